Source: an optimization exercise on an open RTL-to-GDS flow (aim: small area and a short achievable clock period). Production flows keep margins and buffers that such runs may drop.
At most, simulation tests tie the RTL to the original design; equivalence was not proved.
Runs are listed by start time; runs that overlapped did not see each other's results, and the first one shown may already differ from the original design.
Some runs may be left out. An edit can pass the tests and still lose a function that they never use.
Function not checked in runs 4, 6 and 7: the RTL went through the layout flow alone.
Power and IR drop assume default switching activity. The clock port is modelled as an ideal driver; clocking choices that lean on that would not hold on a real chip.

$ cat run.sh
#!/bin/bash
# synth_recipe.tcl (not shown) runs the flow's synth.tcl, then flattens the netlist and writes it again
# the make line also repeats each setting of config.mk as NAME=value (left out here)
make -C /OpenROAD-flow-scripts/flow DESIGN_CONFIG=/design/flow/config.mk WORK_HOME=/design/flow/orfs CLKGATE_MAP_FILE= SYNTH_SCRIPT=/design/flow/synth_recipe.tcl finish
$ cat config.mk
export PLATFORM = sky130hd
export DESIGN_NAME = top_5stage
export DESIGN_NICKNAME = top_5stage
export VERILOG_FILES = /design/flow/design.v
export SDC_FILE = /design/flow/constraint.sdc
export NUM_CORES = 4
export LEC_CHECK = 0
export CAP_MARGIN = 20
export CORE_MARGIN = 2
export CORE_UTILIZATION = 40
export SLEW_MARGIN = 20
$ cat constraint.sdc
create_clock -name core_clock -period 9.0 [get_ports {clk}]
set_input_delay 1.8000 -clock core_clock [delete_from_list [all_inputs] [get_ports {clk}]]
set_output_delay 1.8000 -clock core_clock [all_outputs]
set_load 0.01 [all_outputs]
$ cat design.v
module PC( 
          input logic clk,
          input logic reset,
          input logic[15:0] pc_new,
          input logic pc_write_zero,
          output logic[15:0] pc
          );
          always @(posedge clk) begin
                if(reset == 1'b1)
                     pc <= {32{1'b0}};
                else if(pc_write_zero == 1'b1)
                     pc <= pc;
                else
                    pc <= pc_new;      
         end
endmodule        
module pc_adder_1(
                  input logic[15:0] pc,
                  output logic[15:0] pc_plus4
                  );
                  assign pc_plus4 = pc + 16'b0000_0000_0000_0100;
endmodule
module pc_new_mux(
                  input logic[15:0] pc_plus4,
                  input logic[15:0] dest_pc,
                  input logic pc_src,
                  output logic[15:0] pc_new
                  );
                 assign pc_new = (pc_src)?dest_pc : pc_plus4;
endmodule
module instruction_memory(
                          input logic [15:0] pc,
                          input logic clk,
                          input logic[31:0] imem_rdata,
                          output logic[15:0] imem_addr,
                          output logic[31:0] instr
                          );
                          assign imem_addr = {pc[15:2], 2'b00};
                          always @(posedge clk) begin
                                 instr <= imem_rdata;
                          end
endmodule
module IF_top(
              input logic clk,
              input logic reset,
              input logic pc_src,
              input logic pc_write_zero, 
              input logic[15:0] dest_pc,
              output logic[31:0] instr,
              output logic[15:0] pc  ,
              output logic[15:0] pc_plus4,
              output logic[15:0] imem_addr,
              input logic[31:0] imem_rdata
              );
              wire[15:0] pc_new;
              instruction_memory IM(
                                    .clk(clk),
                                    .pc(pc),
                                    .imem_rdata(imem_rdata),
                                    .imem_addr(imem_addr),
                                    .instr(instr)
                                    );
              PC Pc(
                    .clk(clk),
                    .reset(reset),
                    .pc_new(pc_new),
                    .pc_write_zero(pc_write_zero),
                    .pc(pc)
                    );
             pc_adder_1 PC_adder_1(
                                   .pc(pc),
                                   .pc_plus4(pc_plus4)
                                   );
             pc_new_mux PC_new_mux(
                                   .pc_plus4(pc_plus4),
                                   .dest_pc(dest_pc),
                                   .pc_src(pc_src),
                                   .pc_new(pc_new)
                                   );
endmodule          
module instruction_fetch_pipeline(
                                  input logic clk,
                                  input logic reset,
                                  input logic pc_src,
                                  input logic IF_pipeline_write_zero,
                                  input logic pc_write_zero,
                                  input logic[15:0] dest_pc,
                                  output logic[31:0] instr_D,
                                  output logic[15:0] pc_D,
                                  output logic[15:0] pc_plus4D,
                                  output logic[15:0] imem_addr,
                                  input logic[31:0] imem_rdata
                                  );
                                  wire[15:0] pc_IF;
                                  wire[31:0] instr_IF;
                                  wire[15:0] pc_plus4_IF;
                                  logic[15:0] pc_IFp;
                                  logic[31:0] instr_IFp;
                                  logic[15:0] pc_plus4_IFp;
                                  IF_top IF_stage(
                                         .clk(clk),
                                         .reset(reset),
                                         .pc_src(pc_src),
                                         .pc_write_zero(pc_write_zero),
                                         .dest_pc(dest_pc),
                                         .instr(instr_IF),
                                         .pc(pc_IF),
                                         .pc_plus4(pc_plus4_IF),
                                         .imem_addr(imem_addr),
                                         .imem_rdata(imem_rdata)
                                         );
                                always @(posedge clk) begin
                                         if(reset == 1'b1 || IF_pipeline_write_zero == 1'b1) begin
                                                  pc_IFp <= 0;
                                                  instr_IFp <= 0; 
                                                  pc_plus4_IFp <= 0;
                                         end
                                         else begin
                                             pc_IFp <= pc_IF;
                                             instr_IFp <= instr_IF;
                                             pc_plus4_IFp <= pc_plus4_IF;
                                         end
                                 end
                                 assign instr_D =  instr_IFp ;
                                 assign pc_D = pc_IFp;
                                 assign pc_plus4D = pc_plus4_IFp;
endmodule
module instruction_decode(       
								 input logic[31:0] instr,
								 input logic[15:0] pc,
								 output logic[15:0] dest_pc,
								 output logic[4:0] rs1,
								 output logic[4:0] rs2,
								 output logic[4:0] rd,
								 input logic[15:0] jalr_ra,  
								 output logic[31:0] imm32_final,
								 output logic[2:0] funct3,
								 output logic[6:0] funct7,	
								 output logic[6:0] opcode
								 ); 
								 wire r_inst_check, i_inst_check, s_inst_check, b_inst_check, u_inst_check, j_inst_check, i_jalr_check;
								 wire rs1_valid,rs2_valid, imm_valid,funct3_valid,rd_valid,funct7_valid;
								 wire[11:0] i_imm;
								 wire[6:0] s_msb_imm;
								 wire[4:0] s_lsb_imm;
								 wire[19:0] u_imm;
								 wire[4:0]shamt;	
								 wire[12:0] b_imm;
								 wire[20:0] j_imm;
								 wire[31:0] i_imm_32;
								 wire[31:0] u_imm_32;
								 wire[31:0] s_imm_32;
								 wire[31:0] shamt_32;
								 wire[31:0] b_imm_32;
								 wire[31:0] j_imm_32;		
								 assign opcode = instr[6:0];
								 assign r_inst_check = opcode == 7'b0110011;
								 assign i_inst_check = (opcode & 7'b1101111) == 7'b0000011;  
								 assign s_inst_check = opcode == 7'b0100011;
								 assign b_inst_check = opcode == 7'b1100011;
								 assign u_inst_check = (opcode & 7'b1011111) == 7'b0010111;  
								 assign j_inst_check = opcode == 7'b1101111;
								 assign i_jalr_check = opcode ==7'b1100111;			
								 assign rs2_valid = r_inst_check || s_inst_check || b_inst_check;
								 assign imm_valid = ~r_inst_check;
								 assign funct3_valid = r_inst_check || i_inst_check || s_inst_check || b_inst_check;
								 assign rs1_valid =  r_inst_check || i_inst_check || s_inst_check || b_inst_check;
								 assign funct7_valid = r_inst_check;	
								 assign rd_valid = ~(s_inst_check||b_inst_check);
								 assign funct7 = (funct7_valid)?instr[31:25]:7'b0000000;
								 assign funct3 = (funct3_valid)?instr[14:12]:3'b000;							
								 assign rs1 =(rs1_valid)?instr[19:15]:5'b00000;
								 assign rs2 =(rs2_valid)?instr[24:20]:5'b00000;
								 assign rd = (rd_valid)?instr[11:7]:5'b00000;
								 assign i_imm = instr[31:20];
								 assign i_imm_32 = {{20{i_imm[11]}},i_imm};
								 assign shamt = instr[24:20];
								 assign shamt_32 = {{27{1'b0}},shamt};
								 assign s_msb_imm = instr[31:25];
								 assign s_lsb_imm = instr[11:7]; 
								 assign s_imm_32 = {{20{s_msb_imm[6]}},{s_msb_imm,s_lsb_imm}};
								 assign u_imm = instr[31:12];
								 assign u_imm_32 = {u_imm,{12{1'b0}}};
								 assign b_imm = {instr[31],instr[19:12],instr[20],instr[30:21],1'b0};
								 assign b_imm_32 = {{19{b_imm[12]}},b_imm};
								 assign j_imm = {instr[31],instr[19:12],instr[20],instr[30:21],1'b0};
								 assign j_imm_32 = {{11{j_imm[20]}},j_imm};
								 assign imm32_final = (i_inst_check && (funct3 == 3'b001||funct3==3'b101))?shamt_32:
								                             (i_inst_check)?i_imm_32:														 
															 (s_inst_check)?s_imm_32:
															 (u_inst_check)?u_imm_32:
															 (b_inst_check)?b_imm_32:
															 (j_inst_check)?j_imm_32:
															 (i_jalr_check)?i_imm_32:
															 0;
							assign dest_pc = (b_inst_check)?(pc + b_imm_32[15:0]):
							                 (j_inst_check)?(pc+j_imm_32[15:0]):
							                 (i_jalr_check)?jalr_ra:
							                 0;
endmodule
module control_unit(      
                          input logic[6:0] opcode,
						  input logic[6:0] funct7,
						  input logic[2:0] funct3, 
						  input stall,
					   	  output logic reg_we,
						  output logic mem_we,
						  output logic mem_re,
						  output logic branch,
						  output logic mem_to_reg,
						  output logic alu_src,
						  output logic[6:0] ALU_control,
						  output logic[2:0] mem_read_type,
						  output logic[1:0] mem_store_type
						  );
						  always @(*) begin
                              reg_we = 1'b0;
							  mem_we = 1'b0;
							  mem_re = 1'b0;
							  branch = 1'b0;
						      mem_to_reg = 1'b0;
							  alu_src = 1'b0;  
							  mem_read_type = 3'b000;
							  mem_store_type = 2'b00;
							  ALU_control     = 7'b0000000; 
						      if(stall) begin 
						      end
						      else begin
						  		casez(opcode)
								7'b0110011: begin 
					                reg_we = 1;
						 			mem_we = 0;
									mem_re = 0;
									branch = 0;
									mem_to_reg = 0;
									alu_src = 0;
									mem_store_type = 2'b00;
									mem_read_type = 3'b000;
									if(funct3 == 3'b000) begin
										if(funct7 == 7'b0000000) begin
											ALU_control = 7'b0000000;  
											end
										else begin
											ALU_control = 7'b0001000;  
											end
									end
									else if(funct3 == 3'b010) begin
										ALU_control = 7'b0000010;  
									end
									else if(funct3 == 3'b100) begin
										ALU_control = 7'b0000100;  
									end
									else if(funct3 == 3'b111) begin
										ALU_control = 7'b0000111;  
									end
									else if(funct3 == 3'b001) begin
										ALU_control = 7'b0000001; 
									end
									else if(funct3 == 3'b011) begin
										ALU_control = 7'b0000010; 
									end
									else if(funct3 == 3'b110) begin
										ALU_control = 7'b0000110; 
									end
									else if(funct3 == 3'b101) begin
										if(funct7 == 7'b0000000) begin
											ALU_control = 7'b000101;  
										end
										else begin
										ALU_control = 7'b001101; 
										end
									end
								end
								7'b0010011:begin 
									reg_we = 1;
									mem_we = 0;
									mem_re = 0;
									branch = 0;
									mem_to_reg = 0;
									alu_src = 1;
									mem_store_type = 2'b00;
									mem_read_type = 3'b000;
								if(funct3==3'b000) begin
									ALU_control = 7'b0000000; 
								end
								else if(funct3==3'b110) begin
									ALU_control = 7'b0000110; 
								end
								else if (funct3 == 3'b111) begin 
									ALU_control = 7'b0000111;  
								end
								else if (funct3 == 3'b100) begin 
									ALU_control = 7'b0000100;  
								end
								else if (funct3 == 3'b011) begin
									ALU_control = 7'b0000011;  
								end
								 else if (funct3 == 3'b010) begin
									ALU_control = 7'b0000011;  
								end
								else if (funct3 == 3'b001) begin
									ALU_control = 7'b0000001;  
								end
								else if (funct3 == 3'b101) begin 
									if (funct7 == 7'b0000000) begin 
										ALU_control = 7'b0000101;  
									end 
									else begin 
										ALU_control = 7'b0001101;  
									end
								end
								end
								7'b0000011: begin  
									reg_we = 1;
									mem_we = 0;
									mem_re = 1;
									branch = 0;
									mem_to_reg = 1;
									alu_src = 1; 
									ALU_control = 7'b0000000;
									mem_store_type = 2'b00;
									if(funct3 == 3'b000) begin
										mem_read_type = 3'b001; 
									end
									else if(funct3 == 3'b001) begin
										mem_read_type = 3'b010; 
									end
									else if(funct3 == 3'b010) begin
										mem_read_type = 3'b011; 
									end
									else if(funct3 == 3'b100) begin
										mem_read_type = 3'b100;  
									end
									else if(funct3 == 3'b101) begin
										mem_read_type = 3'b101;  
									end
									end
								  7'b0100011: begin  
									reg_we = 0;
									mem_we = 1;
									mem_re = 0;
									branch = 0;
									mem_to_reg = 1'b0;
									alu_src = 1; 
									ALU_control = 7'b0000000;
									mem_read_type = 3'b000;
									if(funct3 == 3'b000) begin
										mem_store_type = 2'b01;  
									end
									if(funct3 == 3'b001) begin
										mem_store_type = 2'b10;  
									end
									if(funct3 == 3'b010) begin
										mem_store_type = 2'b11;  
								   end		 																								
			                      end	
			                      7'b1100011:begin  
			                        reg_we = 0;
									mem_we = 0;
									mem_re = 0;
									branch = 1;
									mem_to_reg = 1'b0;
									alu_src = 1;
									mem_read_type = 3'b000;
									mem_store_type = 2'b00;
									if(funct3 == 3'b000) begin
									   ALU_control = 7'b0010000; 
									end
									else if(funct3 == 3'b001) begin
									   ALU_control = 7'b0010001; 
									end
									else if(funct3 == 3'b100) begin
									   ALU_control = 7'b0000010; 
									end
									else if(funct3 == 3'b101) begin
									   ALU_control = 7'b0010101; 
									end
									else if(funct3 == 3'b110) begin
									   ALU_control = 7'b0010110; 
									end
									else if(funct3 == 3'b111) begin
									   ALU_control = 7'b0010111;  
									end
								end
								7'b1101111: begin  
								    reg_we = 1;
									mem_we = 0;
									mem_re = 0;
									branch = 1;
									mem_to_reg = 0;
									alu_src = 1;   
									mem_read_type = 3'b000;
									mem_store_type = 2'b00;
									ALU_control = 7'b0011111;
								end
								7'b1100111: begin  
								    reg_we = 1;
									mem_we = 0;
									mem_re = 0;
									branch = 1;
									mem_to_reg = 0;
									alu_src = 1;
									mem_read_type = 3'b000;
									mem_store_type = 2'b00;
									 ALU_control = 7'b0111111;
								end
								7'b0?10111 :begin 
								  reg_we = 1;
								  mem_we = 0;
								  mem_re = 0;
								  branch = 0;
								  mem_to_reg = 0;
								  alu_src = 1;  
								  mem_read_type = 3'b000;
								  mem_store_type = 2'b00;
								  ALU_control = 7'b000000;
								end
								default: begin 
								reg_we = 1;
								  mem_we = 0;
								  mem_re = 0;
								  branch = 0;
								  mem_to_reg = 0;
								  alu_src = 1;  
								  mem_read_type = 3'b000;
								  mem_store_type = 2'b00;
								  ALU_control = 7'b000000;
								  end 
						  endcase
						  end
						  end
endmodule
module hazard_detection_unit(
                             input logic reset,
                             input logic mem_re_E,
                             input logic[4:0] rs1_D,
                             input logic[4:0] rs2_D,
                             input logic[4:0] rd_E,
                             output logic IF_pipeline_write_zero,
                             output logic stall ,
                             output logic pc_write_zero
                             );
                             assign stall = (reset == 1'b1)?1'b0:
                                            ((mem_re_E == 1) && ((rs1_D == rd_E) || (rs2_D == rd_E)))?1'b1:
                                            0;
                             assign IF_pipeline_write_zero = (reset == 1'b1)?1'b0:
                                                         ((mem_re_E == 1) && ((rs1_D == rd_E) || (rs2_D == rd_E)))?1'b1:
                                                         0;
                              assign pc_write_zero = (reset == 1'b1)?1'b0:
                                                     ((mem_re_E == 1) && ((rs1_D == rd_E) || (rs2_D == rd_E)))?1'b1:
                                                     0;
 endmodule
module ID_top(
              input logic[31:0] instr,
			  input logic[15:0] pc,
			  input logic[15:0] jalr_ra,
			  input logic reset,
              input logic mem_re_E,
              input logic[4:0] rs1_D,
              input logic[4:0] rs2_D,
              input logic[4:0] rd_E,
			  output logic[15:0] dest_pc,
			  output logic[4:0] rs1,
			  output logic[4:0] rs2,
			  output logic[4:0] rd,
			  output logic[31:0] imm32_final,
			  output logic reg_we,
			  output logic mem_we,
			  output logic mem_re,
			  output logic branch,
			  output logic mem_to_reg,
			  output logic alu_src,
			  output logic[6:0] ALU_control,
			  output logic[2:0] mem_read_type,
			  output logic[1:0] mem_store_type,
			  output logic IF_pipeline_write_zero,      
              output logic pc_write_zero
			  );
			  wire[2:0] funct3;
			  wire[6:0] funct7;
			  wire[6:0] opcode;
			  wire stall;
			  instruction_decode instrdec(
			                              .instr(instr),
                                          .pc(pc),
                                          .jalr_ra(jalr_ra),
                                          .dest_pc(dest_pc),
                                          .rs1(rs1),
                                          .rs2(rs2),
                                          .rd(rd),
                                          .imm32_final(imm32_final),
                                          .opcode(opcode),
                                          .funct7(funct7),
                                          .funct3(funct3)
			                              );
			   control_unit con(
                        .opcode(opcode),
                        .funct7(funct7),
                        .funct3(funct3),
                        .reg_we(reg_we),
                        .mem_we(mem_we),
                        .mem_re(mem_re),
                        .branch(branch),
                        .mem_to_reg(mem_to_reg),
                        .alu_src(alu_src),
                        .ALU_control(ALU_control),
                        .mem_read_type(mem_read_type),
                        .mem_store_type(mem_store_type),
                        .stall(stall)
                        );         
               hazard_detection_unit Hazard_Unit_detector(
                                                         .reset(reset),
                                                         .mem_re_E(mem_re_E),
                                                         .rs1_D(rs1_D),
                                                         .rs2_D(rs2_D),
                                                         .rd_E(rd_E),
                                                         .IF_pipeline_write_zero(IF_pipeline_write_zero),
                                                         .stall(stall),
                                                         .pc_write_zero(pc_write_zero) 
                                                         );               
endmodule		  
module reg_file(
                input clk,
                input reset,
                input reg_we,
                input logic[4:0] rd,
                input logic[4:0] rs1,
                input logic[4:0] rs2,
                input logic[31:0] wd,
                output logic[31:0] read_reg1,
                output logic[31:0] read_reg2
                );
                logic [31:0] registers[31:0];
                always @(posedge clk) begin
                    if(reset) begin
                        registers[0] <= 0;
                    end
                    else begin
                        if(reg_we && (rd!=5'b00000)) begin
                            registers[rd] <= wd;
                        end
                     end
                 end
                 assign read_reg1 = registers[rs1];
                 assign read_reg2 = registers[rs2];
endmodule
module decode_pipeline(
                        input logic clk,
                        input logic reset,
                        input logic reg_we_W, 
                        input logic[4:0] rd_W, 
                        input logic[31:0] instr_D,
                        input logic[15:0] pc_D, 
                        input logic[15:0] pc_plus4D, 
                        input logic[31:0] final_result, 
                        input logic[15:0] jalr_ra,
                        output logic reg_we_E,
                        output logic mem_we_E,
                        output logic mem_re_E,
                        output logic branch_E,
                        output logic mem_to_reg_E,
                        output logic alu_src_E,
                        output logic[6:0] ALU_control_E,
                        output logic[2:0] mem_read_type_E,
                        output logic[1:0] mem_store_type_E,
                        output logic[4:0] rs1_E,
                        output logic[4:0] rs2_E,
                        output logic[4:0] rd_E,
                        output logic[31:0] imm32_final_E,
                        output logic[15:0] pc_E,
                        output logic[15:0] pc_plus4E,
                        output logic[31:0] read_reg1_E,
                        output logic[31:0] read_reg2_E,
                        output logic[15:0] dest_pc_E,
                        output logic IF_pipeline_write_zero,
                        output logic pc_write_zero                       
                        );
                        wire[4:0] rs1, rs2;
                        wire reg_we_D, mem_we_D, mem_re_D, branch_D, mem_to_reg_D, alu_src_D;
                        wire [6:0] ALU_control_D;
                        wire[2:0] mem_read_type_D;
                        wire[1:0] mem_store_type_D;
                        wire[4:0] rs1_D, rs2_D, rd_D;
                        wire[31:0] imm32_final_D;
                        wire[31:0] read_reg1_D, read_reg2_D;
                        wire[15:0] dest_pc_D;
                        logic reg_we_Dp, mem_we_Dp, mem_re_Dp, branch_Dp, mem_to_reg_Dp, alu_src_Dp;
                        logic [6:0] ALU_control_Dp;
                        logic[2:0] mem_read_type_Dp;
                        logic[1:0] mem_store_type_Dp;
                        logic[4:0] rs1_Dp, rs2_Dp, rd_Dp;
                        logic[31:0] imm32_final_Dp;
                        logic[15:0] pc_Dp;
                        logic[15:0] pc_plus4Dp;
                        logic[31:0] read_reg1_Dp, read_reg2_Dp;
                        logic[15:0] dest_pc_Dp;
                        ID_top id(
                                  .instr(instr_D),
                                  .pc(pc_D),
                                  .jalr_ra(jalr_ra),
                                  .rs1_D(rs1_D),
                                  .rs2_D(rs2_D),
                                  .rd_E(rd_E),
                                  .rs1(rs1_D),
                                  .rs2(rs2_D),
                                  .rd(rd_D),
                                  .imm32_final(imm32_final_D),
                                  .reg_we(reg_we_D),
                                  .mem_we(mem_we_D),
                                  .mem_re(mem_re_D),
                                  .mem_re_E(mem_re_E),
                                  .branch(branch_D),
                                  .mem_to_reg(mem_to_reg_D),
                                  .alu_src(alu_src_D),
                                  .ALU_control(ALU_control_D),
                                  .mem_read_type(mem_read_type_D),
                                  .mem_store_type(mem_store_type_D),
                                  .dest_pc(dest_pc_D),
                                  .pc_write_zero(pc_write_zero),
                                  .IF_pipeline_write_zero(IF_pipeline_write_zero),
                                  .reset(reset)
                                  );
                        reg_file register_file(
                                               .clk(clk),
                                               .reset(reset),
                                               .reg_we(reg_we_W),
                                               .rd(rd_W),
                                               .rs1(rs1_D),
                                               .rs2(rs2_D),
                                               .wd(final_result),
                                               .read_reg1(read_reg1_D),
                                               .read_reg2(read_reg2_D)
                                               );
                         always @(posedge clk or posedge reset) begin
                                if(reset == 1'b1) begin
                                        reg_we_Dp <= 0;
                                        mem_we_Dp <= 0;
                                        mem_re_Dp <= 0;
                                        branch_Dp <=  0;
                                        mem_to_reg_Dp <= 0;
                                        alu_src_Dp <= 0;
                                        ALU_control_Dp <= 0;     
                                        mem_read_type_Dp <= 0;
                                        mem_store_type_Dp <= 0;
                                        rs1_Dp <= 0;
                                        rs2_Dp <= 0;
                                        rd_Dp <= 0;
                                        imm32_final_Dp <= 0;
                                        pc_Dp <= 0;
                                        pc_plus4Dp <= 0;
                                        read_reg1_Dp <= 0;
                                        read_reg2_Dp <= 0;
                                        dest_pc_Dp <=0;
                                  end
                                  else begin
                                        reg_we_Dp <= reg_we_D;
                                        mem_we_Dp <= mem_we_D;
                                        mem_re_Dp <= mem_re_D;
                                        branch_Dp <= branch_D;
                                        mem_to_reg_Dp <=  mem_to_reg_D;
                                        alu_src_Dp <=  alu_src_D;
                                        ALU_control_Dp <= ALU_control_D;     
                                        mem_read_type_Dp <= mem_read_type_D;
                                        mem_store_type_Dp <= mem_store_type_D;
                                        rs1_Dp <= rs1_D;
                                        rs2_Dp <= rs2_D;
                                        rd_Dp <= rd_D;
                                        imm32_final_Dp <= imm32_final_D;
                                        pc_Dp <=  pc_D;
                                        pc_plus4Dp <= pc_plus4D;
                                        read_reg1_Dp <= read_reg1_D;
                                        read_reg2_Dp <= read_reg2_D;
                                        dest_pc_Dp <= dest_pc_D;
                                  end
                         end
                         assign reg_we_E = reg_we_Dp;
                         assign mem_we_E = mem_we_Dp;
                         assign mem_re_E = mem_re_Dp;
                         assign branch_E = branch_Dp;
                         assign mem_to_reg_E = mem_to_reg_Dp;
                         assign alu_src_E = alu_src_Dp;
                         assign ALU_control_E =  ALU_control_Dp;
                         assign mem_read_type_E = mem_read_type_Dp;
                         assign mem_store_type_E =  mem_store_type_Dp;
                         assign rs1_E = rs1_Dp;
                         assign rs2_E = rs2_Dp;
                         assign rd_E = rd_Dp;
                         assign imm32_final_E = imm32_final_Dp;
                         assign pc_E =  pc_Dp;
                         assign pc_plus4E =  pc_plus4Dp;
                         assign read_reg1_E = read_reg1_Dp;
                         assign read_reg2_E = read_reg2_Dp;
                         assign dest_pc_E = dest_pc_Dp;
endmodule                        
module forward_unit(
                    input logic reset,
                    input logic reg_we_M,
                    input logic reg_we_W,
                    input logic[4:0] rd_M,   
                    input logic[4:0] rd_W,
                    input logic[4:0] rs1_E,
                    input logic[4:0] rs2_E,
                    output logic[1:0] forward_A,
                    output logic[1:0] forward_B
                    );
                    assign forward_A = (reset == 1'b0)?2'b00:
                                       ((reg_we_M == 1'b1) && (rd_M != 5'b00000) && (rd_M == rs1_E))?2'b10:
                                       ((reg_we_W == 1'b1) && (rd_W != 5'b00000) && (rd_W == rs1_E) && ~(reg_we_M == 1'b1) && (rd_M != 5'b00000) && (rd_M == rs1_E))?2'b01:
                                       0;
                    assign forward_B = (reset == 1'b0)?2'b00:
                                       ((reg_we_M == 1'b1) && (rd_M != 5'b00000) && (rd_M == rs2_E))?2'b10:
                                       ((reg_we_W == 1'b1) && (rd_W != 5'b00000) && (rd_W == rs2_E) && ~(reg_we_M == 1'b1) && (rd_M != 5'b00000) && (rd_M == rs2_E))?2'b01:
                                       0;
endmodule
module mux1(
            input logic[31:0] read_reg1,
            input logic[31:0] EX_MEM_rd,
            input logic[31:0] MEM_WB_rd,
            input logic[1:0] forward_A,
            output logic[31:0] opr1
            );
            assign opr1 = (forward_A == 2'b00)?read_reg1:
                          (forward_A == 2'b10)?EX_MEM_rd:
                          (forward_A == 2'b01)?MEM_WB_rd:
                          0;
endmodule
module mux2(
            input logic[31:0] read_reg2,
            input logic[31:0] EX_MEM_rd,
            input logic[31:0] MEM_WB_rd,
            input logic[1:0] forward_B,
            output logic[31:0] mux2_result
            );
            assign mux2_result = (forward_B == 2'b00)?read_reg2:
                                 (forward_B == 2'b10)?EX_MEM_rd:
                                 (forward_B == 2'b01)?MEM_WB_rd:
                                 0;
endmodule
module mux3(
            input logic[31:0] imm32_final,
            input logic[31:0] mux2_result,   
            input logic alu_src,
            output logic[31:0] opr2
            );
            assign opr2 = (alu_src == 1'b0)?mux2_result:
                          (alu_src == 1'b1)?imm32_final:
                          0;
endmodule
module ALU(
           input logic[31:0] opr1,
           input logic[31:0] opr2,
           input logic[6:0] ALU_control,
           output logic branch_flag,
           output[31:0] ALU_out
           );
           wire signed[31:0] s_op_1, s_op_2;
           wire SLT, SGTE;
           assign s_op_1 = $signed(opr1);
           assign s_op_2 = $signed(opr2);
           assign SLT = s_op_1 < s_op_2;
           assign SGTE = s_op_1 >= s_op_2;
           assign ALU_out = (ALU_control == 7'b0000000)?(opr1 + opr2):
                            (ALU_control == 7'b0001000)?(opr1 - opr2):
                            (ALU_control == 7'b0000010)?(SLT):
                            (ALU_control == 7'b0010110 || ALU_control == 7'b0000011)?(opr1 < opr2):
                            (ALU_control == 7'b0010101)?(SGTE):
                            (ALU_control == 7'b0010111)?(opr1 >= opr2):
                            (ALU_control == 7'b0000110)?(opr1 | opr2):
                            (ALU_control == 7'b0000100)?(opr1 ^ opr2):
                            (ALU_control == 7'b0000111)?(opr1 & opr2):
                            (ALU_control == 7'b0000001)?(opr1 << opr2):
                            (ALU_control == 7'b0000101)?(opr1 >> opr2):
                            (ALU_control == 7'b0001101)?(opr1 >>> opr2):
                            (ALU_control == 7'b0011111 || ALU_control == 7'b0111111)?(opr1):
                            1'b0;
             assign branch_flag = (ALU_control == 7'b0010000)?(opr1 == opr2):
                           (ALU_control == 7'b0010001)?(opr1 != opr2):
                           (ALU_control == 7'b0000010)?(SLT):
                           (ALU_control == 7'b0010101)?(SGTE):
                           (ALU_control == 7'b0010110)?(opr1 < opr2):
                           (ALU_control == 7'b0010111)?(opr1 >= opr2):
                           1'b0;
endmodule              
module ALU_top(
               input reset,
               input logic[31:0] read_reg1,
               input logic[31:0] read_reg2,
               input logic[31:0] EX_MEM_rd,
               input logic[31:0] MEM_WB_rd,
               input logic alu_src,
               input logic[6:0] ALU_control,
               input logic reg_we_M,
               input logic reg_we_W,
               input logic[4:0] rd_M,
               input logic[4:0] rd_W,
               input logic[4:0] rs1_E,
               input logic[4:0] rs2_E,
               input logic[31:0] imm32_final,
               output logic[31:0] ALU_out,
               output logic branch_flag
               );
               wire[31:0] opr1, opr2, mux2_result;
               wire[1:0] forward_A, forward_B;
               ALU ab(
                      .opr1(opr1),
                      .opr2(opr2),
                      .ALU_control(ALU_control),
                      .branch_flag(branch_flag),
                      .ALU_out(ALU_out)
                      );
                mux1 m1(
                        .read_reg1(read_reg1),
                        .EX_MEM_rd(EX_MEM_rd),
                        .MEM_WB_rd(MEM_WB_rd),
                        .forward_A(forward_A),
                        .opr1(opr1)
                        );
                mux2 m2(
                        .read_reg2(read_reg2),
                        .EX_MEM_rd(EX_MEM_rd),
                        .MEM_WB_rd(MEM_WB_rd),
                        .forward_B(forward_B),
                        .mux2_result(mux2_result)
                        );
                mux3 m3(
                        .imm32_final(imm32_final),
                        .mux2_result(mux2_result),
                        .alu_src(alu_src),
                        .opr2(opr2)
                        );
                forward_unit forwardUnit(
                                        .reg_we_M(reg_we_M),
                                        .reg_we_W(reg_we_W),
                                        .rd_M(rd_M),
                                        .rd_W(rd_W),
                                        .rs1_E(rs1_E),
                                        .rs2_E(rs2_E),
                                        .forward_A(forward_A),
                                        .forward_B(forward_B),
                                        .reset(reset)
                                        );
endmodule
module execution_pipeline(
                        input clk,
                        input reset,
                        input logic reg_we_E,
                        input logic reg_we_W,
                        input logic mem_we_E,
                        input logic mem_re_E,
                        input logic branch_E,
                        input logic mem_to_reg_E,
                        input logic alu_src_E,
                        input logic[4:0] rd_W,
                        input logic[6:0] ALU_control_E,
                        input logic[2:0] mem_read_type_E,
                        input logic[1:0] mem_store_type_E,
                        input logic[4:0] rs1_E,
                        input logic[4:0] rs2_E,
                        input logic[4:0] rd_E,
                        input logic[31:0] imm32_final_E,
                        input logic[15:0] pc_E,
                        input logic[15:0] pc_plus4E,
                        input logic[31:0] read_reg1_E,
                        input logic[31:0] read_reg2_E,
                        input logic[15:0] dest_pc_E,
                        input logic[31:0] ALU_out_W,
                        output logic branch_flag_M,
                        output logic branch_M,
                        output logic reg_we_M,
                        output logic mem_we_M,
                        output logic mem_re_M,
                        output logic mem_to_reg_M,
                        output logic[4:0] rd_M,
                        output logic[15:0] pc_plus4M,
                        output logic[31:0] ALU_out_M,
                        output logic[15:0] dest_pc_M,
                        output logic[2:0] mem_read_type_M,
                        output logic[1:0] mem_store_type_M,
                        output logic[31:0] reg2_din_M
                        );
                        wire[31:0] ALU_out_E;
                        wire branch_flag_E;
                        logic[31:0] ALU_out_Ep;
                        logic branch_flag_Ep;
                        logic branch_Ep;
                        logic reg_we_Ep;
                        logic mem_we_Ep;
                        logic mem_re_Ep;
                        logic mem_to_reg_Ep;
                        logic[4:0] rd_Ep;
                        logic[15:0] pc_plus4Ep;
                        logic[15:0] dest_pc_Ep;
                        logic[2:0] mem_read_type_Ep;
                        logic[1:0] mem_store_type_Ep;
                        logic[31:0] reg2_din_Ep;
                        ALU_top alu_top(
                                        .reset(reset),
                                        .read_reg1(read_reg1_E),
                                        .read_reg2(read_reg2_E),
                                        .EX_MEM_rd(ALU_out_M),
                                        .MEM_WB_rd(ALU_out_W),
                                        .alu_src(alu_src_E),
                                        .ALU_control(ALU_control_E),
                                        .reg_we_M(reg_we_M),
                                        .reg_we_W(reg_we_W),
                                        .rd_M(rd_M),
                                        .rd_W(rd_W),
                                        .rs1_E(rs1_E),
                                        .rs2_E(rs2_E),
                                        .imm32_final(imm32_final_E),
                                        .ALU_out(ALU_out_E),
                                        .branch_flag(branch_flag_E)
                                        );
                                        always @(posedge clk or posedge reset) begin
                                                if(reset == 1'b1) begin
                                                         branch_flag_Ep <= 0;
                                                         branch_Ep <= 0;
                                                         reg_we_Ep <= 0;
                                                         mem_we_Ep <= 0;
                                                         mem_re_Ep <= 0;
                                                         mem_to_reg_Ep <= 0;
                                                         rd_Ep <= 0;
                                                         pc_plus4Ep <= 0;
                                                         ALU_out_Ep <= 0;
                                                         dest_pc_Ep <= 0;
                                                         mem_read_type_Ep <= 0;
                                                         mem_store_type_Ep <= 0;
                                                         reg2_din_Ep <= 0;
                                                 end   
                                                 else begin
                                                         ALU_out_Ep <= ALU_out_E;
                                                         branch_flag_Ep <= branch_flag_E;
                                                         branch_Ep <= branch_E;
                                                         reg_we_Ep <= reg_we_E;
                                                         mem_we_Ep <=  mem_we_E;
                                                         mem_re_Ep <= mem_re_E;
                                                         mem_to_reg_Ep <= mem_to_reg_E;
                                                         rd_Ep <= rd_E;
                                                         pc_plus4Ep <= pc_plus4E;
                                                         ALU_out_Ep <= ALU_out_E;
                                                         dest_pc_Ep <= dest_pc_E; 
                                                         mem_read_type_Ep <=  mem_read_type_E;
                                                         mem_store_type_Ep <= mem_store_type_E;
                                                         reg2_din_Ep <=  read_reg2_E;     
                                                end
                                        end
                                       assign branch_flag_M = branch_flag_Ep;
                                       assign  branch_M = branch_Ep;
                                       assign  reg_we_M = reg_we_Ep;
                                       assign  mem_we_M = mem_we_Ep;
                                       assign  mem_re_M = mem_re_Ep;
                                       assign  mem_to_reg_M = mem_to_reg_Ep;
                                       assign  rd_M = rd_Ep;
                                       assign  pc_plus4M = pc_plus4Ep;
                                       assign  ALU_out_M = ALU_out_Ep;
                                       assign  dest_pc_M = dest_pc_Ep;
                                       assign mem_read_type_M = mem_read_type_Ep;
                                       assign mem_store_type_M = mem_store_type_Ep;
                                       assign reg2_din_M =  reg2_din_Ep;
endmodule
module and_gate(
                input logic branch,
                input logic branch_flag,
                output logic pc_src
                );
                assign pc_src = branch & branch_flag;
endmodule
module data_memory(
                   input logic clk,
                   input logic mem_re,
                   input logic mem_we,
                   input logic[1:0] mem_store_type,
                   input logic[2:0] mem_read_type,
                   input logic[31:0] d_in,
                   input logic[15:0] addr,
                   output logic dmem_re,
                   output logic[15:0] dmem_addr,
                   output logic[31:0] dmem_wdata,
                   output logic[3:0] dmem_wstrb,
                   input logic[31:0] dmem_rdata,
                   output logic[31:0] d_out
                   );
                   assign dmem_addr = addr;
                   assign dmem_wdata = d_in;
                   assign dmem_re = mem_re & ~mem_we;
                   assign dmem_wstrb = (!mem_we) ? 4'b0000 :
                                       (mem_store_type == 2'b01) ? 4'b0001 :  
                                       (mem_store_type == 2'b10) ? 4'b0011 :  
                                       (mem_store_type == 2'b11) ? 4'b1111 :  
                                       4'b0000;
                   always @ (posedge clk) begin
                             if(!mem_we && mem_re) begin
                                if(mem_read_type == 3'b001) begin 
                                    d_out <= {{24{dmem_rdata[7]}}, dmem_rdata[7:0]};
                                end
                                else if(mem_read_type == 3'b010) begin  
                                    d_out <= {{16{dmem_rdata[15]}}, dmem_rdata[15:0]};
                                end
                                else if(mem_read_type == 3'b011) begin  
                                    d_out <= dmem_rdata;
                                end  
                                else if(mem_read_type == 3'b100) begin  
                                    d_out <= {24'b0, dmem_rdata[7:0]};
                                end
                                else if(mem_read_type == 3'b101) begin  
                                    d_out <= {16'b0, dmem_rdata[15:0]};
                                end
                                else begin
                                    d_out <= 32'b0;
                                end
                             end   
                       end         
endmodule
module IM_top(
               input logic clk,
               input logic mem_re,
               input logic mem_we,
               input logic[1:0] mem_store_type,
               input logic[2:0] mem_read_type,
               input logic[31:0] d_in,
               input logic[15:0] addr,
               input logic branch,
               input logic branch_flag,
               output logic pc_src,
               output logic[31:0] d_out,
               output logic dmem_re,
               output logic[15:0] dmem_addr,
               output logic[31:0] dmem_wdata,
               output logic[3:0] dmem_wstrb,
               input logic[31:0] dmem_rdata
               );
               data_memory DM(
                              .clk(clk),
                              .mem_re(mem_re),
                              .mem_we(mem_we),
                              .mem_store_type(mem_store_type),
                              .mem_read_type(mem_read_type),
                              .d_in(d_in),
                              .addr(addr),
                              .dmem_re(dmem_re),
                              .dmem_addr(dmem_addr),
                              .dmem_wdata(dmem_wdata),
                              .dmem_wstrb(dmem_wstrb),
                              .dmem_rdata(dmem_rdata),
                              .d_out(d_out)
                              );
              and_gate andGate(
                               .branch(branch),
                               .branch_flag(branch_flag),
                               .pc_src(pc_src)
                               );
endmodule
module memory_access_pipeline(
                              input logic branch_flag_M,
                              input logic reset,
                              input logic clk,
                              input logic branch_M,
                              input logic reg_we_M,
                              input logic mem_we_M,
                              input logic mem_re_M,
                              input logic mem_to_reg_M,
                              input logic[4:0] rd_M,
                              input logic[15:0] pc_plus4M,
                              input logic[31:0] ALU_out_M,
                              input logic[15:0] dest_pc_M,
                              input logic[2:0] mem_read_type_M,
                              input logic[1:0] mem_store_type_M,
                              input logic[31:0] reg2_din_M,
                              output logic mem_to_reg_W,
                              output logic reg_we_W,
                              output logic[4:0] rd_W,
                              output logic[31:0] ALU_out_W,
                              output logic[31:0] d_out_W,
                              output logic pc_src,
                              output logic dmem_re,
                              output logic[15:0] dmem_addr,
                              output logic[31:0] dmem_wdata,
                              output logic[3:0] dmem_wstrb,
                              input logic[31:0] dmem_rdata
                              );
                            wire[31:0] d_out_M;
                            logic mem_to_reg_Mp;
                            logic reg_we_Mp;
                            logic[4:0] rd_Mp;
                            logic[31:0] ALU_out_Mp;
                            logic[31:0] d_out_Mp;
                            IM_top imt(
                                       .clk(clk),
                                       .mem_re(mem_re_M),
                                       .mem_we(mem_we_M),
                                       .mem_store_type(mem_store_type_M),
                                       .mem_read_type(mem_read_type_M),
                                       .d_in(reg2_din_M),
                                       .addr(ALU_out_M[15:0]),
                                       .dmem_re(dmem_re),
                                       .dmem_addr(dmem_addr),
                                       .dmem_wdata(dmem_wdata),
                                       .dmem_wstrb(dmem_wstrb),
                                       .dmem_rdata(dmem_rdata),
                                       .branch(branch_M),
                                       .branch_flag(branch_flag_M),
                                       .pc_src(pc_src),
                                       .d_out(d_out_M)
                                       );
                            always @(posedge clk or posedge reset) begin
                                    if(reset == 1'b1) begin
                                           mem_to_reg_Mp <= 0;
                                           reg_we_Mp <= 0;
                                           rd_Mp <= 0;
                                           ALU_out_Mp <= 0;
                                           d_out_Mp <= 0;
                                    end
                                    else begin
                                           mem_to_reg_Mp <= mem_to_reg_M;
                                           reg_we_Mp <= reg_we_M;
                                           rd_Mp <= rd_M;
                                           ALU_out_Mp <= ALU_out_M;
                                           d_out_Mp <= d_out_M;
                                    end            
                            end
                            assign mem_to_reg_W = mem_to_reg_Mp;
                            assign reg_we_W = reg_we_Mp;
                            assign rd_W = rd_Mp;
                            assign ALU_out_W = ALU_out_Mp;
                            assign d_out_W = d_out_Mp;
endmodule
module mux_result(
                  input logic mem_to_reg,
                  input logic[31:0] d_out,
                  input logic[31:0] ALU_out,
                  output logic[31:0] final_result
                  );
                  assign final_result = (mem_to_reg)?d_out : ALU_out;
endmodule
module WB_top(
              input logic mem_to_reg_W,
              input logic reg_we_W,
              input logic[4:0] rd_W,
              input logic[31:0] ALU_out_W,
              input logic[31:0] d_out_W,
              output logic[31:0] final_result
              );
              mux_result mux_final(
                                   .mem_to_reg(mem_to_reg_W),
                                   .ALU_out(ALU_out_W),
                                   .d_out(d_out_W),
                                   .final_result(final_result)
                                   );
endmodule                                   
module top_5stage(
           input logic clk,
           input logic reset,
           output logic[15:0] imem_addr,
           input logic[31:0] imem_rdata,
           output logic dmem_re,
           output logic[15:0] dmem_addr,
           output logic[31:0] dmem_wdata,
           output logic[3:0] dmem_wstrb,
           input logic[31:0] dmem_rdata,
           output logic rf_we,
           output logic[4:0] rf_waddr,
           output logic[31:0] rf_wdata
           );
           wire[31:0] instr_D;
           wire reg_we_E, reg_we_M, reg_we_W;
           wire[4:0] rd_E, rd_M, rd_W;
           wire alu_src_E;
           wire mem_to_reg_E, mem_to_reg_M, mem_to_reg_W;
           wire[6:0] ALU_control_E;
           wire[2:0] mem_read_type_E, mem_read_type_M;
           wire[1:0] mem_store_type_E, mem_store_type_M;
           wire mem_re_E, mem_re_M;
           wire mem_we_E, mem_we_M;
           wire[4:0] rs1_E, rs2_E;
           wire[31:0] imm32_final_E;
           wire[15:0] pc_E,pc_D;
           wire[15:0] pc_plus4E, pc_plus4M;
           wire branch_flag_M;
           wire branch_E, branch_M;
           wire[31:0] read_reg1_E;
           wire[31:0] read_reg2_E;
           wire[15:0] dest_pc_E;
           wire[31:0] ALU_out_M;
           wire[15:0] dest_pc_M;
           wire[31:0] reg2_din_M;
           wire[31:0] ALU_out_W;
           wire[31:0] d_out_W;
           wire[31:0] final_result;
           wire pc_src;
wire IF_pipeline_write_zero;
wire pc_write_zero;
           wire [15:0] pc_plus4D; 
           instruction_fetch_pipeline IF_stage(
                                               .clk(clk),
                                               .reset(reset),
                                               .pc_src(pc_src),
                                               .IF_pipeline_write_zero(IF_pipeline_write_zero),
                                               .pc_write_zero(pc_write_zero),
                                               .dest_pc(dest_pc_M),
                                               .instr_D(instr_D),
                                               .pc_D(pc_D),
                                               .pc_plus4D(pc_plus4D),
                                               .imem_addr(imem_addr),
                                               .imem_rdata(imem_rdata)
                                               );
           decode_pipeline ID_stage(
                                    .clk(clk),
                                    .reset(reset),
                                    .reg_we_W(reg_we_W),
                                    .rd_W(rd_W),
                                    .instr_D(instr_D),
                                    .pc_D(pc_D),
                                    .pc_plus4D(pc_plus4D),
                                    .jalr_ra(16'b0),
                                    .final_result(final_result),
                                    .reg_we_E(reg_we_E),
                                    .mem_we_E(mem_we_E),
                                    .mem_re_E(mem_re_E),
                                    .branch_E(branch_E),
                                    .mem_to_reg_E(mem_to_reg_E),
                                    .alu_src_E(alu_src_E),
                                    .ALU_control_E(ALU_control_E),
                                    .mem_read_type_E(mem_read_type_E),
                                    .mem_store_type_E(mem_store_type_E),
                                    .rs1_E(rs1_E),
                                    .rs2_E(rs2_E),
                                    .rd_E(rd_E),
                                    .imm32_final_E(imm32_final_E),
                                    .pc_E(pc_E),
                                    .pc_plus4E(pc_plus4E),
                                    .read_reg1_E(read_reg1_E),
                                    .read_reg2_E(read_reg2_E),
                                    .dest_pc_E(dest_pc_E),
                                    .IF_pipeline_write_zero(IF_pipeline_write_zero),
                                    .pc_write_zero(pc_write_zero)
                                    );
           execution_pipeline IE_stage(
                                       .clk(clk),
                                       .reset(reset),
                                       .reg_we_E(reg_we_E),
                                       .mem_we_E(mem_we_E),
                                       .mem_re_E(mem_re_E),
                                       .branch_E(branch_E),
                                       .mem_to_reg_E(mem_to_reg_E),
                                       .alu_src_E(alu_src_E),
                                       .ALU_control_E(ALU_control_E),
                                       .mem_read_type_E(mem_read_type_E),
                                       .mem_store_type_E(mem_store_type_E),
                                       .rs1_E(rs1_E),
                                       .rs2_E(rs2_E),
                                       .rd_E(rd_E),
                                       .imm32_final_E(imm32_final_E),
                                       .pc_E(pc_E),
                                       .pc_plus4E(pc_plus4E),
                                       .read_reg1_E(read_reg1_E),
                                       .read_reg2_E(read_reg2_E),
                                       .dest_pc_E(dest_pc_E),
                                       .branch_flag_M(branch_flag_M),
                                       .branch_M(branch_M),
                                       .reg_we_M(reg_we_M),
                                       .reg_we_W(reg_we_W),
                                       .mem_we_M(mem_we_M),
                                       .mem_re_M(mem_re_M),
                                       .mem_to_reg_M(mem_to_reg_M),
                                       .rd_M(rd_M),
                                       .rd_W(rd_W),
                                       .pc_plus4M(pc_plus4M),
                                       .ALU_out_M(ALU_out_M),
                                       .ALU_out_W(ALU_out_W),
                                       .dest_pc_M(dest_pc_M),
                                       .mem_read_type_M(mem_read_type_M),
                                       .mem_store_type_M(mem_store_type_M),
                                       .reg2_din_M(reg2_din_M)
                                       );
           memory_access_pipeline MA_stage(
                                           .reset(reset),
                                           .clk(clk),
                                           .branch_M(branch_M),
                                           .branch_flag_M(branch_flag_M),
                                           .reg_we_M(reg_we_M),
                                           .mem_we_M(mem_we_M),
                                           .mem_re_M(mem_re_M),
                                           .mem_to_reg_M(mem_to_reg_M),
                                           .rd_M(rd_M),
                                           .pc_plus4M(pc_plus4M),
                                           .ALU_out_M(ALU_out_M),
                                           .dest_pc_M(dest_pc_M),
                                           .mem_read_type_M(mem_read_type_M),
                                           .mem_store_type_M(mem_store_type_M),
                                           .reg2_din_M(reg2_din_M),
                                           .mem_to_reg_W(mem_to_reg_W),
                                           .reg_we_W(reg_we_W),
                                           .rd_W(rd_W),
                                           .ALU_out_W(ALU_out_W),
                                           .d_out_W(d_out_W),
                                           .pc_src(pc_src),
                                           .dmem_re(dmem_re),
                                           .dmem_addr(dmem_addr),
                                           .dmem_wdata(dmem_wdata),
                                           .dmem_wstrb(dmem_wstrb),
                                           .dmem_rdata(dmem_rdata)
                                           );
           WB_top WB_stage(
                           .reg_we_W(reg_we_W),
                           .mem_to_reg_W(mem_to_reg_W),
                           .rd_W(rd_W),
                           .ALU_out_W(ALU_out_W),
                           .d_out_W(d_out_W),
                           .final_result(final_result)
                           );
           assign rf_we = reg_we_W && (rd_W != 5'b00000);
           assign rf_waddr = rd_W;
           assign rf_wdata = final_result;
endmodule                                                           
==> results.yml, run 1 <==
critical_path:
  cp_max_fo: 50
  critical_path_class: "in -> reg"
  arrival_ns: 7.80
  crit_required_ns: 9.73
  end_kind: "flip-flop"
  startpoint_type: "input port"
synth:
  yosys-top-cells-area: "edfxtp_1, dfrtp_1, nand2_1, mux2i_1, o221ai_1"
  synth-main-ff-cell: "edfxtp_1"
  postSynthCellCount: 6985
  seq_area_frac_synth_pct: 55.6
  netlist_top_cells_count: "nand2_1, edfxtp_1, clkbuf_1"
  yosysTopAreaCell: "edfxtp_1"
  synthArstFlopShare_pct: 21.1
  synth_cell_type_count: 100
  synth.avg_cell_area_sq_um: 10.6
  synth-edff-count: 1056
  synth-seq-cells: 1457
  yosysWarnings: 9
  syn_area_sq_mm: 0.0742
  netlist.area_leader.share_pct: 42.7
  yosysMostFrequentCell: "nand2_1"
clock_network:
  clock-root-buffer: "clkbuf_16"
  cts_made_buffers: 159
  clk_latency_ns: 0.84
  cts_resized: 0
  cts_hold_buf: 0
  htree_levels: 4
  clock-sinks: 1457
  clkTransAtPathRegs_ns: 0.07
  cts_setup_buffers: 0
  cts_tree: "yes"
  clock_path_buffers: 3
worst_hold_path:
  hold_path.class: "reg -> reg"
timing:
  period_share_pct: 78.5
  fmax_ghz: 0.141
  clock_skew_ns: 0.0453
  rsz0062_at_grt: "false"
  worstMarginPinSlew_ns: 1.23
  layout_min_cycle_time_ns: 7.07
  setup_viol: 0
  slew_viol_final: 0
  maxSlewHeadroom_pct: 15.6
  finalHoldViolCount: 0
  final.setup.tns_ns: 0
pwr:
  power.leakage_nw: 30.6
  ir_drop_uv: 236
  powerDensity_mw_per_mm2: 194
grt:
  grt_max_degree: 149
  grt-ovfl-total: 0
  antenna_found_initial: 29
  grt_pass1_vias: 58000
  track_usage_pct: 30.8
  grt_pass1_wl_um: 426000
placed_design:
  port_buffers: 170
  gp_congestion: 0.979
  dp_hpwl_um: 190000
floorplan:
  die_w_um: 435
  coreArea_sq_mm: 0.185
  die_area_sq_mm: 0.189
  start_util_pct: 40.2
  placementRows: 158
  io_pins: 173
  die_h_um: 435
final_layout:
  final_core_util_pct: 45.2
  drive_above_1_share_pct: 8.07
  regArea_sq_mm: 0.0413
  nNetsFinal: 7035
  fillers: 16900
  areaGrowthSynthToFinish_pct: 12.5
  multiInputGateArea_sq_mm: 0.0303
routing:
  drc: 0
  routed_wl_um: 301000
  routed-via-count: 61400
  drt-pass1-iter-count: 6
  avgRoutedWirePerCell_um: 31.8
  first_iter_violations: 8097
  vias_per_cell: 6.48
  drtAntennaViolNets: 0
outcome:
  run_status: "finished clean"
run:
  cap_violations: 0
## per-stage QoR
| step | worst slack (ns) | power [mW] | hold WS, ns | cells | cell area, sq um |
|---|---|---|---|---|---|
| final | 1.93 | 16.2 | 0.344 | 9473 | 83500 |
| after global routing | 1.67 | 16.6 | 0.341 | 9466 | 83500 |
| after global placement | 1.24 | 9.64 | 0.332 | 9169 | 78200 |
| after floorplan | 1.56 | 8.71 | 0.331 | 6986 | 74200 |
| after CTS | 2.13 | 16.2 | 0.341 | 9463 | 83400 |
| after detailed placement | 1.26 | 9.63 | 0.335 | 9170 | 78200 |
## routing by layer
metal | track usage (%) | share of wire, % | vias up | wire (um)
met4 | 21.0 | 7.7 | 24 | 23400
li1 | - | - | 26100 | -
met1 | 38.8 | 38 | 30500 | 113000
met5 | 0 | 0.053 | - | 160
met2 | 48.0 | 45 | 3746 | 137000
met3 | 5.99 | 9.4 | 905 | 28200
## state kept, by name (all words and copies together), names as in the netlist, 32 cells and up
name	flops
ID_stage.read_reg2_Dp	32
MA_stage.imt.DM.d_out	32
IF_stage.instr_IFp	32
IE_stage.reg2_din_Ep	32
ID_stage.imm32_final_Dp	32
ID_stage.read_reg1_Dp	32
IE_stage.ALU_out_Ep	32
ID_stage.register_file.registers	1024
MA_stage.ALU_out_Mp	32
MA_stage.d_out_Mp	32
IF_stage.IF_stage.IM.instr	32
## worst paths after layout
path,slack [ns],from,to,cells past startpoint
setup reg to reg,1.96,MA_stage.rd_Mp[3],IE_stage.ALU_out_Ep[31],21
max in group asynchronous,5.31,reset,ID_stage.read_reg2_Dp[10],5
min in group asynchronous,1.51,reset,ID_stage.dest_pc_Dp[2],3
setup / recovery,1.93,reset,IE_stage.ALU_out_Ep[31],22
hold reg to reg,0.34,MA_stage.imt.DM.d_out[1],MA_stage.d_out_Mp[1],0
hold / removal,0.34,MA_stage.imt.DM.d_out[1],MA_stage.d_out_Mp[1],0
## final cells by class
| class | count | share of cell area [%] |
|---|---|---|
| sequential | 1457 | 49.4 |
| clock inverter | 87 | 1.06 |
| clock buffer | 206 | 5.21 |
| multi-input combinational | 4780 | 36.3 |
| timing repair buffer | 329 | 3.62 |
| inverter | 126 | 0.625 |
| tap | 2480 | 3.72 |
| antenna | 8 | 0.0240 |
## cell families after synthesis
logic type / count (synthesis) / synth area share, %
xor gates and xnor gates: 51 / 0.602
buffers and inverters: 749 / 4.05
muxes: 450 / 6.19
adders and majority gates: 116 / 1.99
and+or+nand+nor: 2311 / 13.8
DFF: 1457 / 55.6
other: 1 / 0.00505
AOI/OAI and AO/OA: 1850 / 17.8
## power by group
part	switching (mW)	internal (mW)
Combinational	1.24	0.598
Sequential	0.285	7.46
Clock	2.84	3.82
Total	4.36	11.9
## worst max-delay path, cell delays in order
cell and delay (ns):
buf_4 0.18, o21ai_1 0.17, or3_1 0.42, buf_4 0.23, a22oi_1 0.24, o21a_1 0.16
o21a_1 0.24, buf_4 0.50, clkinv_1 0.21, ha_1 0.30, or3_1 0.36, o211ai_1 0.39
o211ai_1 0.27, a211oi_1 0.38, buf_4 0.21, o31ai_1 0.16, a221oi_1 0.39, nor2_1 0.09
a2111oi_0 0.49, or3_1 0.18, a22oi_1 0.07, or3_1 0.35
## layout by cell type (no fill, tap or decap), types with 40 or more instances in the layout
cell             netlist  layout
clkbuf_16              0     166
a21o_1                47      47
a311oi_1             200     200
o221ai_1             306     306
nor2_1               273     236
a22oi_1               41      41
mux2_2                49      49
dfxtp_1               94      92
buf_4                 38     149
ha_1                 113     113
a211oi_1             124     124
o21ai_0              196     196
inv_1                113     109
dfrtp_1              307     304
edfxtp_1            1056    1056
clkdlybuf4s50_1        0     169
a31oi_1               87      87
mux2i_1              398     398
and3_1               200     200
o22ai_1              125     125
nand2_1             1276    1268
and2_1                69      56
a21oi_1              365     365
nor3_1                45      44
o31ai_1               79      76
nand3_1              297     297
nand2b_1              40      40
==> inputs of run 2 (changes only) <==
==> design.v (replaced) <==
module top_5stage(
    input  logic        clk,
    input  logic        reset,
    output logic [15:0] imem_addr,
    input  logic [31:0] imem_rdata,
    output logic        dmem_re,
    output logic [15:0] dmem_addr,
    output logic [31:0] dmem_wdata,
    output logic [3:0]  dmem_wstrb,
    input  logic [31:0] dmem_rdata,
    output logic        rf_we,
    output logic [4:0]  rf_waddr,
    output logic [31:0] rf_wdata
);
    logic [15:1] pc;
    logic [31:0] instr;             
    logic [31:0] iD;                
    logic        vD;                
    logic [15:1] pD;                
    logic [31:0] A_E, B_E, C_E;     
    logic [4:0]  rd_E;
    logic [2:0]  f3_E;
    logic        opk_E, sub_E, sgn_E, xsel_E;
    logic        we_E, ld_E, br_E, sta_E, sthw_E, stw_E;    
    logic [31:0] X_M;               
    logic [15:0] Y_M;               
    logic [4:0]  rd_M;
    logic [2:0]  f3_M;
    logic        we_M, ld_M, pcsrc_M, sta_M, sthw_M, stw_M;  
    logic [31:0] LD;                
    logic [31:0] fin_W;
    logic [4:0]  rd_W;
    logic        we_W;              
    logic [31:1][31:0] rf;          
    assign imem_addr = {pc[15:2], 2'b00};
    always_ff @(posedge clk)
        instr <= imem_rdata;
    wire [6:0] op = iD[6:0];
    wire [2:0] f3 = iD[14:12];
    wire isR  = op == 7'b0110011;
    wire isIA = op == 7'b0010011;
    wire isL  = op == 7'b0000011;
    wire isS  = op == 7'b0100011;
    wire isB  = op == 7'b1100011;
    wire isU  = (op & 7'b1011111) == 7'b0010111;
    wire isI  = isIA | isL;
    wire rs1v = isR | isI | isS | isB;
    wire rs2v = isR | isS | isB;
    wire [4:0] rs1f = iD[19:15];
    wire [4:0] rs2f = iD[24:20];
    wire [4:0] rdf  = iD[11:7];
    wire stall = ld_E & (((rs1v ? rs1f : 5'd0) == rd_E) | ((rs2v ? rs2f : 5'd0) == rd_E));
    logic [31:0] rv1, rv2;
    always_comb begin
        rv1 = 32'd0;
        rv2 = 32'd0;
        for (int i = 1; i < 32; i++) begin
            rv1 = rv1 | ({32{rs1f == i[4:0]}} & rf[i]);
            rv2 = rv2 | ({32{rs2f == i[4:0]}} & rf[i]);
        end
    end
    wire shamt_sel = isI & (f3[1:0] == 2'b01);
    wire [31:0] imm_i = shamt_sel ? {27'd0, iD[24:20]} : {{20{iD[31]}}, iD[31:20]};
    wire [31:0] imm_s = {{20{iD[31]}}, iD[31:25], iD[11:7]};
    wire [31:0] imm_u = {iD[31:12], 12'd0};
    wire [31:0] imm_b = {{20{iD[12]}}, iD[20], iD[30:21], 1'b0};
    wire [31:0] imm = isI ? imm_i : isS ? imm_s : isU ? imm_u : isB ? imm_b : 32'd0;
    wire sllD = (isR | isIA) & (f3 == 3'b001);
    logic [31:0] rv1_rev;
    always_comb for (int i = 0; i < 32; i++) rv1_rev[i] = rv1[31-i];
    wire [15:1] dest = pD + imm_b[15:1];
    wire g = vD & ~stall;
    always_ff @(posedge clk) begin
        iD <= instr;
        pD <= pc;
        vD <= ~reset & ~stall;
        A_E <= rs1v ? (sllD ? rv1_rev : rv1) : 32'd0;
        B_E <= isR ? rv2 : imm;
        C_E <= isB ? {16'd0, dest, 1'b0} : rv2;
        rd_E <= rdf;
        f3_E <= f3;
        opk_E <= isR | isIA;
        sub_E <= (isR & (f3 == 3'b000) & (iD[31:25] != 7'd0)) | ((isR | isIA) & (f3[2:1] == 2'b01)) | isB;
        sgn_E <= isR | (isB & ~f3[1]);
        xsel_E <= isS | isB;
    end
    always_ff @(posedge clk or posedge reset) begin
        if (reset) begin
            we_E <= 1'b0; ld_E <= 1'b0; br_E <= 1'b0;
            sta_E <= 1'b0; sthw_E <= 1'b0; stw_E <= 1'b0;
        end else begin
            we_E   <= g & ~isS & ~isB & (rdf != 5'd0);
            ld_E   <= g & isL;
            br_E   <= g & isB & (f3[2:1] != 2'b01);
            sta_E  <= g & isS & ((f3 == 3'b000) | (f3 == 3'b001) | (f3 == 3'b010));
            sthw_E <= g & isS & ((f3 == 3'b001) | (f3 == 3'b010));
            stw_E  <= g & isS & (f3 == 3'b010);
        end
    end
    wire [31:0] Bx = sub_E ? ~B_E : B_E;
    wire [32:0] sum33 = {1'b0, A_E} + {1'b0, Bx} + {32'd0, sub_E};
    wire [31:0] sum = sum33[31:0];
    wire cout = sum33[32];
    wire ltu = ~cout;
    wire lts = (A_E[31] ^ B_E[31]) ? A_E[31] : ~cout;
    wire lt  = sgn_E ? lts : ltu;
    wire eq  = A_E == B_E;
    wire flag = f3_E[2] ? (lt ^ f3_E[0]) : (eq ^ f3_E[0]);
    wire big = |B_E[31:5];
    wire [31:0] sr = big ? 32'd0 : (A_E >> B_E[4:0]);
    logic [31:0] sr_rev;
    always_comb for (int i = 0; i < 32; i++) sr_rev[i] = sr[31-i];
    logic [31:0] res;
    always_comb begin
        if (!opk_E) res = sum;
        else case (f3_E)
            3'b000: res = sum;
            3'b001: res = sr_rev;
            3'b010, 3'b011: res = {31'd0, lt};
            3'b100: res = A_E ^ B_E;
            3'b101: res = sr;
            3'b110: res = A_E | B_E;
            default: res = A_E & B_E;
        endcase
    end
    always_ff @(posedge clk) begin
        X_M <= xsel_E ? C_E : res;
        Y_M <= sum[15:0];
        rd_M <= rd_E;
        f3_M <= f3_E;
    end
    always_ff @(posedge clk or posedge reset) begin
        if (reset) begin
            we_M <= 1'b0; ld_M <= 1'b0; pcsrc_M <= 1'b0;
            sta_M <= 1'b0; sthw_M <= 1'b0; stw_M <= 1'b0;
        end else begin
            we_M <= we_E; ld_M <= ld_E; pcsrc_M <= br_E & flag;
            sta_M <= sta_E; sthw_M <= sthw_E; stw_M <= stw_E;
        end
    end
    assign dmem_re    = ld_M;
    assign dmem_addr  = Y_M;
    assign dmem_wdata = X_M;
    assign dmem_wstrb = {stw_M, stw_M, sthw_M, sta_M};
    logic [31:0] ldv;
    always_comb begin
        case (f3_M)
            3'b000: ldv = {{24{dmem_rdata[7]}}, dmem_rdata[7:0]};
            3'b001: ldv = {{16{dmem_rdata[15]}}, dmem_rdata[15:0]};
            3'b010: ldv = dmem_rdata;
            3'b100: ldv = {24'd0, dmem_rdata[7:0]};
            3'b101: ldv = {16'd0, dmem_rdata[15:0]};
            default: ldv = 32'd0;
        endcase
    end
    always_ff @(posedge clk) begin
        if (ld_M) LD <= ldv;
        fin_W <= ld_M ? LD : X_M;
        rd_W <= rd_M;
    end
    always_ff @(posedge clk or posedge reset) begin
        if (reset) we_W <= 1'b0;
        else we_W <= we_M;
    end
    always_ff @(posedge clk) begin
        if (reset) pc <= 15'd0;
        else if (!stall) pc <= pcsrc_M ? X_M[15:1] : pc + 15'd2;
    end
    assign rf_we    = we_W;
    assign rf_waddr = rd_W;
    assign rf_wdata = fin_W;
    always_ff @(posedge clk)
        for (int i = 1; i < 32; i++)
            if (we_W && rd_W == i[4:0]) rf[i] <= fin_W;
endmodule
==> run 2 against run 1 <==
Compared with the run above:
- clock skew decreased by 0.0084 ns
- sequential power decreased by 11%
- first-iteration DRC count increased by 38%
- total power decreased by 15%
- synthesized cell count decreased by 36%
- count of clock-buffer cells in the layout decreased by 19
- synthesized area decreased by 22%
- critical path depth decreased by 21
- setup slack improved by 2.6 ns
- register-to-register slack improved by 2.8 ns
- global-route usage increased by 5.8 points
- die area decreased by 22%
- critical endpoint is now rf_wdata[19]
- largest power group unchanged
- highest routed layer unchanged
==> results.yml, run 2 <==
routing:
  routed-via-count: 48400
  drc: 0
  drtAntennaViolNets: 0
  routed_wl_um: 280000
  first_iter_violations: 11200
  avgRoutedWirePerCell_um: 42.1
  drt-pass1-iter-count: 10
  vias_per_cell: 7.30
critical_path:
  crit_path_cell_trace: "clkdlybuf4s50_1"
  r2r-start: "B_E[0]"
  reg2reg_slack_ns: 4.71
  cp_max_fo: 32
  crit_required_ns: 7.20
  worst-path-buf-inv: 1
  cp_top_family: "flip-flops"
  reg2reg_to: "pcsrc_M"
  end_kind: "output port"
  startpoint_type: "flip-flop"
  arrival_ns: 2.69
  max_stage_delay_ns: 1.03
  reg2reg_depth: 12
  critical_path_class: "reg -> out"
  slowest_stage: "dfxtp_1"
final_layout:
  areaGrowthSynthToFinish_pct: 16.1
  regArea_sq_mm: 0.0370
  final_cell_mix: "edfxtp_1, a22oi_1, dfxtp_1, nand3_1, a22o_1"
  fin_cells: 6635
  final_common_cell: "edfxtp_1"
  largest_register_ffs: 992
  drive_above_1_share_pct: 11.9
  top_register: "rf"
  multiInputGateArea_sq_mm: 0.0200
  fillers: 12500
  nNetsFinal: 4788
grt:
  grt_pass1_wl_um: 372000
  antenna_found_initial: 17
  grt_max_degree: 46
  grt_pass1_vias: 45100
  grt-ovfl-total: 0
  track_usage_pct: 36.6
floorplan:
  io_pins: 173
  die_area_sq_mm: 0.148
  coreArea_sq_mm: 0.144
  die_h_um: 385
  die_w_um: 385
  placementRows: 139
  start_util_pct: 40.3
worst_hold_path:
  hold_path.class: "reg -> reg"
  holdPathEnd: "iD[7]"
  hp-start: "instr[7]"
  hold_depth: 0
clock_network:
  cts_setup_buffers: 0
  cts_tree: "yes"
  cts_resized: 0
  clock_path_buffers: 3
  cts_made_buffers: 141
  clkTransAtPathRegs_ns: 0.06
  htree_levels: 4
  clk_latency_ns: 0.80
  cts_hold_buf: 0
  clock-root-buffer: "clkbuf_16"
  clock-sinks: 1333
synth:
  synth_cell_type_count: 86
  synth-edff-count: 1024
  synth.avg_cell_area_sq_um: 12.9
  synth-main-ff-cell: "edfxtp_1"
  synthArstFlopShare_pct: 0.975
  yosysMostFrequentCell: "edfxtp_1"
  yosysTopAreaCell: "edfxtp_1"
  yosysWarnings: 1
  seq_area_frac_synth_pct: 63.8
  syn_area_sq_mm: 0.0580
  postSynthCellCount: 4482
  netlist_top_cells_count: "edfxtp_1, a22oi_1, dfxtp_1"
  synth-seq-cells: 1333
  netlist.area_leader.share_pct: 53.0
  yosys-top-cells-area: "edfxtp_1, dfxtp_1, a22oi_1, a22o_1, a221oi_1"
pwr:
  power.leakage_nw: 23.0
  powerDensity_mw_per_mm2: 206
  ir_drop_uv: 203
outcome:
  run_status: "finished clean"
placed_design:
  gp_congestion: 1.01
  dp_hpwl_um: 150000
  port_buffers: 170
  place_inst: 6370
run:
  cap_violations: 0
timing:
  worstMarginPinSlew_ns: 1.24
  slew_viol_final: 0
  layout_min_cycle_time_ns: 4.49
  final.setup.tns_ns: 0
  finalHoldViolCount: 0
  clock_skew_ns: 0.0369
  maxSlewHeadroom_pct: 16.9
  setup_viol: 0
  period_share_pct: 49.9
  rsz0062_at_grt: "false"
  fmax_ghz: 0.223
-- run 2: cell types whose count changed after synthesis, moves of 166 or more --
cell      previous run  this run
a311oi_1           200         3
o221ai_1           306        26
a21oi_1            365       130
and3_1             200        22
mux2i_1            398        33
dfrtp_1            307        13
a22o_1              25       217
clkbuf_1           509       242
a221oi_1            20       186
a22oi_1             41       555
nand2_1           1276       212
dfxtp_1             94       296
-- run 2: where the power goes --
group          switching [mW]  internal, mW
combinational           0.632         0.265
clock                    2.58          3.52
sequential              0.125          6.73
total                    3.34          10.5
-- run 2: per-stage QoR --
stage | hold slack (ns) | util (%) | worst slack (ns) | area [sq um] | power, mW
finish | 0.317 | 46.8 | 4.51 | 67400 | 13.9
global route | 0.331 | 46.8 | 4.46 | 67400 | 14.1
CTS | 0.325 | 46.8 | 4.57 | 67400 | 13.8
detailed placement | 0.312 | 43.5 | 4.76 | 62500 | 7.82
global placement | 0.313 | 43.5 | 4.73 | 62500 | 7.81
floorplan | 0.310 | - | 5.57 | 58000 | 7.31
-- run 2: routing by layer --
metal / global-route usage (%) / part of all wire (%) / wire length, um / vias to the layer above
met2: 51.8 / 41 / 113000 / 5176
met1: 45.3 / 34 / 95100 / 23400
met4: 22.9 / 8.1 / 22600 / 18
li1: - / - / - / 18300
met3: 16.5 / 17 / 48300 / 1454
met5: 0.325 / 0.065 / 183 / -
-- run 2: layout make-up --
type	instances	area share, %
diodes	7	0.0260
clock buffers	187	5.93
clock inverters	71	1.23
inverters	91	0.507
multi-input cells	2731	29.7
flip-flops and latches	1333	54.9
well taps	1903	3.53
repair buffers	312	4.11
-- run 2: worst max path at each step --
stage / startpoint / to / slack [ns] / depth (start not counted)
5_1_grt: B_E[0] / pcsrc_M / 4.46 / 12
6_report: fin_W[19] / rf_wdata[19] / 4.51 / 1
2_1_floorplan: sub_E / pcsrc_M / 5.57 / 13
3_5_place_dp: B_E[0] / pcsrc_M / 4.76 / 12
4_1_cts: fin_W[19] / rf_wdata[19] / 4.57 / 1
3_3_place_gp: B_E[0] / pcsrc_M / 4.73 / 12
-- run 2: cells by family after synthesis --
kind of cell	Yosys count	synth area share, %
fa+ha+maj	112	2.44
other cells	1	0.00646
flops	1333	63.8
mux	101	2.41
compound gates	1406	18.6
xor+xnor	75	1.13
simple gates	1035	8.72
buf+inv	419	2.96
==> inputs of run 3 (changes only) <==
--- a/config.mk
+++ b/config.mk
@@ -7,2 +7,3 @@
 export LEC_CHECK = 0
+export ABC_CLOCK_PERIOD_IN_PS = 3000
 export CAP_MARGIN = 20
@@ -10,2 +11,3 @@
 export CORE_UTILIZATION = 40
+export SETUP_SLACK_MARGIN = 5
 export SLEW_MARGIN = 20
==> run 3 against run 2 <==
Compared with the run above:
- setup slack gained 0.41 ns
- via count grew 0.78%
- sequential cell count is the same
- cell count grew 0.15%
- largest power group unchanged
- combinational power is essentially flat
- clock skew grew 0.0027 ns
- non-clock buffer count grew 5
- synthesized cell count is the same
- critical endpoint is now C_E[3]
- clock power is essentially flat
- first-iteration DRC count grew 0.62%
- total power is essentially flat
==> results.yml, run 3 <==
synth:
  netlist_top_cells_count: "edfxtp_1, a22oi_1, dfxtp_1"
  postSynthCellCount: 4482
  synthArstFlopShare_pct: 0.975
  yosysTopAreaCell: "edfxtp_1"
  seq_area_frac_synth_pct: 63.8
  synth.avg_cell_area_sq_um: 12.9
  synth-edff-count: 1024
  synth-main-ff-cell: "edfxtp_1"
  yosys-top-cells-area: "edfxtp_1, dfxtp_1, a22oi_1, a22o_1, a221oi_1"
  syn_area_sq_mm: 0.0580
  netlist.area_leader.share_pct: 53.0
  synth-seq-cells: 1333
  synth_cell_type_count: 86
  yosysWarnings: 1
  yosysMostFrequentCell: "edfxtp_1"
final_layout:
  largest_register_ffs: 992
  final_core_util_pct: 47.0
  final_common_cell: "edfxtp_1"
  drive_above_1_share_pct: 12.3
  top_register: "rf"
  multiInputGateArea_sq_mm: 0.0200
  final_cell_mix: "edfxtp_1, a22oi_1, dfxtp_1, nand3_1, a22o_1"
  final_area_sq_mm: 0.0675
  regArea_sq_mm: 0.0371
  fin_cells: 6645
  fillers: 12500
  nNetsFinal: 4793
  areaGrowthSynthToFinish_pct: 16.4
timing:
  finalHoldViolCount: 0
  slew_viol_final: 0
  fmax_ghz: 0.245
  holdWs_ns: 0.325
  layout_min_cycle_time_ns: 4.08
  final.setup.tns_ns: 0
  postLayoutSetupSlackWorst_ns: 4.92
  worstMarginPinSlew_ns: 1.23
  setup_viol: 0
  rsz0062_at_grt: "true"
  clock_skew_ns: 0.0396
  maxSlewHeadroom_pct: 17.5
  period_share_pct: 45.3
floorplan:
  coreArea_sq_mm: 0.144
  die_area_sq_mm: 0.148
  start_util_pct: 40.3
  io_pins: 173
  die_w_um: 385
  die_h_um: 385
  placementRows: 139
grt:
  grt_max_degree: 46
  grt-ovfl-total: 0
  grt_pass1_wl_um: 373000
  track_usage_pct: 36.7
  antenna_found_initial: 14
  grt_pass1_vias: 45100
placed_design:
  dpl_cell_area_sq_mm: 0.0625
  place_inst: 6370
  port_buffers: 170
  dp_hpwl_um: 150000
  gp_congestion: 1.01
  place_ws_ns: 4.76
routing:
  drc: 0
  drtAntennaViolNets: 0
  avgRoutedWirePerCell_um: 42.2
  first_iter_violations: 11300
  routed_wl_um: 280000
  drt-pass1-iter-count: 10
  routed-via-count: 48800
  vias_per_cell: 7.34
critical_path:
  critical_path_class: "reg -> reg"
  crit_required_ns: 9.69
  reg2reg_slack_ns: 4.92
  startpoint_type: "flip-flop"
  arrival_ns: 4.77
  end_kind: "flip-flop"
  cp_max_fo: 17
clock_network:
  cts_tree: "yes"
  clk_latency_ns: 0.80
  clock_path_buffers: 3
  htree_levels: 4
  clock-sinks: 1333
  clkTransAtPathRegs_ns: 0.06
  clock-root-buffer: "clkbuf_16"
  cts_made_buffers: 141
pwr:
  power_frac_seq_pct: 49.5
  powerDensity_mw_per_mm2: 205
  p_int_mw: 10.5
  p_clk_share_pct: 44.0
  ir_drop_uv: 208
  p_comb_share_pct: 6.5
  p_switching_mw: 3.33
  fin_total_pwr_mw: 13.8
  swShare_pct: 24.1
  power.leakage_nw: 23.1
worst_hold_path:
  hold_path.class: "reg -> reg"
outcome:
  run_status: "finished clean"
run:
  cap_violations: 0
run 3: cell counts after synthesis:
Identical to the previous run, type by type.
run 3: area by class of cell:
class	count	share of cell area, %
diodes	12	0.0445
flip-flops and latches	1333	54.9
multi-input cells	2731	29.7
repair buffers	317	4.24
clock inverters	71	1.22
well taps	1903	3.53
inverters	91	0.506
clock buffers	187	5.91
run 3: per-layer routing:
layer / track usage (%) / part of all wire, %
met3: 16.7 / 17
met2: 51.8 / 41
met5: 0.325 / 0.050
met4: 22.9 / 8.2
met1: 45.3 / 34
run 3: power by group through the flow:
stage	registers (mW)	logic [mW]	clock network [mW]
after CTS	6.85	0.838	6.10
after floorplan	6.94	0.371	0
after global placement	6.98	0.832	0
final	6.85	0.898	6.10
after detailed placement	6.98	0.835	0
after global routing	6.86	0.907	6.35
run 3: worst max-delay path, cell delays in order, from the launching register on:
cell and delay (ns):
dfxtp_1 0.68, nand3b_1 0.45, nor2_4 1.07, buf_4 0.63, a22oi_1 0.18, nand4_1 0.18, or3_1 0.43, nor2_1 0.09
a21oi_1 0.22
run 3: path summary, 6_finish.rpt:
check | start | endpoint | depth (start not counted)
worst max-delay path | iD[24] | C_E[3] | 8
worst min-delay path | instr[3] | iD[3] | 0
worst max register to register | iD[24] | C_E[3] | 8
worst min register to register | instr[3] | iD[3] | 0
max in group asynchronous | reset | ld_M | 2
min in group asynchronous | reset | pcsrc_M | 2
run 3: kinds of logic (layout without fill, tap and decap cells):
logic type | Yosys count | count (layout) | synth area share (%)
mux | 101 | 101 | 2.41
other cells | 1 | 14 | 0.00646
simple gates | 1035 | 1035 | 8.72
fa+ha+maj | 112 | 112 | 2.44
xor+xnor | 75 | 75 | 1.13
compound gates | 1406 | 1406 | 18.6
buf+inv | 419 | 666 | 2.96
flops | 1333 | 1333 | 63.8
run 3: what timing repair did:
| item | 4_1_cts | 5_1_grt |
|---|---|---|
| hold buffers | 0 | 0 |
| endpoints found under the setup margin | 26 | 15 |
| pin swaps | 0 | 2 |
| gates resized for setup | 26 | 15 |
| buffers inserted | 1 | 3 |
| gates cloned | 0 | 1 |
==> inputs of run 4 (changes only) <==
--- a/design.v
+++ b/design.v
@@ -1 +1,7 @@
+module rf_aoi3(
+    input  logic a1, b1, a2, b2, a3, b3,
+    output logic y
+);
+    assign y = ~((a1 & b1) | (a2 & b2) | (a3 & b3));
+endmodule
 module top_5stage(
@@ -52,10 +58,21 @@
     wire stall = ld_E & (((rs1v ? rs1f : 5'd0) == rd_E) | ((rs2v ? rs2f : 5'd0) == rd_E));
+    logic [31:0] s1, s2;
+    always_comb
+        for (int i = 0; i < 32; i++) begin
+            s1[i] = rs1f == i[4:0];
+            s2[i] = rs2f == i[4:0];
+        end
     logic [31:0] rv1, rv2;
-    always_comb begin
-        rv1 = 32'd0;
-        rv2 = 32'd0;
-        for (int i = 1; i < 32; i++) begin
-            rv1 = rv1 | ({32{rs1f == i[4:0]}} & rf[i]);
-            rv2 = rv2 | ({32{rs2f == i[4:0]}} & rf[i]);
+    logic [31:0][10:0] t1, t2;
+    for (genvar b = 0; b < 32; b++) begin : g_rd
+        for (genvar k = 0; k < 10; k++) begin : g_t
+            rf_aoi3 u1(.a1(s1[3*k+1]), .b1(rf[3*k+1][b]), .a2(s1[3*k+2]), .b2(rf[3*k+2][b]),
+                       .a3(s1[3*k+3]), .b3(rf[3*k+3][b]), .y(t1[b][k]));
+            rf_aoi3 u2(.a1(s2[3*k+1]), .b1(rf[3*k+1][b]), .a2(s2[3*k+2]), .b2(rf[3*k+2][b]),
+                       .a3(s2[3*k+3]), .b3(rf[3*k+3][b]), .y(t2[b][k]));
         end
+        assign t1[b][10] = ~(s1[31] & rf[31][b]);
+        assign t2[b][10] = ~(s2[31] & rf[31][b]);
+        assign rv1[b] = ~&t1[b];
+        assign rv2[b] = ~&t2[b];
     end
==> flow/run.sh (new file) <==
#!/bin/bash
# Standard layout with a tighter setup repair target and plain buffers on the ports.
set -uo pipefail
bash standard.sh "SETUP_SLACK_MARGIN=5.8" "BUFFER_PORTS_ARGS=-buffer_cell sky130_fd_sc_hd__buf_4" finish > make_finish.log 2>&1
==> standard.sh (new file) <==
#!/bin/bash
# synth_recipe.tcl (not shown) runs the flow's synth.tcl, then flattens the netlist and writes it again
# the make line also repeats each setting of config.mk as NAME=value (left out here)
make -C /OpenROAD-flow-scripts/flow DESIGN_CONFIG=/design/flow/config.mk WORK_HOME=/design/flow/orfs CLKGATE_MAP_FILE= SYNTH_SCRIPT=/design/flow/synth_recipe.tcl "${@:-finish}"
--- a/config.mk
+++ b/config.mk
@@ -11,3 +11,4 @@
 export CORE_UTILIZATION = 40
-export SETUP_SLACK_MARGIN = 5
 export SLEW_MARGIN = 20
+export SYNTH_HIERARCHICAL = 1
+export SYNTH_MINIMUM_KEEP_SIZE = 0
removed: run.sh
==> run 4 against run 3 <==
Compared with the run above:
- critical path depth is 3 higher
- sequential power about the same
- first-iteration DRC count decreased by 16%
- combinational power up 19%
- via count down 9.2%
- utilization up 2.2 points
- synthesized cell count down 12%
- setup slack gained 0.74 ns
- highest routed layer unchanged
- global-route usage fell by 4.9 points
- worst hold slack got worse by 0.0045 ns
==> results.yml, run 4 <==
synth:
  yosysWarnings: 7
  synth-seq-cells: 1333
  netlist.area_leader.share_pct: 54.9
  yosysMostFrequentCell: "edfxtp_1"
  synth-main-ff-cell: "edfxtp_1"
  netlist_top_cells_count: "edfxtp_1, a222oi_1, dfxtp_1"
  seq_area_frac_synth_pct: 66.0
  synth-edff-count: 1024
  yosys-top-cells-area: "edfxtp_1, a222oi_1, dfxtp_1, ha_1, nor2_1"
  synth.avg_cell_area_sq_um: 14.2
  syn_area_sq_mm: 0.0560
  yosysTopAreaCell: "edfxtp_1"
  postSynthCellCount: 3943
  synthArstFlopShare_pct: 0.975
  synth_cell_type_count: 88
floorplan:
  die_h_um: 378
  placementRows: 137
  die_area_sq_mm: 0.143
  io_pins: 173
  coreArea_sq_mm: 0.139
  die_w_um: 378
  start_util_pct: 40.2
critical_path:
  critical_path_class: "reg -> reg"
  max_stage_delay_ns: 0.55
  arrival_ns: 3.97
  end_kind: "flip-flop"
  startpoint_type: "flip-flop"
  crit_path_cell_trace: "nor2_1 -> nand2_2 -> nor2_4 -> buf_4 -> a222oi_1 -> nand4_1 -> a2111oi_4 -> buf_4 -> nor2_1 -> a21oi_1 -> nor2_1"
  cp_top_family: "simple AND/OR/NAND/NOR gates"
  cp_max_fo: 32
  crit_required_ns: 9.63
  worst-path-buf-inv: 2
  slowest_stage: "nand4_1"
  cpMostUsedCell: "nor2_1"
timing:
  layout_min_cycle_time_ns: 3.34
  fmax_ghz: 0.300
  slew_viol_final: 0
  postLayoutSetupSlackWorst_ns: 5.66
  rsz0062_at_grt: "true"
  maxSlewHeadroom_pct: 37.0
  period_share_pct: 37.1
  worstMarginPinSlew_ns: 0.945
  clock_skew_ns: 0.0398
  final.setup.tns_ns: 0
  finalHoldViolCount: 0
  setup_viol: 0
clock_network:
  htree_levels: 4
  cts_hold_buf: 0
  clk_latency_ns: 0.79
  clock_path_buffers: 3
  clock-root-buffer: "clkbuf_16"
  cts_tree: "yes"
  clkTransAtPathRegs_ns: 0.06
  cts_made_buffers: 142
  clock-sinks: 1333
grt:
  grt_pass1_wl_um: 319000
  grt_max_degree: 64
  track_usage_pct: 31.7
  antenna_found_initial: 17
  grt-ovfl-total: 0
  grt_pass1_vias: 41500
final_layout:
  nNetsFinal: 4596
  top_register: "rf"
  final_core_util_pct: 49.1
  drive_above_1_share_pct: 22.6
  final_area_sq_mm: 0.0684
  fin_cells: 6410
  areaGrowthSynthToFinish_pct: 22.1
  largest_register_ffs: 992
  final_common_cell: "edfxtp_1"
  final_cell_mix: "edfxtp_1, a222oi_1, buf_4, nand2_1, dfxtp_1"
routing:
  drtAntennaViolNets: 0
  vias_per_cell: 6.91
  routed-via-count: 44300
  avgRoutedWirePerCell_um: 36.5
  drc: 0
  drt-pass1-iter-count: 15
  routed_wl_um: 234000
  first_iter_violations: 9435
placed_design:
  dp_hpwl_um: 138000
  gp_congestion: 0.983
  place_ws_ns: 5.12
  dpl_cell_area_sq_mm: 0.0607
  place_inst: 5990
  port_buffers: 170
pwr:
  powerDensity_mw_per_mm2: 200
  ir_drop_uv: 177
  power.leakage_nw: 24.1
worst_hold_path:
  hold_path.class: "reg -> reg"
run:
  cap_violations: 0
outcome:
  run_status: "finished clean"
[run 4: cell type report]
| cell class | instances | area, sq um |
|---|---|---|
| fillers | 12000 | 70900 |
| flip-flops and latches | 1333 | 37200 |
| multi-input cells | 2365 | 18900 |
| repair buffers | 483 | 5080 |
| clock buffers | 193 | 3900 |
| well taps | 1876 | 2350 |
| clock inverters | 63 | 618 |
| inverters | 93 | 357 |
| diodes | 4 | 10.0 |
[run 4: metrics by stage]
stage / power, mW / hold slack [ns]
finish: 13.7 / 0.320
global route: 14.0 / 0.320
CTS: 13.6 / 0.319
detailed placement: 7.80 / 0.312
global placement: 7.79 / 0.312
floorplan: 7.32 / 0.310
[run 4: Yosys stat by module, one instance, submodules excluded]
| module | flip-flops and latches | times used | cells | area, sq um |
|---|---|---|---|---|
| top_5stage | 1333 | 1 | 3303 | 49600 |
| rf_aoi3 | 0 | 640 | 1 | 10.0 |
[run 4: power by group]
group / internal, mW / switching, mW
Combinational: 0.390 / 0.683
Clock: 3.28 / 2.49
Sequential: 6.73 / 0.101
Total: 10.4 / 3.27
[run 4: repair_timing]
item,in CTS,in global routing
buffers inserted,92,32
endpoints found under the hold margin,0,0
pin swaps,12,24
cloned,34,1
endpoints found under the setup margin,207,100
resized for setup,301,61
[run 4: metal layers]
layer,vias up,GRT usage [%],routed length (um)
met4,14,13.9,11800
met3,619,11.2,35500
met2,3632,48.0,103000
li1,18000,-,-
met5,-,0,100
met1,22100,41.1,83700
[run 4: kinds of logic (layout without fill, tap and decap cells)]
family | after synthesis | in the layout | synth area share (%)
other cells | 1 | 6 | 0.00669
simple gates | 878 | 880 | 7.52
flops | 1333 | 1333 | 66.0
xor+xnor | 73 | 73 | 1.14
mux | 110 | 110 | 2.54
compound gates | 1188 | 1188 | 18.4
fa+ha+maj | 112 | 112 | 2.53
buf+inv | 248 | 832 | 1.87
[run 4: final timing paths]
path / startpoint / to / slack (ns) / cells past startpoint
worst max register to register: iD[19] / A_E[1] / 5.66 / 11
max in group asynchronous: reset / ld_M / 7.17 / 2
worst min-delay path: instr[19] / iD[19] / 0.32 / 0
worst min register to register: instr[19] / iD[19] / 0.32 / 0
min in group asynchronous: reset / sta_M / 1.27 / 2
worst max-delay path: iD[19] / A_E[1] / 5.66 / 11
==> inputs of run 5 (changes only) <==
--- a/design.v
+++ b/design.v
@@ -58,7 +58,7 @@
     wire stall = ld_E & (((rs1v ? rs1f : 5'd0) == rd_E) | ((rs2v ? rs2f : 5'd0) == rd_E));
-    logic [31:0] s1, s2;
-    always_comb
-        for (int i = 0; i < 32; i++) begin
-            s1[i] = rs1f == i[4:0];
-            s2[i] = rs2f == i[4:0];
+    logic [31:1] s1, s2;
+    always_ff @(posedge clk)
+        for (int i = 1; i < 32; i++) begin
+            s1[i] <= instr[19:15] == i[4:0];
+            s2[i] <= instr[24:20] == i[4:0];
         end
@@ -89,2 +89,3 @@
     wire g = vD & ~stall;
+    wire subD = (isR & (f3 == 3'b000) & (iD[31:25] != 7'd0)) | ((isR | isIA) & (f3[2:1] == 2'b01)) | isB;
     always_ff @(posedge clk) begin
@@ -94,3 +95,3 @@
         A_E <= rs1v ? (sllD ? rv1_rev : rv1) : 32'd0;
-        B_E <= isR ? rv2 : imm;
+        B_E <= (isR ? rv2 : imm) ^ {32{subD}};
         C_E <= isB ? {16'd0, dest, 1'b0} : rv2;
@@ -99,3 +100,3 @@
         opk_E <= isR | isIA;
-        sub_E <= (isR & (f3 == 3'b000) & (iD[31:25] != 7'd0)) | ((isR | isIA) & (f3[2:1] == 2'b01)) | isB;
+        sub_E <= subD;
         sgn_E <= isR | (isB & ~f3[1]);
@@ -116,10 +117,23 @@
     end
-    wire [31:0] Bx = sub_E ? ~B_E : B_E;
-    wire [32:0] sum33 = {1'b0, A_E} + {1'b0, Bx} + {32'd0, sub_E};
-    wire [31:0] sum = sum33[31:0];
-    wire cout = sum33[32];
+    wire [31:0] p = A_E ^ B_E;
+    wire [31:0] gg = A_E & B_E;
+    logic [31:0] G, P;
+    always_comb begin
+        G = gg;
+        P = p;
+        G[0] = gg[0] | (p[0] & sub_E);
+        for (int l = 0; l < 5; l++)
+            for (int i = 0; i < 32; i++)
+                if ((i >> l) & 1) begin
+                    G[i] = G[i] | (P[i] & G[((i >> l) << l) - 1]);
+                    P[i] = P[i] & P[((i >> l) << l) - 1];
+                end
+    end
+    wire [31:0] cin = {G[30:0], sub_E};
+    wire [31:0] sum = p ^ cin;
+    wire cout = G[31];
     wire ltu = ~cout;
-    wire lts = (A_E[31] ^ B_E[31]) ? A_E[31] : ~cout;
+    wire lts = p[31] ? ~cout : A_E[31];
     wire lt  = sgn_E ? lts : ltu;
-    wire eq  = A_E == B_E;
+    wire eq  = &p;
     wire flag = f3_E[2] ? (lt ^ f3_E[0]) : (eq ^ f3_E[0]);
@@ -129,15 +143,11 @@
     always_comb for (int i = 0; i < 32; i++) sr_rev[i] = sr[31-i];
-    logic [31:0] res;
-    always_comb begin
-        if (!opk_E) res = sum;
-        else case (f3_E)
-            3'b000: res = sum;
-            3'b001: res = sr_rev;
-            3'b010, 3'b011: res = {31'd0, lt};
-            3'b100: res = A_E ^ B_E;
-            3'b101: res = sr;
-            3'b110: res = A_E | B_E;
-            default: res = A_E & B_E;
-        endcase
-    end
+    wire is_add = ~opk_E | (f3_E == 3'b000);
+    wire en_p = is_add | (f3_E == 3'b100) | (f3_E == 3'b110);
+    wire en_c = is_add;
+    wire en_g = opk_E & f3_E[2] & f3_E[1];
+    wire en_sr = opk_E & (f3_E == 3'b101);
+    wire en_sl = opk_E & (f3_E == 3'b001);
+    wire en_lt = opk_E & (f3_E[2:1] == 2'b01);
+    wire [31:0] res = ((p & {32{en_p}}) ^ (cin & {32{en_c}})) | (gg & {32{en_g}})
+                    | (sr & {32{en_sr}}) | (sr_rev & {32{en_sl}}) | {31'd0, lt & en_lt};
     always_ff @(posedge clk) begin
==> flow/run.sh (replaced) <==
#!/bin/bash
# Standard layout with a tighter setup repair target, plain buffers on the ports and a clock
# tree without dummy loads.
set -uo pipefail
bash standard.sh "SETUP_SLACK_MARGIN=5.9" \
  "BUFFER_PORTS_ARGS=-buffer_cell sky130_fd_sc_hd__buf_2" \
  "CTS_ARGS=-sink_clustering_enable -repair_clock_nets -dont_use_dummy_load -sink_clustering_size 30 -sink_clustering_max_diameter 100" \
  finish > make_finish.log 2>&1
--- a/config.mk
+++ b/config.mk
@@ -10,3 +10,3 @@
 export CORE_MARGIN = 2
-export CORE_UTILIZATION = 40
+export CORE_UTILIZATION = 55
 export SLEW_MARGIN = 20
==> run 5 against run 4 <==
Compared with the run above:
- still clean on timing, DRC and antenna
- sequential power is 4.5% higher
- synthesized area shrank 0.75%
- maximum frequency grew 4.6%
- critical path depth down 10
- sequential share of layout area increased by 6.9 points
- sequential cell count is 62 higher
- design area decreased by 8.2%
- largest cell class unchanged
==> results.yml, run 5 <==
synth:
  synthArstFlopShare_pct: 0.932
  synth-seq-cells: 1395
  netlist_top_cells_count: "edfxtp_1, a222oi_1, dfxtp_1"
  synth.avg_cell_area_sq_um: 14.8
  yosysTopAreaCell: "edfxtp_1"
  synth-edff-count: 1024
  yosys-top-cells-area: "edfxtp_1, dfxtp_1, a222oi_1, nor2_1, nand4_1"
  yosysWarnings: 7
  yosysMostFrequentCell: "edfxtp_1"
  seq_area_frac_synth_pct: 68.8
  syn_area_sq_mm: 0.0556
  synth_cell_type_count: 87
  netlist.area_leader.share_pct: 55.3
  postSynthCellCount: 3766
  synth-main-ff-cell: "edfxtp_1"
timing:
  rsz0062_at_grt: "true"
  worstMarginPinSlew_ns: 1.24
  setup_viol: 0
  postLayoutSetupSlackWorst_ns: 5.81
  slew_viol_final: 0
  clock_skew_ns: 0.0897
  period_share_pct: 35.5
  finalHoldViolCount: 0
  fmax_ghz: 0.313
  final.setup.tns_ns: 0
  maxSlewHeadroom_pct: 17.5
  layout_min_cycle_time_ns: 3.19
routing:
  avgRoutedWirePerCell_um: 41.1
  drt-pass1-iter-count: 11
  routed_wl_um: 224000
  vias_per_cell: 7.91
  drtAntennaViolNets: 0
  drc: 0
  routed-via-count: 43000
  first_iter_violations: 10700
clock_network:
  cts_tree: "yes"
  clock_path_buffers: 3
  htree_levels: 2
  cts_hold_buf: 0
  clkTransAtPathRegs_ns: 0.12
  clk_latency_ns: 0.74
  cts_made_buffers: 55
  clock-root-buffer: "clkbuf_16"
  clock-sinks: 1395
worst_hold_path:
  hp-start: "instr[7]"
  hold_depth: 0
  holdPathEnd: "iD[7]"
  hold_path.class: "reg -> reg"
floorplan:
  start_util_pct: 55.5
  placementRows: 116
  die_w_um: 322
  die_h_um: 322
  io_pins: 173
  coreArea_sq_mm: 0.100
  die_area_sq_mm: 0.104
critical_path:
  critical_path_class: "reg -> out"
  crit_required_ns: 7.20
  startpoint_type: "flip-flop"
  reg2reg_slack_ns: 5.82
  max_stage_delay_ns: 0.53
  cp_top_family: "flip-flops"
  arrival_ns: 1.39
  slowest_stage: "dfrtp_2"
  end_kind: "output port"
  worst-path-buf-inv: 1
  crit_path_cell_trace: "buf_6"
  reg2reg_to: "A_E[2]"
  cp_max_fo: 2
  r2r-start: "s1[1]"
  reg2reg_depth: 6
final_layout:
  largest_register_ffs: 992
  fin_cells: 5441
  final_core_util_pct: 62.7
  final_common_cell: "edfxtp_1"
  areaGrowthSynthToFinish_pct: 12.9
  drive_above_1_share_pct: 18.9
  top_register: "rf"
  regArea_sq_mm: 0.0385
  multiInputGateArea_sq_mm: 0.0172
  nNetsFinal: 4261
  final_area_sq_mm: 0.0628
  final_cell_mix: "edfxtp_1, a222oi_1, dfxtp_1, nand2_1, buf_4"
  fillers: 7414
grt:
  grt-ovfl-total: 0
  grt_max_degree: 44
  antenna_found_initial: 11
  grt_pass1_wl_um: 306000
  grt_pass1_vias: 41000
  track_usage_pct: 42.1
placed_design:
  port_buffers: 170
  place_inst: 5277
  dpl_cell_area_sq_mm: 0.0591
  dp_hpwl_um: 134000
  gp_congestion: 0.959
  place_ws_ns: 5.33
outcome:
  run_status: "finished clean"
run:
  cap_violations: 0
pwr:
  powerDensity_mw_per_mm2: 178
  ir_drop_uv: 159
  power.leakage_nw: 21.4
-- run 5: worst max path at each step --
| stage | start | to | slack [ns] | depth (start not counted) |
|---|---|---|---|---|
| after floorplan | B_E[0] | X_M[30] | 5.93 | 15 |
| after global placement | B_E[0] | pcsrc_M | 5.29 | 13 |
| after detailed placement | B_E[0] | pcsrc_M | 5.33 | 13 |
| after CTS | ld_M | dmem_re | 5.80 | 1 |
| after global routing | fin_W[21] | rf_wdata[21] | 5.80 | 2 |
| final | ld_M | dmem_re | 5.81 | 1 |
-- run 5: area by class of cell --
| type | count | area share [%] |
|---|---|---|
| multi-input cells | 2200 | 27.3 |
| flip-flops and latches | 1395 | 61.3 |
| clock buffers | 55 | 2.19 |
| repair buffers | 453 | 6.36 |
| well taps | 1298 | 2.59 |
| diodes | 3 | 0.0120 |
| inverters | 37 | 0.241 |
-- run 5: metrics by stage --
stage               hold slack (ns)  power [mW]
finish                        0.329        11.2
global route                  0.337        11.4
CTS                           0.332        11.1
detailed placement            0.312        8.12
global placement              0.313        8.11
floorplan                     0.310        7.63
-- run 5: kinds of logic (layout without fill, tap and decap cells) --
group | Yosys count | in the layout | synth area share (%)
flip-flops | 1395 | 1395 | 68.8
AO/OA/AOI/OAI | 1118 | 1118 | 17.4
AND/OR/NAND/NOR | 806 | 807 | 6.80
buffers and inverters | 173 | 545 | 1.43
multiplexers | 140 | 140 | 3.08
XOR/XNOR | 80 | 80 | 1.26
adder cells (fa/ha/maj) | 53 | 53 | 1.27
other | 1 | 5 | 0.00674
-- run 5: per-layer routing --
layer	up-vias	share of wire, %	track usage [%]
li1	17100	-	-
met1	21100	33	51.6
met2	3996	45	65.7
met3	902	16	15.2
met4	12	6.9	21.9
met5	-	0.095	0
-- run 5: where the power goes --
part / internal [mW] / switching (mW) / total [mW]
registers: 7.03 / 0.116 / 7.14
logic: 0.379 / 0.680 / 1.06
clock network: 1.10 / 1.91 / 3.01
total: 8.50 / 2.70 / 11.2
-- run 5: Yosys stat by module (local to each module, per instance) --
module	times used	area (sq um)	flops+latches	cells
top_5stage	1	49200	1395	3126
rf_aoi3	640	10.0	0	1
-- run 5: repair_timing --
item / 4_1_cts / 5_1_grt
endpoints found under the setup margin: 112 / 67
setup buffers: 72 / 12
gates resized for setup: 249 / 38
pin swaps: 4 / 12
gates cloned: 21 / 1
==> inputs of run 6 (changes only) <==
--- a/design.v
+++ b/design.v
@@ -35,2 +35,3 @@
     logic        we_M, ld_M, pcsrc_M, sta_M, sthw_M, stw_M;  
+    logic        ldi_M;             
     logic [31:0] LD;                
@@ -183,4 +184,5 @@
     always_ff @(posedge clk) begin
-        if (ld_M) LD <= ldv;
-        fin_W <= ld_M ? LD : X_M;
+        ldi_M <= ld_E;
+        if (ldi_M & ~reset) LD <= ldv;
+        fin_W <= ldi_M ? LD : X_M;
         rd_W <= rd_M;
==> run 6 against run 5 <==
Compared with the run above:
- clock skew increased by 0.037 ns
- cell count is 0.44% higher
- global-route usage is 1.6 points higher
- via count is 0.17% lower
- sequential power hardly changed
==> results.yml, run 6 <==
synth:
  synth.avg_cell_area_sq_um: 14.8
  synthArstFlopShare_pct: 0.931
  yosysTopAreaCell: "edfxtp_1"
  synth-seq-cells: 1396
  seq_area_frac_synth_pct: 68.8
  postSynthCellCount: 3766
  syn_area_sq_mm: 0.0556
  synth-edff-count: 1024
  yosysMostFrequentCell: "edfxtp_1"
  yosysWarnings: 7
  netlist_top_cells_count: "edfxtp_1, a222oi_1, dfxtp_1"
  synth-main-ff-cell: "edfxtp_1"
  synth_cell_type_count: 94
  netlist.area_leader.share_pct: 55.3
  yosys-top-cells-area: "edfxtp_1, dfxtp_1, a222oi_1, nand4_1, nand2_1"
grt:
  track_usage_pct: 43.7
  grt-ovfl-total: 0
  grt_pass1_wl_um: 313000
  grt_max_degree: 65
  grt_pass1_vias: 40200
  antenna_found_initial: 13
final_layout:
  final_cell_mix: "edfxtp_1, a222oi_1, dfxtp_1, buf_4, nand2_1"
  fillers: 7411
  areaGrowthSynthToFinish_pct: 13.9
  top_register: "rf"
  final_core_util_pct: 63.2
  drive_above_1_share_pct: 18.6
  nNetsFinal: 4278
  largest_register_ffs: 992
  final_common_cell: "edfxtp_1"
clock_network:
  clk_latency_ns: 0.75
  clock_path_buffers: 3
  clock-root-buffer: "clkbuf_16"
  cts_hold_buf: 0
  cts_tree: "yes"
  cts_made_buffers: 55
  htree_levels: 2
  clock-sinks: 1396
  clkTransAtPathRegs_ns: 0.12
routing:
  drt-pass1-iter-count: 13
  avgRoutedWirePerCell_um: 42.4
  routed-via-count: 43000
  drc: 0
  routed_wl_um: 232000
  first_iter_violations: 9660
  drtAntennaViolNets: 0
  vias_per_cell: 7.86
pwr:
  ir_drop_uv: 181
  powerDensity_mw_per_mm2: 178
  power.leakage_nw: 21.7
  fin_total_pwr_mw: 11.2
timing:
  period_share_pct: 36.7
  setup_viol: 0
  worstMarginPinSlew_ns: 1.21
  final.setup.tns_ns: 0
  clock_skew_ns: 0.126
  rsz0062_at_grt: "true"
  fmax_ghz: 0.303
  slew_viol_final: 0
  layout_min_cycle_time_ns: 3.31
  finalHoldViolCount: 0
  maxSlewHeadroom_pct: 17.5
critical_path:
  startpoint_type: "flip-flop"
  reg2reg_slack_ns: 5.69
  crit_required_ns: 9.61
  arrival_ns: 3.92
  cp_max_fo: 25
  max_stage_delay_ns: 0.74
  cp_top_family: "compound AO/OA/AOI/OAI gates"
  end_kind: "flip-flop"
  cpMostUsedCell: "buf_4"
  worst-path-buf-inv: 2
  critical_path_class: "reg -> reg"
  crit_path_cell_trace: "buf_4 -> a222oi_1 -> nand4_1 -> a2111oi_1 -> buf_4 -> nor2_1 -> a21oi_1 -> xnor2_1"
  slowest_stage: "a2111oi_1"
run:
  cap_violations: 0
placed_design:
  gp_congestion: 1.02
  port_buffers: 170
  dp_hpwl_um: 133000
floorplan:
  die_w_um: 322
  placementRows: 116
  io_pins: 173
  coreArea_sq_mm: 0.100
  start_util_pct: 55.5
  die_area_sq_mm: 0.104
  die_h_um: 322
outcome:
  run_status: "finished clean"
worst_hold_path:
  hold_path.class: "reg -> reg"
run 6: cell count changes after synthesis, moves of 9 or more:
cell / previous run / this run
mux2_2: 76 / 40
nor2b_1: 24 / 54
xnor2_1: 60 / 42
buf_1: 15 / 6
mux4_2: 16 / 4
a211oi_1: 16 / 43
xor2_1: 20 / 36
o21a_1: 9 / 24
o21ai_0: 60 / 81
a22oi_1: 13 / 2
nand3_1: 37 / 23
nor2_1: 248 / 201
run 6: final cells by class:
type / count / area (sq um) / share of cell area [%]
Antenna cell: 10 / 25.0 / 0.0395
Timing Repair inverter: 1 / 11.3 / 0.0178
Clock buffer: 55 / 1380 / 2.17
Inverter: 35 / 158 / 0.249
Timing Repair Buffer: 467 / 4420 / 6.97
Sequential cell: 1396 / 38600 / 60.9
Tap cell: 1298 / 1620 / 2.56
Multi-Input combinational cell: 2203 / 17100 / 27.1
run 6: per-stage QoR:
stage	worst slack (ns)	std cells	instance area, sq um	hold WS [ns]
2_1_floorplan	5.98	3767	55600	0.310
5_1_grt	5.74	5455	63300	0.333
3_3_place_gp	4.77	5271	59100	0.317
4_1_cts	5.79	5435	62900	0.330
6_report	5.69	5465	63300	0.329
3_5_place_dp	4.75	5271	59100	0.312
run 6: timing repair:
action / CTS / global route
gates resized for setup: 300 / 42
endpoints found under the setup margin: 145 / 75
setup buffers: 81 / 17
pin swaps: 4 / 18
cloned: 28 / 2
run 6: modules after synthesis, one instance, submodules excluded:
module	area, sq um	times used	cells	flops+latches
top_5stage	49200	1	3126	1396
rf_aoi3	10.0	640	1	0
run 6: cells by family after synthesis:
| kind of cell | share of synthesized area, % |
|---|---|
| flops | 68.8 |
| compound gates | 18.0 |
| simple gates | 6.90 |
| buf+inv | 1.41 |
| mux | 2.32 |
| xor+xnor | 1.23 |
| fa+ha+maj | 1.27 |
| other cells | 0.00675 |
run 6: worst paths after layout:
path,from,to,cells past startpoint
min reg2reg,rd_M[2],rd_W[2],0
max reg2reg,s2[28],B_E[7],8
min in group asynchronous,reset,ld_M,2
min,rd_M[2],rd_W[2],0
max,s2[28],B_E[7],8
max in group asynchronous,reset,pcsrc_M,2
run 6: metal layers:
layer	GRT usage (%)	vias up	wire (um)
met4	36.1	8	24000
met5	0.331	-	44
met1	51.0	20900	72300
met3	15.8	878	36400
li1	-	17100	-
met2	64.7	4086	99000
run 6: power breakdown:
group          leakage [nW]  switching [mW]  internal [mW]
clock                 0.678            1.89           1.10
combinational          8.37           0.728          0.386
sequential             12.7           0.126           7.02
==> inputs of run 7 (changes only) <==
==> flow/run.sh (replaced) <==
#!/bin/bash
# Standard layout with a tighter setup repair target, plain buffers on the ports and a clock
# tree without dummy loads.
set -uo pipefail
bash standard.sh "SETUP_SLACK_MARGIN=5.9" \
  "BUFFER_PORTS_ARGS=-buffer_cell sky130_fd_sc_hd__buf_2" \
  "CTS_ARGS=-sink_clustering_enable -repair_clock_nets -dont_use_dummy_load -sink_clustering_size 30 -sink_clustering_max_diameter 90" \
  finish > make_finish.log 2>&1
--- a/config.mk
+++ b/config.mk
@@ -10,3 +10,3 @@
 export CORE_MARGIN = 2
-export CORE_UTILIZATION = 55
+export CORE_UTILIZATION = 60
 export SLEW_MARGIN = 20
==> run 7 against run 6 <==
Compared with the run above:
- still clean
- sequential power about the same
- worst hold slack better by 0.0096 ns
- non-clock buffer count fell by 10
- critical path type unchanged
- largest power group unchanged
==> results.yml, run 7 <==
final_layout:
  final_area_sq_mm: 0.0630
  final_cell_mix: "edfxtp_1, a222oi_1, dfxtp_1, buf_4, nand2_1"
  fin_cells: 5401
  nNetsFinal: 4267
  largest_register_ffs: 992
  final_common_cell: "edfxtp_1"
  final_core_util_pct: 68.7
  areaGrowthSynthToFinish_pct: 13.4
  drive_above_1_share_pct: 18.4
  top_register: "rf"
timing:
  slew_viol_final: 0
  rsz0062_at_grt: "true"
  layout_min_cycle_time_ns: 3.23
  worstMarginPinSlew_ns: 1.13
  fmax_ghz: 0.310
  postLayoutSetupSlackWorst_ns: 5.77
  clock_skew_ns: 0.0646
  final.setup.tns_ns: 0
  finalHoldViolCount: 0
  setup_viol: 0
  maxSlewHeadroom_pct: 24.8
  period_share_pct: 35.9
routing:
  vias_per_cell: 8.05
  routed_wl_um: 228000
  first_iter_violations: 11100
  drt-pass1-iter-count: 14
  avgRoutedWirePerCell_um: 42.1
  routed-via-count: 43500
  drc: 0
  drtAntennaViolNets: 0
clock_network:
  clock-sinks: 1396
  cts_hold_buf: 0
  clock-root-buffer: "clkbuf_16"
  cts_made_buffers: 55
  clkTransAtPathRegs_ns: 0.11
  clk_latency_ns: 0.75
  clock_path_buffers: 3
  cts_tree: "yes"
  htree_levels: 2
grt:
  track_usage_pct: 47.1
  gr-usage-met1_pct: 55.7
  antenna_found_initial: 12
  grt_pass1_vias: 40800
  use_met3_pct: 17.0
  grt_max_degree: 65
  top_usage_layer: "met2"
  gr-usage-met2_pct: 69.5
  grt-ovfl-total: 0
  grt_pass1_wl_um: 310000
synth:
  synth-main-ff-cell: "edfxtp_1"
  seq_area_frac_synth_pct: 68.8
  synth.avg_cell_area_sq_um: 14.8
  syn_area_sq_mm: 0.0556
  synth_cell_type_count: 94
  yosysWarnings: 7
  postSynthCellCount: 3766
  netlist.area_leader.share_pct: 55.3
  synth-edff-count: 1024
  synthArstFlopShare_pct: 0.931
  yosys-top-cells-area: "edfxtp_1, dfxtp_1, a222oi_1, nand4_1, nand2_1"
  yosysTopAreaCell: "edfxtp_1"
  netlist_top_cells_count: "edfxtp_1, a222oi_1, dfxtp_1"
  yosysMostFrequentCell: "edfxtp_1"
  synth-seq-cells: 1396
floorplan:
  die_area_sq_mm: 0.0951
  die_w_um: 308
  placementRows: 111
  coreArea_sq_mm: 0.0918
  io_pins: 173
  die_h_um: 308
  start_util_pct: 60.5
worst_hold_path:
  hp-start: "instr[27]"
  hold_path.class: "reg -> reg"
pwr:
  p_switching_mw: 2.74
  powerDensity_mw_per_mm2: 178
  power.leakage_nw: 21.6
  p_int_mw: 8.49
  p_comb_share_pct: 9.7
  p_clk_share_pct: 26.6
  power_frac_seq_pct: 63.6
  swShare_pct: 24.4
  ir_drop_uv: 168
placed_design:
  place_ws_ns: 4.71
  gp_congestion: 1.00
  dpl_cell_area_sq_mm: 0.0590
  place_inst: 5222
  dp_hpwl_um: 131000
  port_buffers: 170
outcome:
  run_status: "finished clean"
critical_path:
  crit_path_start: "s1[30]"
  cp_max_fo: 24
  r2r-start: "s1[30]"
  arrival_ns: 3.81
  end_kind: "flip-flop"
  critical_path_class: "reg -> reg"
  startpoint_type: "flip-flop"
  crit_required_ns: 9.58
run:
  cap_violations: 0
[run 7: cell types whose count changed in the layout (fill, tap and decap cells not counted), sizes merged]
cell	previous run	this run
diode	10	12
buf	439	432
bufbuf	28	25
inv	35	34
[run 7: cell type report]
cell class	count	area, sq um
fillers	6265	28800
diodes	12	30.0
inverters	35	158
well taps	1243	1560
repair buffers	457	4200
multi-input cells	2203	17200
clock buffers	55	1380
flip-flops and latches	1396	38500
[run 7: path summary, 6_finish.rpt]
path | cells past startpoint | slack, ns | to
setup reg to reg | 7 | 5.77 | A_E[21]
hold reg to reg | 0 | 0.34 | iD[27]
min in group asynchronous | 2 | 1.29 | we_E
setup / recovery | 7 | 5.77 | A_E[21]
hold / removal | 0 | 0.34 | iD[27]
max in group asynchronous | 2 | 7.29 | pcsrc_M
[run 7: cells by family after synthesis]
logic type                 count (synthesis)  share of synthesized area, %
AOI/OAI and AO/OA                       1175                          18.0
xor gates and xnor gates                  78                          1.23
adders and majority gates                 53                          1.27
buffers and inverters                    169                          1.41
DFF                                     1396                          68.8
muxes                                    111                          2.32
other                                      1                       0.00675
and+or+nand+nor                          783                          6.90
[run 7: per-stage QoR]
stage / hold slack [ns] / power (mW)
6_report: 0.338 / 11.2
5_1_grt: 0.345 / 11.4
4_1_cts: 0.338 / 11.1
3_5_place_dp: 0.312 / 8.12
3_3_place_gp: 0.314 / 8.10
2_1_floorplan: 0.310 / 7.61
[run 7: what timing repair did]
action,CTS,global route
resized for setup,266,59
setup buffers,72,14
endpoints found under the setup margin,134,105
pin swaps,4,18
gates cloned,25,1
[run 7: routing by layer]
layer,vias to the layer above,wire [um]
li1,17100,-
met1,21000,69500
met2,4368,96900
met3,981,37400
met4,14,23600
met5,-,131
[run 7: critical path, cell delays in order (launching register included)]
cell and delay [ns]:
dfxtp_1 0.46, buf_4 0.34, a222oi_1 0.42, nand4_1 0.47, a2111oi_0 0.90, buf_4 0.26
nor2b_1 0.15, a211oi_1 0.07
[run 7: Yosys stat by module, one instance, submodules excluded]
module / copies in the design / flip-flops and latches
rf_aoi3: 640 / 0
top_5stage: 1 / 1396
[run 7: power by group through the flow]
stage	logic [mW]	registers (mW)	clock network [mW]
2_1_floorplan	0.309	7.30	0
3_3_place_gp	0.797	7.31	0
3_5_place_dp	0.813	7.31	0
4_1_cts	1.01	7.14	2.96
5_1_grt	1.09	7.15	3.17
6_report	1.09	7.15	2.99
==> inputs of run 8 (changes only) <==
--- a/design.v
+++ b/design.v
@@ -35,3 +35,2 @@
     logic        we_M, ld_M, pcsrc_M, sta_M, sthw_M, stw_M;  
-    logic        ldi_M;             
     logic [31:0] LD;                
@@ -184,5 +183,4 @@
     always_ff @(posedge clk) begin
-        ldi_M <= ld_E;
-        if (ldi_M & ~reset) LD <= ldv;
-        fin_W <= ldi_M ? LD : X_M;
+        if (ld_M) LD <= ldv;
+        fin_W <= ld_M ? LD : X_M;
         rd_W <= rd_M;
==> flow/run.sh (replaced) <==
#!/bin/bash
# Standard layout with a tighter setup repair target, plain buffers on the ports and a clock
# tree without dummy loads.
set -uo pipefail
bash standard.sh "SETUP_SLACK_MARGIN=6.1" \
  "BUFFER_PORTS_ARGS=-buffer_cell sky130_fd_sc_hd__buf_2" \
  "CTS_ARGS=-sink_clustering_enable -repair_clock_nets -dont_use_dummy_load -sink_clustering_size 30 -sink_clustering_max_diameter 100" \
  finish > make_finish.log 2>&1
--- a/config.mk
+++ b/config.mk
@@ -10,3 +10,3 @@
 export CORE_MARGIN = 2
-export CORE_UTILIZATION = 60
+export CORE_UTILIZATION = 55
 export SLEW_MARGIN = 20
==> run 8 against run 7 <==
Compared with the run above:
- still clean on timing, DRC and antenna
- setup slack gained 0.046 ns
- global-route usage shrank 4.4 points
- maximum frequency grew 1.5%
- non-clock buffer count grew 53
- critical path depth shrank 6
- synthesized area is essentially flat
- total power shrank 0.26%
- worst hold slack lost 0.024 ns
- combinational power is essentially flat
- sequential cell count shrank 1
- first-iteration DRC count shrank 1.0%
- largest cell class unchanged
- highest routed layer unchanged
==> results.yml, run 8 <==
outcome:
  run_status: "finished clean"
clock_network:
  cts_hold_buf: 0
  cts_tree: "yes"
  clkTransAtPathRegs_ns: 0.12
  clock-root-buffer: "clkbuf_16"
  clock_path_buffers: 3
  htree_levels: 2
  clock-sinks: 1395
  clk_latency_ns: 0.76
  cts_made_buffers: 54
grt:
  grt_max_degree: 44
  grt_pass1_vias: 41700
  grt_pass1_wl_um: 310000
  grt-ovfl-total: 0
  track_usage_pct: 42.6
  antenna_found_initial: 12
final_layout:
  largest_register_ffs: 992
  top_register: "rf"
  drive_above_1_share_pct: 21.5
  final_common_cell: "edfxtp_1"
  areaGrowthSynthToFinish_pct: 15.4
  nNetsFinal: 4317
  final_core_util_pct: 64.1
  final_cell_mix: "edfxtp_1, a222oi_1, buf_4, dfxtp_1, nand2_1"
critical_path:
  max_stage_delay_ns: 0.53
  worst-path-buf-inv: 1
  critical_path_class: "reg -> out"
  startpoint_type: "flip-flop"
  cp_top_family: "flip-flops"
  crit_required_ns: 7.20
  slowest_stage: "dfrtp_2"
  end_kind: "output port"
  cp_max_fo: 2
  arrival_ns: 1.38
  reg2reg_slack_ns: 5.98
  crit_path_cell_trace: "buf_6"
routing:
  vias_per_cell: 7.91
  drt-pass1-iter-count: 14
  first_iter_violations: 11000
  drc: 0
  avgRoutedWirePerCell_um: 41.4
  routed_wl_um: 228000
  drtAntennaViolNets: 0
  routed-via-count: 43500
placed_design:
  gp_congestion: 0.985
  dp_hpwl_um: 134000
  port_buffers: 170
timing:
  maxSlewHeadroom_pct: 23.4
  fmax_ghz: 0.314
  final.setup.tns_ns: 0
  setup_viol: 0
  worstMarginPinSlew_ns: 1.15
  holdWs_ns: 0.315
  layout_min_cycle_time_ns: 3.18
  slew_viol_final: 0
  finalHoldViolCount: 0
  clock_skew_ns: 0.102
  period_share_pct: 35.4
  rsz0062_at_grt: "true"
synth:
  syn_area_sq_mm: 0.0556
  synth-seq-cells: 1395
  yosysWarnings: 7
  synth-main-ff-cell: "edfxtp_1"
  yosysMostFrequentCell: "edfxtp_1"
  synth_cell_type_count: 87
  yosys-top-cells-area: "edfxtp_1, dfxtp_1, a222oi_1, nor2_1, nand4_1"
  postSynthCellCount: 3766
  synthArstFlopShare_pct: 0.932
  synth.avg_cell_area_sq_um: 14.8
  yosysTopAreaCell: "edfxtp_1"
  synth-edff-count: 1024
  netlist.area_leader.share_pct: 55.3
  seq_area_frac_synth_pct: 68.8
  netlist_top_cells_count: "edfxtp_1, a222oi_1, dfxtp_1"
pwr:
  ir_drop_uv: 157
  power.leakage_nw: 21.9
  powerDensity_mw_per_mm2: 175
floorplan:
  io_pins: 173
  die_h_um: 322
  die_w_um: 322
  die_area_sq_mm: 0.104
  coreArea_sq_mm: 0.100
  placementRows: 116
  start_util_pct: 55.5
run:
  cap_violations: 0
worst_hold_path:
  hold_path.class: "reg -> reg"
[run 8: cell types whose count changed after synthesis, sizes merged, moves of 18 or more]
cell,delta
o21ai,-30
nor2,+46
a211oi,-28
xnor2,+18
mux2,+24
nor2b,-30
[run 8: logic make-up (layout without fill, tap and decap cells)]
family	count (synthesis)	in the layout	synth area share, %
and+or+nand+nor	806	807	6.80
buffers and inverters	173	601	1.43
other	1	8	0.00674
adders and majority gates	53	53	1.27
muxes	140	140	3.08
AOI/OAI and AO/OA	1118	1118	17.4
xor gates and xnor gates	80	80	1.26
DFF	1395	1395	68.8
[run 8: worst paths after layout]
check                           to  startpoint  cells after the start
setup reg to reg           X_M[15]      B_E[4]                     10
hold / removal              iD[28]   instr[28]                      0
hold reg to reg             iD[28]   instr[28]                      0
min in group asynchronous    sta_M       reset                      2
max in group asynchronous     we_W       reset                      2
setup / recovery           dmem_re        ld_M                      1
[run 8: per-layer routing]
layer	GRT usage, %	wire [um]	vias up
met5	0.189	78	-
met4	25.4	18200	10
met3	13.8	34800	997
met2	67.1	103000	4177
met1	51.4	72200	21200
li1	-	-	17200
[run 8: through the flow]
step                      cell area [sq um]  worst slack [ns]  std cells  power, mW
final                                 64200              5.82       5500       11.2
after global routing                  64200              5.83       5495       11.4
after global placement                59200              5.31       5281       8.11
after CTS                             63500              5.80       5472       11.1
after detailed placement              59200              5.26       5282       8.12
after floorplan                       55700              6.11       3767       7.63
[run 8: what timing repair did]
action                     4_1_cts  5_1_grt
setup buffers                  115       20
pin swaps                       17       43
gates resized for setup        403      108
gates cloned                    21        2
setup endpoints to repair      163      179
[run 8: layout make-up]
type / count / area (sq um)
Antenna cell: 6 / 15.0
Fill cell: 7237 / 36000
Tap cell: 1298 / 1620
Inverter: 37 / 151
Timing Repair Buffer: 510 / 5010
Clock buffer: 54 / 1350
Sequential cell: 1395 / 38600
Multi-Input combinational cell: 2200 / 17500
[run 8: power breakdown]
part           internal (mW)  switching (mW)
Sequential              7.02           0.113
Clock                   1.08            1.89
Combinational          0.410           0.687
Total                   8.51            2.69
[run 8: Yosys stat by module (local to each module, per instance)]
module      flip-flops and latches  area, sq um
rf_aoi3                          0         10.0
top_5stage                    1395        49200
==> inputs of run 9 (changes only) <==
--- a/flow/run.sh
+++ b/flow/run.sh
@@ -4,3 +4,3 @@
 set -uo pipefail
-bash standard.sh "SETUP_SLACK_MARGIN=6.1" \
+bash standard.sh "SETUP_SLACK_MARGIN=5.9" \
   "BUFFER_PORTS_ARGS=-buffer_cell sky130_fd_sc_hd__buf_2" \
--- a/config.mk
+++ b/config.mk
@@ -7,3 +7,3 @@
 export LEC_CHECK = 0
-export ABC_CLOCK_PERIOD_IN_PS = 3000
+export ABC_CLOCK_PERIOD_IN_PS = 2000
 export CAP_MARGIN = 20
==> run 9 against run 8 <==
Compared with the run above:
- design area shrank 2.2%
- die area is the same
- sequential cell count is the same
- synthesized cell count is the same
- first-iteration DRC count shrank 2.5%
- register-to-register slack lost 0.16 ns
- setup slack lost 0.0085 ns
- routed wire length shrank 1.8%
- critical path depth is the same
- sequential power is essentially flat
- cell count shrank 1.1%
- largest cell class unchanged
- largest power group unchanged
==> results.yml, run 9 <==
outcome:
  run_status: "finished clean"
critical_path:
  worst-path-buf-inv: 1
  cp_max_fo: 2
  arrival_ns: 1.39
  crit_path_cell_trace: "buf_6"
  critical_path_class: "reg -> out"
  crit_path_start: "ld_M"
  max_stage_delay_ns: 0.53
  slowest_stage: "dfrtp_2"
  reg2reg_to: "A_E[2]"
  reg2reg_depth: 6
  startpoint_type: "flip-flop"
  end_kind: "output port"
  cp_top_family: "flip-flops"
  crit_required_ns: 7.20
  reg2reg_slack_ns: 5.82
  endpoint: "dmem_re"
  cp.depth: 1
  r2r-start: "s1[1]"
routing:
  drc: 0
  drtAntennaViolNets: 0
  vias_per_cell: 7.91
  met3WireLength_um: 35000
  first_iter_violations: 10700
  routed_wl_um: 224000
  wl_met2_um: 100000
  routed-via-count: 43000
  met1Wirelength_um: 72700
  avgRoutedWirePerCell_um: 41.1
  top_layer: "met5"
  drt-pass1-iter-count: 11
placed_design:
  dp_hpwl_um: 134000
  port_buffers: 170
  gp_congestion: 0.959
timing:
  worstMarginPinSlew_ns: 1.24
  fmax_ghz: 0.313
  holdWs_ns: 0.329
  layout_min_cycle_time_ns: 3.19
  rsz0062_at_grt: "true"
  clock_skew_ns: 0.0897
  finalHoldViolCount: 0
  final.setup.tns_ns: 0
  setup_viol: 0
  slew_viol_final: 0
  maxSlewHeadroom_pct: 17.5
  period_share_pct: 35.5
pwr:
  p_switching_mw: 2.70
  powerDensity_mw_per_mm2: 178
  fin_total_pwr_mw: 11.2
  swShare_pct: 24.1
  p_clk_share_pct: 26.8
  power_frac_seq_pct: 63.7
  p_int_mw: 8.50
  power.leakage_nw: 21.4
  ir_drop_uv: 159
  p_comb_share_pct: 9.4
synth:
  seq_area_frac_synth_pct: 68.8
  yosysTopAreaCell: "edfxtp_1"
  synthAdderAreaFrac_pct: 1.27
  synth-edff-count: 1024
  synthMuxAreaShare_pct: 3.08
  synth-compound-area-share_pct: 17.4
  postSynthCellCount: 3766
  yosys.area_share.simple_pct: 6.80
  synth-seq-cells: 1395
  yosysWarnings: 7
  netlist.area_leader.share_pct: 55.3
  syn_area_sq_mm: 0.0556
  synth_top_family_by_area: "compound AO/OA/AOI/OAI gates"
  yosysMostFrequentCell: "edfxtp_1"
  yosys-top-cells-area: "edfxtp_1, dfxtp_1, a222oi_1, nor2_1, nand4_1"
  synth_cell_type_count: 87
  synth-xor-area-share_pct: 1.26
  synth.avg_cell_area_sq_um: 14.8
  netlist_top_cells_count: "edfxtp_1, a222oi_1, dfxtp_1"
  synth-main-ff-cell: "edfxtp_1"
  synthArstFlopShare_pct: 0.932
clock_network:
  clock_path_buffers: 3
  clock-sinks: 1395
  cts_tree: "yes"
  htree_levels: 2
  clk_latency_ns: 0.74
  clkTransAtPathRegs_ns: 0.12
  clock-root-buffer: "clkbuf_16"
  cts_made_buffers: 55
  cts_hold_buf: 0
final_layout:
  drive_above_1_share_pct: 18.9
  nNetsFinal: 4261
  final_common_cell: "edfxtp_1"
  areaGrowthSynthToFinish_pct: 12.9
  final_cell_mix: "edfxtp_1, a222oi_1, dfxtp_1, nand2_1, buf_4"
  top_register: "rf"
  largest_register_ffs: 992
worst_hold_path:
  hold_path.class: "reg -> reg"
grt:
  grt_max_degree: 44
  antenna_found_initial: 11
  grt-ovfl-total: 0
  track_usage_pct: 42.1
  grt_pass1_vias: 41000
  grt_pass1_wl_um: 306000
floorplan:
  die_area_sq_mm: 0.104
  io_pins: 173
  start_util_pct: 55.5
  placementRows: 116
  die_w_um: 322
  coreArea_sq_mm: 0.100
  die_h_um: 322
run:
  cap_violations: 0
## run 9: changes by cell type in the layout (fill, tap and decap cells not counted), moves of 13 or more
| cell | change |
|---|---|
| buf_2 | +72 |
| dfxtp_1 | +28 |
| buf_6 | -80 |
| buf_4 | -39 |
| o21ai_0 | +13 |
| dfxtp_4 | -18 |
## run 9: repair_timing
| item | in CTS | in global routing |
|---|---|---|
| endpoints found under the setup margin | 112 | 67 |
| gates cloned | 21 | 1 |
| pin swaps | 4 | 12 |
| setup buffers | 72 | 12 |
| resized for setup | 249 | 38 |
## run 9: area by class of cell
type	count	area, sq um
diodes	3	7.51
clock buffers	55	1380
fillers	7414	37300
inverters	37	151
multi-input cells	2200	17200
flip-flops and latches	1395	38500
well taps	1298	1620
repair buffers	453	4000
## run 9: how the worst min path moves through the flow
stage	startpoint	end	depth (start not counted)
global route	instr[28]	iD[28]	0
finish	instr[7]	iD[7]	0
detailed placement	rd_M[2]	rd_W[2]	0
CTS	instr[7]	iD[7]	0
floorplan	instr[0]	iD[0]	0
global placement	instr[13]	iD[13]	0
## run 9: cells by family (layout without fill, tap and decap cells)
kind of cell    after synthesis  after routing
fa+ha+maj                    53             53
xor+xnor                     80             80
compound gates             1118           1118
buf+inv                     173            545
flops                      1395           1395
mux                         140            140
other cells                   1              5
simple gates                806            807
## run 9: Yosys stat by module, one instance, submodules excluded
module / cell area (sq um) / cells
rf_aoi3: 10.0 / 1
top_5stage: 49200 / 3126
## run 9: metrics by stage
step / std cells / cell area (sq um) / setup WS [ns] / util, %
after global routing: 5438 / 62800 / 5.80 / 62.7
final: 5441 / 62800 / 5.81 / 62.7
after CTS: 5425 / 62500 / 5.80 / 62.4
after detailed placement: 5277 / 59100 / 5.33 / 59.1
after floorplan: 3767 / 55600 / 5.93 / -
after global placement: 5277 / 59100 / 5.29 / 59.0
## run 9: power groups by stage
stage,clock [mW],sequential (mW),combinational (mW)
floorplan,0,7.31,0.320
detailed placement,0,7.32,0.807
global route,3.20,7.15,1.08
finish,3.01,7.14,1.06
CTS,2.99,7.14,0.999
global placement,0,7.31,0.796
## run 9: per-layer routing
layer	track usage [%]	up-vias
li1	-	17100
met1	51.6	21100
met2	65.7	3996
met3	15.2	902
met4	21.9	12
met5	0	-

[re-timing with driven ports]
The results above use ideal ports. As a check the final layouts listed here were re-extracted and re-timed, cells and wires unchanged.
Step 1 sets driving cells, clkbuf_16 on the clock port and buf_2 on the other inputs (assumed; they add their load-dependent delay and slew).
Step 2 also shifts input and output timing later by t, the mid clock arrival at the registers, as if the neighbouring blocks saw the same clock.
a / b / c = no drivers / after step 1 / after step 2; a / b = the first two.
run	t (ns)	setup WS [ns]	worst setup path after step 2
run 1	0.901	1.932 / 1.958 / 1.089	input to register
run 2	0.855	4.509 / 4.431 / 4.708	register to register
run 3	0.861	4.920 / 4.920 / 4.920	register to register
run 4	0.855	5.662 / 5.617 / 5.662	register to register
run 5	0.771	5.808 / 5.731 / 5.638	input to register
run 6	0.768	5.695 / 5.695 / 5.695	register to register
run 7	0.786	5.770 / 5.727 / 5.770	register to register
run 8	0.770	5.816 / 5.736 / 5.461	input to register
run 9	0.771	5.808 / 5.731 / 5.638	input to register
After both steps every run listed still meets setup and hold. For run 1, which loses most, drivers alone change the setup slack by +0.026 ns; drivers and shift together by -0.843 ns.
